What follows belongs to an exercise in optimizing a design on an open flow for small area and a short achievable clock period; a production flow would make more cautious choices.
Where RTL was checked, it was by simulation tests only, not by an equivalence proof against the original.
Order is by start time. A run may have started before the one above it ended, and the first run may already hold edits.
The series may have gaps, and a smaller design here may also do less where the tests do not look.
The RTL of runs 2 and 3 was laid out without a check of its function.
Power figures rest on the tool's default switching activity, not on a simulated workload.

**design.v**
```verilog
module ALU(
	   input      [31:0]	 a, b,
	   input      [2:0]	 alucont,
	   output reg [31:0]     result
);
	wire [31:0] b2, sum, slt;
	assign b2 = alucont[2] ? ~b : b;
	assign sum = a + b2 + alucont[2];
	assign slt = sum[31];
	always @(*)
		case(alucont[1:0])
		  2'b00: result = a & b;
		  2'b01: result = a | b;
		  2'b10: result = sum;
		  2'b11: result = slt;
		endcase
endmodule
module adder(input  [31:0] a, b,
	     output reg [31:0] sum);
	     always @(*) 
                   sum = a + b;
endmodule
module shift_left_2(input  [31:0] a,
		    output reg [31:0] b);
	always @(*)
              b = {a[29:0], 2'b00};
endmodule
module sign_ext(input  [15:0] a,
		output reg [31:0] b);
	always @(*)
              b = {{16{a[15]}}, a};
endmodule
module mux2_32
	(input  [31 : 0] d0, d1,
	 input              s,
	 output reg [31 : 0] y);
	always @(*)
              if (s == 1) y = d1;
              else y = d0;
endmodule
module mux2_5
	(input  [4 : 0] d0, d1,
	 input              s,
	 output reg [4 : 0] y);
	always @(*)
              if (s == 1) y = d1;
              else y = d0;
endmodule
module mux3_32
	(input [31 : 0] d0, d1, d2,
	 input [1:0] s,
	 output reg [31 : 0] y);
	always @(*)
              if (s[1] == 1) y = d2;
              else if (s[0] == 1) y = d1;
              else y = d0;
endmodule
module mux4_32
	(input [31 : 0] d0, d1, d2, d3,
	 input [1:0] s,
	 input stall,
	 output reg [31 : 0] y);
	always @(*)
              if (stall == 1) y = d3;
              else if (s[1] == 1) y = d2;
              else if (s[0] == 1) y = d1;
              else y = d0;
endmodule
module reg_file(input        clk,
		input [4:0]  addr1, addr2,
		output reg [31:0] rd_data1, rd_data2,
		input        write_en,
		input [4:0]  addr3,
		input [31:0] write_data);
	reg [31:0] regfile[31:0];
	always @(*)
              begin
                if (addr1 != 0) rd_data1 = regfile[addr1];
                else rd_data1 = 0;
                if (addr2 != 0) rd_data2 = regfile[addr2];
                else rd_data2 = 0;
              end
	always @(negedge clk)   
		if (write_en) regfile[addr3] <= write_data;
endmodule
module flopr_32
(
	input			clk, reset,
	input	    [31 : 0]	d,
	output  reg [31 : 0]	q);
	always @(posedge clk, posedge reset)
		if(reset) q <= 0;
		else q <= d;
endmodule
module flopr_5
(
	input			clk, reset,
	input	    [4 : 0]	d,
	output  reg [4 : 0]	q);
	always @(posedge clk, posedge reset)
		if(reset) q <= 0;
		else q <= d;
endmodule
module flopr_4
(
	input			clk, reset,
	input	    [3 : 0]	d,
	output  reg [3 : 0]	q);
	always @(posedge clk, posedge reset)
		if(reset) q <= 0;
		else q <= d;
endmodule
module flopr_2
(
	input			clk, reset,
	input	    [1 : 0]	d,
	output  reg [1 : 0]	q);
	always @(posedge clk, posedge reset)
		if(reset) q <= 0;
		else q <= d;
endmodule
module floprc_32
	(input clk, reset, clear,
	 input [31 : 0] d,
	 output reg [31 : 0] q);
	 always @(posedge clk, posedge reset)
	     begin
	         if(reset) q <= 0;
		 else if(clear) q <= 0;
		 else q <= d;
	     end
endmodule
module floprc_10
	(input clk, reset, clear,
	 input [9 : 0] d,
	 output reg [9 : 0] q);
	 always @(posedge clk, posedge reset)
	     begin
	         if(reset) q <= 0;
		 else if(clear) q <= 0;
		 else q <= d;
	     end
endmodule
module floprc_5
	(input clk, reset, clear,
	 input [4 : 0] d,
	 output reg [4 : 0] q);
	 always @(posedge clk, posedge reset)
	     begin
	         if(reset) q <= 0;
		 else if(clear) q <= 0;
		 else q <= d;
	     end
endmodule
module flopenr_32
	(input clk, reset, en,
	 input [31 : 0] d,
	 output reg [31 : 0] q);
	 always @(posedge clk, posedge reset)
	     begin
	         if(reset) q <= 0;
		 else if(en) q <= d;
	     end
endmodule
module flopenrc_32
	(input clk, reset, en, clear,
	 input [31 : 0] d,
	 output reg [31 : 0] q);
	always @(posedge clk, posedge reset)
	    begin
	        if(reset) q <= 0;
		else if(clear) q <= 0;
		else if(en) q <= d;
	    end
endmodule
module eqcmp
(
     input [31 : 0] a, b,
     output reg y
);
     always @(*)
           if (a == b) y = 1;
           else y = 0;
endmodule
module hazard
(
	input [4:0] rsD, rtD, rsE, rtE,
	input memtoregE, memtoregM,
	input regwriteE, regwriteM, regwriteW,
	input [4:0] writeregE, writeregM, writeregW,
	input branchD,
	output stallF, stallD, 
	output reg forwardAD, forwardBD,
	output reg [1:0] forwardAE, forwardBE,
	output flushE
);
	wire lwstallD, branchstallD;
	always @(*)
		begin						
			if ((rsE != 0) & (rsE == writeregM) & regwriteM) forwardAE = 2'b10;
			else if ((rsE != 0) & (rsE == writeregW) & regwriteW) forwardAE = 2'b01;
			else forwardAE = 2'b00;
			if ((rtE != 0) & (rtE == writeregM) & regwriteM) forwardBE = 2'b10;
			else if ((rtE != 0) & (rtE == writeregW) & regwriteW) forwardBE = 2'b01;
			else forwardBE = 2'b00;
                        if (rsD != 0 & rsD == writeregM & regwriteM) forwardAD = 1;
                        else forwardAD = 0;
                        if (rtD != 0 & rtD == writeregM & regwriteM) forwardBD = 1;
                        else forwardBD = 0;
		end
	assign lwstallD = (rsD == rtE | rtD == rtE) & memtoregE;
	assign branchstallD = branchD & (((rsD == writeregE | rtD == writeregE) & regwriteE) | ((rsD == writeregM | rtD == writeregM) & memtoregM)); 
	assign flushE = lwstallD | branchstallD;   
	assign stallD = flushE;  
	assign stallF = flushE;  
endmodule
module datapath
(	input clk, reset, accbypass, loadstartaddrW, loaddatasizeW,
	input [31:0] instrF,
	input [31:0] readdataM,
	input jumpD,
	input memtoregE, memtoregM, memtoregW,
	input pcsrcD,
	input branchD,
	input [2:0] alucontrolE,
	input alusrcE,
	input regdstE,
	input regwriteE, regwriteM, regwriteW,
	output equalD,
	output [31:0] pcF,
	output [31:0] aluoutM,
	output [31:0] writedataM,
	output [5:0] opD,
	output [5:0] functD,
	output flushE,
        output [31:0] fullinstruction,
        output reg [31:0] startaddr,
        output reg [31:0] datasize
);
	wire [31:0] pcplus4F, pcplus4D, pcbranchD, pcshD, pcnext;
	wire [31:0] instrD;
	wire [31:0] readdata1, readdata2;
	wire [31:0] resultW;
	wire [31:0] signimmD, signimmshD, signimmE;
	wire [31:0] aluoutE, aluoutW, srcaD, srcbD;
	wire [4:0] writeregE, writeregM, writeregW;
	wire [31:0] writedataE;
	wire [31:0] readdataW;
	wire [4:0] rsD, rtD, rdD, rsE, rtE, rdE;
	wire [31:0]srcaE, srcbE, srca2E, srcb2E, srcb3E;
	wire stallF, stallD;
	wire forwardAD, forwardBD;
	wire [1:0] forwardAE, forwardBE;
	wire flushD;
	assign rsD = instrD[25:21];
	assign rtD = instrD[20:16];
	assign rdD = instrD[15:11];
	assign opD = instrD[31:26];
	assign functD = instrD[5:0];
        assign fullinstruction = instrD[31:0];
	hazard h(rsD, rtD, rsE, rtE, memtoregE, memtoregM, regwriteE, regwriteM, regwriteW, 
	         writeregE, writeregM, writeregW, branchD, stallF, stallD, forwardAD, forwardBD,
		 forwardAE, forwardBE, flushE);
	reg_file rg(clk, rsD, rtD, readdata1, readdata2, regwriteW, writeregW, resultW);
	flopenr_32 pcreg(clk, reset, ~stallF, pcnext, pcF);
	assign flushD = jumpD | pcsrcD | accbypass;
	flopenrc_32 r1D(clk, reset, ~stallD, flushD, pcplus4F, pcplus4D);
	flopenrc_32 r2D(clk, reset, ~stallD, flushD, instrF, instrD);
	sign_ext se(instrD[15:0], signimmD);
	shift_left_2 sl1(signimmD, signimmshD);
	mux2_32 equalforwarda(readdata1, aluoutM, forwardAD, srcaD);
	mux2_32 equalforwardb(readdata2, aluoutM, forwardBD, srcbD);
	eqcmp eq(srcaD, srcbD, equalD);
	shift_left_2 sl2({6'b000000, instrD[25:0]}, pcshD);
	adder pcadder1(signimmshD, pcplus4D, pcbranchD);
	adder pcadder2(pcF, 32'b100, pcplus4F);
	mux4_32 pcmux(pcplus4F, pcbranchD, {pcplus4D[31:28], pcshD[27:0]}, pcF, {jumpD, pcsrcD}, accbypass, pcnext);
	floprc_32 r1E(clk, reset, flushE, readdata1, srcaE);
	floprc_32 r2E(clk, reset, flushE, readdata2, srcbE);
	floprc_5 r3E(clk, reset, flushE, rsD, rsE);
	floprc_5 r4E(clk, reset, flushE, rtD, rtE);
	floprc_5 r5E(clk, reset, flushE, rdD, rdE);
	floprc_32 r6E(clk, reset, flushE, signimmD, signimmE);
	mux2_5 writedst(rtE, rdE, regdstE, writeregE);
	mux3_32 srcamux(srcaE, resultW, aluoutM, forwardAE, srca2E);
	mux3_32 srcbmux1(srcbE, resultW, aluoutM, forwardBE, srcb2E);
	mux2_32 srcbmux2(srcb2E, signimmE, alusrcE, srcb3E);
	ALU alu(srca2E, srcb3E, alucontrolE, aluoutE);
	flopr_32 r1M(clk, reset, aluoutE, aluoutM);
	flopr_32 r2M(clk, reset, srcb2E, writedataM);
	flopr_5 r3M(clk, reset, writeregE, writeregM);
	flopr_32 r1W(clk, reset, readdataM, readdataW);
	flopr_32 r2W(clk, reset, aluoutM, aluoutW);
	flopr_5 r3W(clk, reset, writeregM, writeregW);
	mux2_32 relsultmux(aluoutW, readdataW, memtoregW, resultW);
        always @(posedge clk, posedge reset)
              if (reset)
              begin 
                startaddr <= 0;
                datasize <= 0;
              end
              else if (loadstartaddrW) startaddr <= readdataW;
              else if (loaddatasizeW) datasize <= readdataW;
endmodule
module controller
(
	input clk, reset, accdone,
	input [5:0] functD, opD,
	input flushE,
	input equalD,
        input [31:0] fullinstruction,
	output jumpD,
	output memtoregE, memtoregM, memtoregW,
	output memwriteM,
	output pcsrcD,
	output branchD,
	output [2:0] alucontrolE,
	output alusrcE,
	output regdstE,
	output regwriteE, regwriteM, regwriteW, accbypass,
        output [31:0] accfullinstruction,
        output loadstartaddrW,
        output loaddatasizeW
);
	wire [1:0] aluopD;
	wire regwriteD, memtoregD, memwriteD, alusrcD, regdstD;
	wire [2:0] alucontrolD;
	wire memwriteE;
        wire loadstartaddrD, loadstartaddrE, loadstartaddrM;
        wire loaddatasizeD, loaddatasizeE, loaddatasizeM;
	main_decode md(clk, reset, opD, accdone, fullinstruction, jumpD, memtoregD, memwriteD, branchD, aluopD, alusrcD, regdstD, regwriteD, accbypass, accfullinstruction, loadstartaddrD, loaddatasizeD);
	alu_decode  ad(functD, aluopD, alucontrolD);
	assign pcsrcD = branchD & equalD;
	floprc_10 regE(clk, reset, flushE, 
			{regwriteD, memtoregD, memwriteD, alucontrolD, alusrcD, regdstD, loadstartaddrD, loaddatasizeD}, 
			{regwriteE, memtoregE, memwriteE, alucontrolE, alusrcE, regdstE, loadstartaddrE, loaddatasizeE});
	flopr_5 regM(clk, reset, {regwriteE, memtoregE, memwriteE, loadstartaddrE, loaddatasizeE}, {regwriteM, memtoregM, memwriteM, loadstartaddrM, loaddatasizeM});
	flopr_4 regW(clk, reset, {regwriteM, memtoregM, loadstartaddrM, loaddatasizeM}, {regwriteW, memtoregW, loadstartaddrW, loaddatasizeW});
endmodule
module main_decode(input clk, reset,
                   input [5:0] op,
                   input accdone,
                   input [31:0] fullinstruction,
		   output jump,
		   output memtoreg,
		   output memwrite,
		   output branch,
		   output [1:0] aluop,
		   output alusrc,
		   output regdst,
		   output regwrite,
                   output reg accbypass,
                   output reg [31:0] accfullinstruction,
                   output reg loadstartaddr,
                   output reg loaddatasize);
	reg [8:0] controls;
	assign {regwrite, regdst, alusrc, branch, 
		memwrite,memtoreg, jump, aluop} = controls;
	always @(*)
              begin
		if (op == 6'b000000) 
                begin
                  controls = 9'b110000010;   
                  loadstartaddr = 0;
                  loaddatasize = 0;
                end
		else if (op == 6'b001000) 
                begin
                  controls = 9'b101000000;   
                  loadstartaddr = 0;
                  loaddatasize = 0;
                end
                else if (op == 6'b100011)
                begin
                  controls = 9'b101001000;   
                  loadstartaddr = 0;
                  loaddatasize = 0;
                end
                else if (op == 6'b101011)
                begin
                  controls = 9'b001010000;   
                  loadstartaddr = 0;
                  loaddatasize = 0;
                end
                else if (op == 6'b000100)
                begin
                  controls = 9'b000100001;   
                  loadstartaddr = 0;
                  loaddatasize = 0;
                end
                else if (op == 6'b000010)
                begin
                  controls = 9'b000000111;   
                  loadstartaddr = 0;
                  loaddatasize = 0;
                end
                else if (op == 6'b111110) 
                begin
                  controls = 9'b001001000;   
                  loadstartaddr = 1;
                  loaddatasize = 0;
                end
                else if (op == 6'b111101) 
                begin 
                  controls = 9'b001001000;   
                  loadstartaddr = 0;
                  loaddatasize = 1;
                end
                else if (op == 6'b111111)
                begin
                  controls = 9'b000000000;   
                  loadstartaddr = 0;
                  loaddatasize = 0;
                end
                else
                begin
                  controls = 9'b000000000;   
                  loadstartaddr = 0;
                  loaddatasize = 0;
                end
               end
         always @(negedge clk)
               begin
                 if (reset | accdone == 1)
                 begin
                   accbypass <= 0;
                   accfullinstruction <= 0;
                 end
                 else if (op == 6'b111111)
                 begin
                   accbypass <= 1;
                   accfullinstruction <= fullinstruction;
                 end
               end
endmodule
module alu_decode
(
	input  [5:0] funct,
	input  [1:0] aluop,
	output reg [2:0] alucontrol);
	always @(*)
		case(aluop)
		          2'b00 : alucontrol <= 3'b010;   
			  2'b01 : alucontrol <= 3'b110;   
			  default: 
			      case(funct)		  
			          6'b100000 : alucontrol <= 3'b010;   
			          6'b100010 : alucontrol <= 3'b110;   
			          6'b100100 : alucontrol <= 3'b000;   
			          6'b100101 : alucontrol <= 3'b001;   
			          6'b101010 : alucontrol <= 3'b111;   
			          default :   alucontrol <= 3'b010;   
			      endcase
		  endcase
endmodule
module acc
(
	input clk, reset,
        input accbypass,
        input [31:0] fullinstruction,
        output reg accbypassA,
        output reg [31:0] fullinstructionA
);
	reg countflag;
 	reg [1:0] count;
	always @(posedge clk)
	begin
	  if (reset | ~accbypass) 
          begin
            count <= 0;
	  end
	  else
          begin
            if (countflag) count <= count + 1;
            else count <= count;
          end
	end
        always @(posedge clk)
        if (reset | ~accbypass)
        begin
          fullinstructionA <= 0;
          accbypassA <= 0;
        end
        else if (countflag == 0)
        begin
          fullinstructionA <= fullinstruction;
          accbypassA <= accbypass;
        end
        else
        begin
          fullinstructionA <= 0;
          accbypassA <= 0;
        end
        always @(*)
        begin
          if (reset | ~accbypass) countflag = 1;
          else if (count == 2'b11) countflag = 0;
          else countflag = 1;
        end
endmodule
module mipspipelined
(
	input clk, reset, accdone,
	input [31:0] instrF,
	input [31:0] readdataM,
	output memwriteM,
	output [31:0] pcF,
	output [31:0] aluoutM,
	output [31:0] writedataM,
        output accbypassA,
        output [31:0] fullinstructionA,
        output [31:0] startaddrA,
        output [31:0] datasizeA
);	
	wire [5:0] opD, functD;
	wire flushE, equalD;
	wire memtoregE, memtoregM, memtoregW;
	wire pcsrcD, branchD;
	wire [2:0] alucontrolE;
	wire jumpD;
	wire alusrcE, regdstE, regwriteE, regwriteM, regwriteW;
        wire accbypass;
        wire [31:0] accfullinstruction;
        wire [31:0] fullinstruction;
        wire loadstartaddrW;
        wire loaddatasizeW;
	controller c(clk, reset, accdone, functD, opD, flushE, equalD, fullinstruction,
		     jumpD, memtoregE, memtoregM, memtoregW, memwriteM, 
                     pcsrcD, branchD, alucontrolE, alusrcE, 
                     regdstE, regwriteE, regwriteM, regwriteW, accbypass, accfullinstruction, loadstartaddrW, loaddatasizeW);
	datapath dp(clk, reset, accbypass, loadstartaddrW, loaddatasizeW, instrF, readdataM, jumpD, memtoregE, memtoregM, memtoregW,
		    pcsrcD, branchD, alucontrolE, alusrcE, regdstE, regwriteE, regwriteM, regwriteW,
		    equalD, pcF, aluoutM, writedataM, opD, functD, flushE, fullinstruction, startaddrA, datasizeA);
        acc a(clk, reset, accbypass, accfullinstruction, accbypassA, fullinstructionA);
endmodule
```
**run.sh**
```bash
#!/bin/bash
# synth_recipe.tcl (not shown) runs the flow's synth.tcl, then flattens the netlist and writes it again
# the make line also repeats each setting of config.mk as NAME=value (left out here)
make -C /OpenROAD-flow-scripts/flow DESIGN_CONFIG=/design/flow/config.mk WORK_HOME=/design/flow/orfs CLKGATE_MAP_FILE= SYNTH_SCRIPT=/design/flow/synth_recipe.tcl finish
```
**constraint.sdc**
```tcl
create_clock -name core_clock -period 10.0 [get_ports {clk}]
set_input_delay 2.0000 -clock core_clock [delete_from_list [all_inputs] [get_ports {clk}]]
set_output_delay 2.0000 -clock core_clock [all_outputs]
set_load 0.01 [all_outputs]
```
**config.mk**
```make
export PLATFORM = sky130hd
export DESIGN_NAME = mipspipelined
export DESIGN_NICKNAME = mipspipelined
export VERILOG_FILES = /design/flow/design.v
export SDC_FILE = /design/flow/constraint.sdc
export NUM_CORES = 4
export LEC_CHECK = 0
export CAP_MARGIN = 20
export CORE_MARGIN = 2
export CORE_UTILIZATION = 40
export SLEW_MARGIN = 20
```
==> metrics.log, run 1 <==
[metrics] remaining number of nets flagged by the antenna check after routing: 0
[metrics] Die Width: 428 um
[metrics] biggest cell delay along the critical path: 0.74 ns
[metrics] cell count after placement: 7473
[metrics] simple-gate area share of the yosys netlist: 0.0722
[metrics] final instance count without filler cells: 8840
[metrics] wire length reported by the detailed router: roughly 260000 um
[metrics] ranking of synthesized cells by area: edfxtp_1 43%, dfrtp_1 14%, mux4_2 12%
[metrics] gate count of the mapped netlist: 5045
[metrics] category of the most critical setup path: reg -> reg
[metrics] slowest stage cell on the critical path: nor3_4
[metrics] Clock Latency Late Sink: about 0.86 ns
[metrics] Tightest Hold Check Type: reg -> reg
[metrics] count of synthesis-stage warnings from yosys: 23
[metrics] area taken by multi-input logic gates: ~0.028 sq mm
[metrics] Post-Synth Adder-Cell Area: 0.0154
[metrics] data arrival time of the worst path: ~10 ns
[metrics] instance count along the most critical hold path: 0
[metrics] DRC violation count after routing: 0
[metrics] Die Y-Extent: roughly 430 um
[metrics] number of max-capacitance violations reported: 0
[metrics] remaining global-route overflow: 0
[metrics] met3 track demand over resource: 0.0820
[metrics] setup repair after global routing missed its margin: false
[metrics] maximum fanout along the worst path: 24
[metrics] final weighted congestion in routability-driven placement: 0.973
[metrics] number of global-route vias before repair: ~54000
[metrics] H-tree levels: 4
[metrics] global route hottest layer: met2
[metrics] Post-Syn Area: just over 0.07 sq mm
[metrics] Yosys reg bits: 1499
[metrics] ratio of total power to cell area: between 200 and 250 mW/mm^2
[metrics] worst reg2reg path depth: 12
[metrics] Layout area overhead: 21.2%
[metrics] area of all sequential standard cells: 0.0423 sq mm
[metrics] worst-case clock buffer depth: 3
[metrics] HP Start: c.regE.q[0]
[metrics] root buffer cell: clkbuf_16
[metrics] initial standard-cell utilization of the core: 0.403
[metrics] post-synthesis area per instance: 14.3 sq um
[metrics] number of distinct standard cells referenced by the synthesized netlist: 102
[metrics] per-cell routed wire length: slightly below 30 um
[metrics] clock sink count: 1499
[metrics] CTS tree: built
[metrics] GR Util All Layers: 0.278
[metrics] worst slew margin relative to its limit: 0.171
[metrics] final setup vio count: 0
[metrics] result of the run: timing/DRC/antenna clean
[metrics] Sum Neg Setup Slack: 0 ns
[metrics] post-synthesis mux area share: 0.182
[metrics] violation count after the first detailed-route iteration: 6327
[metrics] maximum number of pins on one net before global-route repair: approximately 160
[metrics] clk_skew: 0.0867 ns
[metrics] ys async rst share: 0.272
[metrics] area fraction of the dominant cell type after synthesis: 0.427
[metrics] count of final max-slew check failures: 0
[metrics] fraction of the mapped netlist area in compound gates: 0.0923
[metrics] clock-pin slew of the registers on the worst-case setup and hold paths: 0.06 ns
[metrics] initial antenna violation count: 7
[metrics] Core Region: 0.179 sq mm
[metrics] number of synthesized flops with an enable pin: 1024
[metrics] kind of launch point of the worst setup path: flip-flop
[metrics] capture point of the worst reg-to-reg path: dp.r1D.q[5]
[metrics] fraction of synthesized cell area in xor and xnor cells: 0.0204
[metrics] measured slew at the worst slew-check pin: approximately 1.2 ns
[metrics] global-route wire length before repair: 371000 um
[metrics] # fillers: between 15000 and 20000
[metrics] portion of the post-synthesis area used by sequential elements: 0.587
[metrics] setup bufs post-CTS: 0
[metrics] hold bufs inserted after CTS: 0
[metrics] count of cells resized by post-cts repair: 0
[metrics] routed via count: 53445
[metrics] leakage power of the design: 35.0 nW
[metrics] IO Pins: 261
[metrics] share of layout cells above drive strength 1: 0.159
[metrics] endpoint with the worst hold slack: c.regM.q[0]
[metrics] GR met2 Demand/Resource: 0.425
[metrics] top cell type by total area after synthesis: edfxtp_1
[metrics] row cnt: 155
[metrics] die area: approximately 0.18 sq mm
[metrics] I/O Buffers: 260
[metrics] worst path cell trace: mux4_2 > a22oi_1 > nand4_1 > o22ai_1 > a222oi_1 > o2111a_1 > nand4_1 > or4_4 > o21ai_2 > nor3_4 > buf_4 > o2bb2ai_1
[metrics] number of hold violations in the final report: 0
[metrics] Required @ worst endpoint: 10.75 ns
[metrics] Post-layout nets: approximately 6500
[metrics] reg-to-reg slack, setup: approximately 0.31 ns
[metrics] TritonCTS Buffers: around 170
[metrics] VDD IR max: between 150 and 200 uV
[metrics] met1 usage: 0.354
[metrics] most used cell, CP: nand4_1
[metrics] startpoint of the worst register-to-register path: dp.rg.regfile[28][17]
[metrics] DR pass1 iterations: 6
[metrics] HPWL after detailed placement: 164000 um
[metrics] via density per instance: 6.05
[metrics] main combinational cell family by area after synthesis: multiplexers
[metrics] type of element capturing the critical path: flip-flop
[metrics] leading register cell type out of synthesis: edfxtp_1
==> flip-flops by register name, summed over array words and instances (netlist names), 10 cells and up <==
signal / flops
a.fullinstructionA: 32
c.md.accfullinstruction: 32
c.regE.q: 10
dp.datasize: 32
dp.pcreg.q: 32
dp.r1D.q: 32
dp.r1E.q: 32
dp.r1M.q: 32
dp.r1W.q: 32
dp.r2D.q: 32
dp.r2E.q: 32
dp.r2M.q: 32
dp.r2W.q: 32
dp.r6E.q: 12
dp.rg.regfile: 1024
dp.startaddr: 32
==> layout make-up <==
cell class,count,share of cell area
Sequential cell,1499,0.485
Multi-Input combinational cell,3106,0.320
Clock inverter,1171,0.0598
Clock buffer,186,0.0507
Timing Repair Buffer,430,0.0471
Tap cell,2355,0.0337
Inverter,84,0.00365
Antenna cell,9,0.000258
==> cell usage in the layout (no fill, tap or decap), types with 38 or more instances in the layout <==
cell	n
a22oi_1	140
a21oi_1	170
o21a_1	38
clkbuf_16	174
a22o_1	82
o21ai_0	169
and2_1	71
ha_1	61
inv_1	1167
nand2_1	353
dfrtp_1	397
buf_4	153
nor2_1	175
dfxtp_1	68
mux4_2	378
xor2_1	66
xnor2_1	102
clkdlybuf4s50_1	260
and3_1	52
nand4_1	53
mux2_2	99
edfxtp_1	1024
nand3_1	100
o22ai_1	60
mux2i_1	350
==> per-stage QoR <==
step	utilization	setup slack, ns	cell area [sq um]	hold WS, ns	power (W)
finish	0.488	0.313	87300	0.347	0.0200
global route	0.488	0.116	87300	0.363	0.0210
CTS	0.488	0.498	87300	0.351	0.0201
detailed placement	0.434	0.495	77600	0.335	0.0126
global placement	0.434	0.467	77500	0.333	0.0125
floorplan	-	0.368	72100	0.331	0.0108
==> routing by layer <==
layer	vias up	part of all wire
li1	22372	-
met1	27208	0.38
met2	3234	0.46
met3	625	0.11
met4	6	0.051
met5	-	0.00025
==> critical path: cells and delay by family (launching register included) <==
kind | cells | cell delay [ns]
flops | 1 | 0.40
compound gates | 6 | 1.64
buf+inv | 1 | 0.38
mux | 1 | 0.48
simple gates | 4 | 1.72
==> how the worst max path moves through the flow <==
stage / startpoint / end / slack (ns) / depth (start not counted)
2_1_floorplan: reset / a.fullinstructionA[22] / 0.37 / 4
3_3_place_gp: dp.rg.regfile[9][22] / dp.pcreg.q[13] / 0.47 / 13
3_5_place_dp: dp.rg.regfile[27][20] / dp.r1D.q[28] / 0.50 / 13
4_1_cts: dp.rg.regfile[25][20] / dp.r1D.q[5] / 0.50 / 13
5_1_grt: dp.rg.regfile[24][0] / dp.r1D.q[5] / 0.12 / 13
6_report: dp.rg.regfile[28][17] / dp.r1D.q[5] / 0.31 / 12
==> where the power goes <==
part	switching, W	internal [W]	total, W	leakage (nW)
Sequential	0.000493	0.00769	0.00819	14.7
Clock	0.00382	0.00425	0.00807	8.45
Combinational	0.00240	0.00135	0.00375	11.8
==> synthesized netlist by cell type (all sizes together) (20+ instances only) <==
master,number
o21ai,183
nor3,41
a21oi,170
a22oi,142
edfxtp,1024
o31ai,21
and2,76
clkbuf,173
maj3,31
o22ai,60
a31oi,29
mux4,378
nand3,100
nand4,53
dfxtp,68
and3,52
mux2i,351
ha,61
nor2,215
inv,83
a22o,82
dfrtp,407
a21o,27
a221oi,20
xor2,66
buf,182
xnor2,102
o221ai,22
nand2,353
o21a,38
nor2b,28
mux2,99
==> cells by family after synthesis <==
group | count (synthesis)
flops | 1499
mux | 828
buf+inv | 440
simple gates | 1051
compound gates | 965
xor+xnor | 168
fa+ha+maj | 94
==> run 2, diff against run 1 <==
==> design.v (replaced) <==
module mipspipelined
(
	input clk, reset, accdone,
	input [31:0] instrF,
	input [31:0] readdataM,
	output memwriteM,
	output [31:0] pcF,
	output [31:0] aluoutM,
	output [31:0] writedataM,
	output accbypassA,
	output [31:0] fullinstructionA,
	output [31:0] startaddrA,
	output [31:0] datasizeA
);
	reg [31:2] pc;
	reg [31:11] instrDh;
	reg [10:0]  instrDl;
	wire [31:0] instrD = {instrDh, instrDl};
	reg        accq;             
	reg [25:0] acccmd;           
	reg [1:0]  acccount;
	reg        accbypassA_r;
	reg [31:0] srcaE, srcbE;
	reg [15:0] immE;
	reg [4:0]  writeregE;
	reg        regwriteE, memtoregE, memwriteE, alusrcE, lsaE, ldsE;
	reg [2:0]  alucE;
	reg        fwdAE, fwdBE;     
	reg [31:0] aluoutM_r, writedataM_r;
	reg [4:0]  writeregM;
	reg        regwriteM, memtoregM, memwriteM_r, lsaM, ldsM;
	reg [31:0] ldW;
	reg        lsaW, ldsW;
	reg [31:0] startaddr, datasize;
	reg [31:0] rf [1:31];
	assign pcF = {pc, 2'b00};
	assign aluoutM = aluoutM_r;
	assign writedataM = writedataM_r;
	assign memwriteM = memwriteM_r;
	assign startaddrA = startaddr;
	assign datasizeA = datasize;
	assign accbypassA = accbypassA_r;
	assign fullinstructionA = {32{accbypassA_r}} & {6'b111111, acccmd};
	wire [5:0] opD = instrD[31:26];
	wire [4:0] rsD = instrD[25:21];
	wire [4:0] rtD = instrD[20:16];
	wire [4:0] rdD = instrD[15:11];
	wire [5:0] functD = instrD[5:0];
	wire isR   = opD == 6'b000000;
	wire isADDI= opD == 6'b001000;
	wire isLW  = opD == 6'b100011;
	wire isSW  = opD == 6'b101011;
	wire isBEQ = opD == 6'b000100;
	wire isJ   = opD == 6'b000010;
	wire isLSA = opD == 6'b111110;
	wire isLDS = opD == 6'b111101;
	wire isACC = opD == 6'b111111;
	wire regwriteD = isR | isADDI | isLW;
	wire memtoregD = isLW | isLSA | isLDS;
	wire alusrcD   = isADDI | isLW | isSW | isLSA | isLDS;
	wire [4:0] writeregD = isR ? rdD : rtD;
	reg  [2:0] alucD;
	always @(*)
		if (!isR) alucD = 3'b010;
		else case (functD)
			6'b100010: alucD = 3'b110;
			6'b100100: alucD = 3'b000;
			6'b100101: alucD = 3'b001;
			6'b101010: alucD = 3'b111;
			default:   alucD = 3'b010;
		endcase
	wire [31:0] rd1 = (rsD == 5'd0) ? 32'd0 : rf[rsD];
	wire [31:0] rd2 = (rtD == 5'd0) ? 32'd0 : rf[rtD];
	wire fwdAD = (rsD != 5'd0) & (rsD == writeregM) & regwriteM;
	wire fwdBD = (rtD != 5'd0) & (rtD == writeregM) & regwriteM;
	wire [31:0] srcaD = fwdAD ? aluoutM_r : rd1;
	wire [31:0] srcbD = fwdBD ? aluoutM_r : rd2;
	wire equalD = srcaD == srcbD;
	wire pcsrcD = isBEQ & equalD;
	wire lwstall = ((rsD == writeregE) | (rtD == writeregE)) & memtoregE;
	wire branchstall = isBEQ & ((((rsD == writeregE) | (rtD == writeregE)) & regwriteE) |
	                            (((rsD == writeregM) | (rtD == writeregM)) & memtoregM));
	wire stall = lwstall | branchstall;
	wire accb = ~reset & ~accdone & (isACC | accq);
	wire flushD = isJ | pcsrcD | accb;
	wire [31:2] pcplus1 = pc + 30'd1;
	wire [31:2] pcbranch = pc + {{14{instrD[15]}}, instrD[15:0]};
	wire [31:2] pcjump = {pc[31:28], instrD[25:0]};
	always @(posedge clk, posedge reset)
		if (reset) pc <= 0;
		else if (!(stall | accb))
			pc <= isJ ? pcjump : pcsrcD ? pcbranch : pcplus1;
	always @(posedge clk, posedge reset)
		if (reset) instrDh <= 0;
		else if (flushD) instrDh <= 0;
		else if (!stall) instrDh <= instrF[31:11];
	always @(posedge clk)
		if (!stall) instrDl <= instrF[10:0];
	always @(posedge clk) begin
		accq <= accb;
		if (!accq) acccmd <= instrD[25:0];
		if (!accb) begin
			acccount <= 0;
			accbypassA_r <= 0;
		end else begin
			if (acccount != 2'b11) acccount <= acccount + 2'd1;
			accbypassA_r <= acccount == 2'b11;
		end
	end
	wire [31:0] resultM = memtoregM ? readdataM : aluoutM_r;
	wire fwdWa = (rsD != 5'd0) & (rsD == writeregM) & regwriteM;
	wire fwdWb = (rtD != 5'd0) & (rtD == writeregM) & regwriteM;
	always @(posedge clk) begin
		srcaE <= fwdWa ? resultM : rd1;
		srcbE <= fwdWb ? resultM : rd2;
		immE <= instrD[15:0];
		writeregE <= writeregD;
		alusrcE <= alusrcD;
		alucE <= alucD;
		fwdAE <= (rsD != 5'd0) & (rsD == writeregE) & regwriteE;
		fwdBE <= (rtD != 5'd0) & (rtD == writeregE) & regwriteE;
	end
	always @(posedge clk, posedge reset)
		if (reset) begin
			regwriteE <= 0; memtoregE <= 0; memwriteE <= 0; lsaE <= 0; ldsE <= 0;
		end else if (stall) begin
			regwriteE <= 0; memtoregE <= 0; memwriteE <= 0; lsaE <= 0; ldsE <= 0;
		end else begin
			regwriteE <= regwriteD;
			memtoregE <= memtoregD;
			memwriteE <= isSW;
			lsaE <= isLSA;
			ldsE <= isLDS;
		end
	wire [31:0] srca2E = fwdAE ? aluoutM_r : srcaE;
	wire [31:0] srcb2E = fwdBE ? aluoutM_r : srcbE;
	wire [31:0] srcb3E = alusrcE ? {{16{immE[15]}}, immE} : srcb2E;
	wire [31:0] bb = alucE[2] ? ~srcb3E : srcb3E;
	wire [31:0] sum = srca2E + bb + {31'd0, alucE[2]};
	reg  [31:0] aluoutE;
	always @(*)
		case (alucE[1:0])
			2'b00: aluoutE = srca2E & srcb3E;
			2'b01: aluoutE = srca2E | srcb3E;
			2'b10: aluoutE = sum;
			2'b11: aluoutE = {31'd0, sum[31]};
		endcase
	always @(posedge clk) begin
		aluoutM_r <= aluoutE;
		writedataM_r <= srcb2E;
		writeregM <= writeregE;
	end
	always @(posedge clk, posedge reset)
		if (reset) begin
			regwriteM <= 0; memtoregM <= 0; memwriteM_r <= 0; lsaM <= 0; ldsM <= 0;
		end else begin
			regwriteM <= regwriteE;
			memtoregM <= memtoregE;
			memwriteM_r <= memwriteE;
			lsaM <= lsaE;
			ldsM <= ldsE;
		end
	integer i;
	always @(posedge clk)
		if (regwriteM)
			for (i = 1; i < 32; i = i + 1)
				if (writeregM == i) rf[i] <= resultM;
	always @(posedge clk) ldW <= readdataM;
	always @(posedge clk, posedge reset)
		if (reset) begin
			lsaW <= 0; ldsW <= 0;
		end else begin
			lsaW <= lsaM; ldsW <= ldsM;
		end
	always @(posedge clk, posedge reset)
		if (reset) begin
			startaddr <= 0;
			datasize <= 0;
		end else if (lsaW) startaddr <= ldW;
		else if (ldsW) datasize <= ldW;
endmodule
==> run 2 against run 1 <==
Net effect:
- register-to-register slack better by 0.43 ns
- via count up 7.5%
- highest routed layer unchanged
- die area down 11%
- critical path depth up 14
- utilization down 1.5 points
==> metrics.log, run 2 <==
[metrics] result of the run: timing/DRC/antenna clean
[metrics] measured slew at the worst slew-check pin: 1.30 ns (+0.0914 ns)
[metrics] remaining number of nets flagged by the antenna check after routing: 0 (unchanged)
[metrics] number of hold violations in the final report: 0 (unchanged)
[metrics] VDD IR max: 196 uV (+2.6%)
[metrics] slowest stage cell on the critical path: nor2_2
[metrics] Required @ worst endpoint: 10.75 ns (about the same)
[metrics] routed via count: 57465 (+7.5%)
[metrics] count of final max-slew check failures: 0 (unchanged)
[metrics] clk_skew: 0.0357 ns (-0.0510 ns)
[metrics] highest-count cells in the layout ignoring fill and taps: 1029 x edfxtp_1, 920 x and3_1, 271 x a2111oi_0
[metrics] Post-layout nets: 5740 (-11%)
[metrics] count leader, synth: edfxtp_1
[metrics] final critical path time including I/O delays and setup: 9.25 ns
[metrics] Die Y-Extent: 404 um (-5.7%)
[metrics] gate count of the mapped netlist: 5367 (+6.4%)
[metrics] post-synthesis area per instance: 11.9 sq um (-17%)
[metrics] die area: 0.163 sq mm (-11%)
[metrics] global-route wire length before repair: 449000 um (+21%)
[metrics] max reg flops: 992 (-3.1%)
[metrics] area of placed instances: 0.0700 sq mm (-9.8%)
[metrics] H-tree levels: 4 (unchanged)
[metrics] hold bufs inserted after CTS: 0 (unchanged)
[metrics] per-cell routed wire length: 42.8 um (+46%)
[metrics] biggest cell delay along the critical path: 0.91 ns (+0.17 ns)
[metrics] Yosys reg bits: 1352 (-9.8%)
[metrics] row cnt: 146 (-5.8%)
[metrics] Worst path top cell family by delay: simple AND/OR/NAND/NOR gates
[metrics] cell count after placement: 7527 (+0.72%)
[metrics] leading cell types by count after synthesis: 1029 x edfxtp_1, 923 x and3_1, 324 x clkbuf_1
[metrics] Max Freq: roughly 110 MHz
[metrics] final instance area: 0.0751 sq mm (-14%)
[metrics] final instance count without filler cells: 7845 (-11%)
[metrics] category of the most critical setup path: reg -> reg
[metrics] count of cells resized by post-cts repair: 0 (unchanged)
[metrics] count of synthesis-stage warnings from yosys: 34 (+48%)
[metrics] worst slew margin relative to its limit: 0.108 (-0.0627)
[metrics] most frequent standard cell in the layout excluding fill and tap cells: edfxtp_1
[metrics] ranking of synthesized cells by area: edfxtp_1 48%, and3_1 9.0%, dfxtp_1 6.1%
[metrics] violation count after the first detailed-route iteration: 11965 (+89%)
[metrics] Tightest Hold Check Type: reg -> reg
[metrics] most flop-heavy register: rf
[metrics] setup repair after global routing missed its margin: false
[metrics] number of synthesized flops with an enable pin: 1029 (+0.49%)
[metrics] type of element capturing the critical path: flip-flop
[metrics] IO Pins: 261 (unchanged)
[metrics] leakage power of the design: 29.7 nW (-15%)
[metrics] remaining global-route overflow: 0 (unchanged)
[metrics] ratio of total power to cell area: 216 mW/mm^2 (-5.9%)
[metrics] initial standard-cell utilization of the core: 0.404 (+0.000490)
[metrics] top cell type by total area after synthesis: edfxtp_1
[metrics] worst slack at placement: 1.08 ns (+0.581 ns)
[metrics] Layout area overhead: 17.3%
[metrics] area fraction of the dominant cell type after synthesis: 0.483 (+0.0562)
[metrics] final weighted congestion in routability-driven placement: 1.09 (+12%)
[metrics] buffering stage count on the worst path with inverters included: 3 (+2)
[metrics] CTS tree: built
[metrics] maximum fanout along the worst path: 22 (-8.3%)
[metrics] HPWL after detailed placement: 217000 um (+32%)
[metrics] Sum Neg Setup Slack: 0 ns (unchanged)
[metrics] Core Region: 0.159 sq mm (-11%)
[metrics] root buffer cell: clkbuf_16
[metrics] final setup vio count: 0 (unchanged)
[metrics] wire length reported by the detailed router: 335000 um (+29%)
[metrics] share of layout cells above drive strength 1: 0.133 (-0.0257)
[metrics] maximum number of pins on one net before global-route repair: 94 (-39%)
[metrics] # fillers: 14179 (-10%)
[metrics] worst-case clock buffer depth: 3 (unchanged)
[metrics] clock-pin slew of the registers on the worst-case setup and hold paths: 0.07 ns (about the same)
[metrics] leading register cell type out of synthesis: edfxtp_1
[metrics] number of max-capacitance violations reported: 0 (unchanged)
[metrics] data arrival time of the worst path: 10.00 ns (-0.44 ns)
[metrics] I/O Buffers: 258 (-0.77%)
[metrics] number of global-route vias before repair: 52749 (-2.8%)
[metrics] portion of the post-synthesis area used by sequential elements: 0.594 (+0.00702)
[metrics] Clock Latency Late Sink: 0.85 ns (about the same)
[metrics] DR pass1 iterations: 10 (+4)
[metrics] post-layout util: 0.474 (-0.0149)
[metrics] ys async rst share: 0.0939 (-0.178)
[metrics] initial antenna violation count: 37 (+30)
[metrics] kind of launch point of the worst setup path: flip-flop
[metrics] setup bufs post-CTS: 0 (unchanged)
[metrics] clock sink count: 1352 (-9.8%)
[metrics] post-route worst setup slack: 0.746 ns (+0.433 ns)
[metrics] TritonCTS Buffers: 148 (-10%)
[metrics] ratio of final minimum period to clock period: 0.925
[metrics] DRC violation count after routing: 0 (unchanged)
[metrics] GR Util All Layers: 0.399 (+0.121)
[metrics] Die Width: 404 um (-5.7%)
[metrics] via density per instance: 7.33 (+21%)
[metrics] Post-Syn Area: 0.0640 sq mm (-11%)
[metrics] number of distinct standard cells referenced by the synthesized netlist: 91 (-11%)
## run 2: kinds of logic after synthesis
family,synth area share
buffers and inverters,0.0353
XOR/XNOR,0.0140
flip-flops,0.594
adder cells (fa/ha/maj),0.0174
multiplexers,0.0341
AND/OR/NAND/NOR,0.168
other,0.0000586
AO/OA/AOI/OAI,0.137
## run 2: final timing paths
path,start,end,slack (ns),cells after the start
worst min register to register,ldsE,ldsM,0.35,0
worst max register to register,instrDh[20],pc[31],0.75,26
worst max-delay path,instrDh[20],pc[31],0.75,26
worst min-delay path,ldsE,ldsM,0.35,0
max in group asynchronous,reset,startaddr[4],6.96,3
min in group asynchronous,reset,instrDh[27],1.72,2
## run 2: layout make-up
class	count	area, sq um	share of cell area
well taps	2072	2590	0.0345
multi-input cells	3467	24200	0.323
repair buffers	534	4840	0.0645
clock inverters	78	861	0.0115
flip-flops and latches	1352	38000	0.506
inverters	108	410	0.00547
clock buffers	196	4040	0.0538
diodes	38	95.1	0.00127
## run 2: power breakdown
| part | internal (W) | total, W | switching (W) | leakage, nW |
|---|---|---|---|---|
| Clock | 0.00316 | 0.00561 | 0.00244 | 2.37 |
| Combinational | 0.00103 | 0.00326 | 0.00224 | 14.7 |
| Sequential | 0.00696 | 0.00732 | 0.000358 | 12.6 |
## run 2: through the flow
| step | hold slack (ns) | total power, W |
|---|---|---|
| finish | 0.350 | 0.0162 |
| global route | 0.353 | 0.0165 |
| CTS | 0.350 | 0.0160 |
| detailed placement | 0.335 | 0.0105 |
| global placement | 0.334 | 0.0105 |
| floorplan | 0.331 | 0.00882 |
## run 2: metal layers
| metal | vias up | share of wire | global-route usage |
|---|---|---|---|
| li1 | 21678 | - | - |
| met1 | 27982 | 0.35 | 0.487 |
| met2 | 6055 | 0.40 | 0.557 |
| met3 | 1728 | 0.16 | 0.178 |
| met4 | 22 | 0.089 | 0.283 |
| met5 | - | 0.0012 | 0.00892 |
==> run 3, diff against run 2 <==
--- a/design.v
+++ b/design.v
@@ -13,11 +13,10 @@
 	output [31:0] datasizeA
 );
 	reg [31:2] pc;
-	reg [31:11] instrDh;
-	reg [10:0]  instrDl;
-	wire [31:0] instrD = {instrDh, instrDl};
+	reg [31:0] instrD;           
+	reg        validD;           
+	reg [31:0] selA, selB;       
 	reg        accq;             
-	reg [25:0] acccmd;           
 	reg [1:0]  acccount;
 	reg        accbypassA_r;
 	reg [31:0] srcaE, srcbE;
@@ -40,11 +39,11 @@
 	assign startaddrA = startaddr;
 	assign datasizeA = datasize;
 	assign accbypassA = accbypassA_r;
-	assign fullinstructionA = {32{accbypassA_r}} & {6'b111111, acccmd};
-	wire [5:0] opD = instrD[31:26];
-	wire [4:0] rsD = instrD[25:21];
-	wire [4:0] rtD = instrD[20:16];
-	wire [4:0] rdD = instrD[15:11];
+	assign fullinstructionA = {32{accbypassA_r}} & {6'b111111, instrD[25:0]};
+	wire [5:0] opD = instrD[31:26] & {6{validD}};
+	wire [4:0] rsD = instrD[25:21] & {5{validD}};
+	wire [4:0] rtD = instrD[20:16] & {5{validD}};
+	wire [4:0] rdD = instrD[15:11] & {5{validD}};
 	wire [5:0] functD = instrD[5:0];
 	wire isR   = opD == 6'b000000;
 	wire isADDI= opD == 6'b001000;
@@ -69,12 +68,18 @@
 			6'b101010: alucD = 3'b111;
 			default:   alucD = 3'b010;
 		endcase
-	wire [31:0] rd1 = (rsD == 5'd0) ? 32'd0 : rf[rsD];
-	wire [31:0] rd2 = (rtD == 5'd0) ? 32'd0 : rf[rtD];
-	wire fwdAD = (rsD != 5'd0) & (rsD == writeregM) & regwriteM;
-	wire fwdBD = (rtD != 5'd0) & (rtD == writeregM) & regwriteM;
-	wire [31:0] srcaD = fwdAD ? aluoutM_r : rd1;
-	wire [31:0] srcbD = fwdBD ? aluoutM_r : rd2;
+	reg [31:0] rd1, rd2, srcaD, srcbD;
+	integer k;
+	always @(*) begin
+		rd1 = 0;
+		rd2 = 0;
+		for (k = 1; k < 32; k = k + 1) begin
+			rd1 = rd1 | ({32{selA[k]}} & rf[k]);
+			rd2 = rd2 | ({32{selB[k]}} & rf[k]);
+		end
+		srcaD = rd1 | ({32{selA[0]}} & aluoutM_r);
+		srcbD = rd2 | ({32{selB[0]}} & aluoutM_r);
+	end
 	wire equalD = srcaD == srcbD;
 	wire pcsrcD = isBEQ & equalD;
 	wire lwstall = ((rsD == writeregE) | (rtD == writeregE)) & memtoregE;
@@ -86,19 +91,28 @@
 	wire [31:2] pcplus1 = pc + 30'd1;
 	wire [31:2] pcbranch = pc + {{14{instrD[15]}}, instrD[15:0]};
 	wire [31:2] pcjump = {pc[31:28], instrD[25:0]};
+	wire        hold = stall | accb;
+	wire [31:2] pcseq = hold ? pc : isJ ? pcjump : pcplus1;
+	wire        takebranch = pcsrcD & ~hold;
 	always @(posedge clk, posedge reset)
 		if (reset) pc <= 0;
-		else if (!(stall | accb))
-			pc <= isJ ? pcjump : pcsrcD ? pcbranch : pcplus1;
+		else pc <= takebranch ? pcbranch : pcseq;
 	always @(posedge clk, posedge reset)
-		if (reset) instrDh <= 0;
-		else if (flushD) instrDh <= 0;
-		else if (!stall) instrDh <= instrF[31:11];
+		if (reset) validD <= 0;
+		else validD <= ~flushD & (validD | ~stall);
 	always @(posedge clk)
-		if (!stall) instrDl <= instrF[10:0];
+		if (!(stall | accb)) instrD <= instrF;
+	wire [4:0] rsN = stall ? rsD : instrF[25:21];
+	wire [4:0] rtN = stall ? rtD : instrF[20:16];
+	wire fwdAN = (rsN != 5'd0) & (rsN == writeregE) & regwriteE;
+	wire fwdBN = (rtN != 5'd0) & (rtN == writeregE) & regwriteE;
+	always @(posedge clk)
+		for (k = 0; k < 32; k = k + 1) begin
+			selA[k] <= (k == 0) ? fwdAN : ~fwdAN & (rsN == k);
+			selB[k] <= (k == 0) ? fwdBN : ~fwdBN & (rtN == k);
+		end
 	always @(posedge clk) begin
 		accq <= accb;
-		if (!accq) acccmd <= instrD[25:0];
 		if (!accb) begin
 			acccount <= 0;
 			accbypassA_r <= 0;
@@ -108,11 +122,9 @@
 		end
 	end
 	wire [31:0] resultM = memtoregM ? readdataM : aluoutM_r;
-	wire fwdWa = (rsD != 5'd0) & (rsD == writeregM) & regwriteM;
-	wire fwdWb = (rtD != 5'd0) & (rtD == writeregM) & regwriteM;
 	always @(posedge clk) begin
-		srcaE <= fwdWa ? resultM : rd1;
-		srcbE <= fwdWb ? resultM : rd2;
+		srcaE <= selA[0] ? resultM : rd1;
+		srcbE <= selB[0] ? resultM : rd2;
 		immE <= instrD[15:0];
 		writeregE <= writeregD;
 		alusrcE <= alusrcD;
==> flow/run.sh (new file) <==
#!/bin/bash
# The standard ORFS layout (standard.sh) with these changes:
#  - ports are buffered with buf_2 instead of the default delay buffer
#  - CTS does not insert dummy loads
set -euo pipefail
bash standard.sh \
  SETUP_SLACK_MARGIN=7 \
  "BUFFER_PORTS_ARGS=-buffer_cell sky130_fd_sc_hd__buf_2" \
  "CTS_ARGS=-sink_clustering_enable -repair_clock_nets -dont_use_dummy_load" \
  finish > standard_make.log 2>&1
==> standard.sh (new file) <==
#!/bin/bash
# synth_recipe.tcl (not shown) runs the flow's synth.tcl, then flattens the netlist and writes it again
# the make line also repeats each setting of config.mk as NAME=value (left out here)
make -C /OpenROAD-flow-scripts/flow DESIGN_CONFIG=/design/flow/config.mk WORK_HOME=/design/flow/orfs CLKGATE_MAP_FILE= SYNTH_SCRIPT=/design/flow/synth_recipe.tcl "${@:-finish}"
removed: run.sh
==> run 3 against run 2 <==
Net effect:
- still clean on timing, DRC and antenna
- final area shrank 0.17%
- register-to-register slack gained 5.1 ns
- first-iteration DRC count shrank 3.6%
- utilization grew 2.8 points
- largest power group unchanged
==> metrics.log, run 3 <==
[metrics] fraction of the mapped netlist area in compound gates: 0.177 (+0.0404)
[metrics] GR Util All Layers: 0.361 (-0.0374)
[metrics] routed via count: 51765 (-9.9%)
[metrics] most frequent standard cell in the layout excluding fill and tap cells: edfxtp_1
[metrics] Max Freq: 242 MHz (+120%)
[metrics] highest-count cells in the layout ignoring fill and taps: 1024 x edfxtp_1, 626 x a22oi_1, 299 x buf_4
[metrics] maximum fanout along the worst path: 24 (+9.1%)
[metrics] root buffer cell: clkbuf_16
[metrics] result of the run: timing/DRC/antenna clean
[metrics] Required @ worst endpoint: 10.63 ns (-0.12 ns)
[metrics] IO Pins: 261 (unchanged)
[metrics] post-synthesis area per instance: 13.1 sq um (+9.6%)
[metrics] ranking of synthesized cells by area: edfxtp_1 51%, dfxtp_1 8.6%, a22oi_1 7.8%
[metrics] Sum Neg Setup Slack: 0 ns (unchanged)
[metrics] final instance count without filler cells: 7190 (-8.3%)
[metrics] Die Y-Extent: 392 um (-3.0%)
[metrics] gate count of the mapped netlist: 4606 (-14%)
[metrics] Core Region: 0.150 sq mm (-5.7%)
[metrics] count leader, synth: edfxtp_1
[metrics] hold bufs inserted after CTS: 0 (unchanged)
[metrics] kind of launch point of the worst setup path: flip-flop
[metrics] # fillers: 12673 (-11%)
[metrics] cell count after placement: 6690 (-11%)
[metrics] ys async rst share: 0.0769 (-0.0170)
[metrics] number of hold violations in the final report: 0 (unchanged)
[metrics] number of global-route vias before repair: 48327 (-8.4%)
[metrics] CP Launch Point: selB[6]
[metrics] remaining global-route overflow: 0 (unchanged)
[metrics] fraction of synthesized cell area in xor and xnor cells: 0.0198 (+0.00583)
[metrics] final weighted congestion in routability-driven placement: 0.933 (-15%)
[metrics] startpoint of the worst register-to-register path: selB[6]
[metrics] setup repair after global routing missed its margin: true
[metrics] portion of the post-synthesis area used by sequential elements: 0.642 (+0.0479)
[metrics] CTS tree: built
[metrics] area taken by multi-input logic gates: 0.0223 sq mm (-8.1%)
[metrics] max reg flops: 992 (unchanged)
[metrics] worst-case clock buffer depth: 3 (unchanged)
[metrics] maximum number of pins on one net before global-route repair: 84 (-11%)
[metrics] leakage power of the design: 26.4 nW (-11%)
[metrics] clock sink count: 1391 (+2.9%)
[metrics] clock-pin slew of the registers on the worst-case setup and hold paths: 0.06 ns (about the same)
[metrics] measured slew at the worst slew-check pin: 1.17 ns (-0.131 ns)
[metrics] ratio of total power to cell area: 214 mW/mm^2 (-0.58%)
[metrics] number of max-capacitance violations reported: 0 (unchanged)
[metrics] Die Width: 392 um (-3.0%)
[metrics] wire length reported by the detailed router: 291000 um (-13%)
[metrics] violation count after the first detailed-route iteration: 11536 (-3.6%)
[metrics] final critical path time including I/O delays and setup: 4.13 ns (-5.13 ns)
[metrics] type of element capturing the critical path: flip-flop
[metrics] number of distinct standard cells referenced by the synthesized netlist: 87 (-4.4%)
[metrics] TritonCTS Buffers: 144 (-2.7%)
[metrics] simple-gate area share of the yosys netlist: 0.0782 (-0.0902)
[metrics] Clock Latency Late Sink: 0.81 ns (-0.04 ns)
[metrics] Yosys reg bits: 1391 (+2.9%)
[metrics] H-tree levels: 4 (unchanged)
[metrics] DR pass1 iterations: 22 (+12)
[metrics] per-cell routed wire length: 40.4 um (-5.5%)
[metrics] DRC violation count after routing: 0 (unchanged)
[metrics] Post-Syn Area: 0.0602 sq mm (-5.9%)
[metrics] ratio of final minimum period to clock period: 0.413 (-0.513)
[metrics] worst slew margin relative to its limit: 0.220 (+0.112)
[metrics] area of all sequential standard cells: 0.0390 sq mm (+2.6%)
[metrics] remaining number of nets flagged by the antenna check after routing: 0 (unchanged)
[metrics] leading cell types by count after synthesis: 1024 x edfxtp_1, 629 x a22oi_1, 269 x nor2_1
[metrics] clk_skew: 0.0886 ns (+0.0529 ns)
[metrics] area fraction of the dominant cell type after synthesis: 0.511 (+0.0280)
[metrics] die area: 0.154 sq mm (-5.9%)
[metrics] post-synthesis mux area share: 0.0377 (+0.00365)
[metrics] Layout area overhead: 24.5%
[metrics] via density per instance: 7.20 (-1.7%)
[metrics] data arrival time of the worst path: 4.75 ns (-5.25 ns)
[metrics] count of final max-slew check failures: 0 (unchanged)
[metrics] Tightest Hold Check Type: reg -> reg
[metrics] Final Total Pwr: 0.0161 W (-0.75%)
[metrics] category of the most critical setup path: reg -> reg
[metrics] count of synthesis-stage warnings from yosys: 2 (-94%)
[metrics] HP Start: lsaE
[metrics] most flop-heavy register: rf
[metrics] VDD IR max: 189 uV (-3.7%)
[metrics] number of synthesized flops with an enable pin: 1024 (-0.49%)
[metrics] top cell type by total area after synthesis: edfxtp_1
[metrics] global-route wire length before repair: 384000 um (-14%)
[metrics] Post-layout nets: 5297 (-7.7%)
[metrics] initial standard-cell utilization of the core: 0.402 (-0.00121)
[metrics] row cnt: 142 (-2.7%)
[metrics] share of layout cells above drive strength 1: 0.296 (+0.163)
[metrics] HPWL after detailed placement: 143000 um (-34%)
[metrics] final setup vio count: 0 (unchanged)
[metrics] I/O Buffers: 258 (unchanged)
[metrics] leading register cell type out of synthesis: edfxtp_1
[metrics] Post-Synth Adder-Cell Area: 0.0185 (+0.00114)
[metrics] main combinational cell family by area after synthesis: compound AO/OA/AOI/OAI gates
[metrics] initial antenna violation count: 12 (-68%)
run 3: changes by cell type after synthesis, sizes merged, moves of 59 or more:
cell	previous run	this run
nand2	245	172
a2111oi	279	6
a222oi	5	64
and3	923	20
a22oi	129	629
clkbuf	324	204
o21ai	150	72
a22o	25	148
dfxtp	196	260
nor2	185	269
run 3: cell families (layout without fill, tap and decap cells):
family                     Yosys count  after routing
AOI/OAI and AO/OA                 1426           1426
xor gates and xnor gates           136            136
adders and majority gates           94             94
buffers and inverters              394            952
DFF                               1391           1391
muxes                              214            214
other                                1             11
and+or+nand+nor                    950            950
run 3: metal layers:
metal  track usage  vias to the layer above  routed length, um
li1              -                    19477                  -
met1         0.446                    25097              97900
met2         0.494                     5577             114000
met3         0.167                     1587              50000
met4         0.258                       27              27600
met5        0.0131                        -                558
run 3: path summary, 6_finish.rpt:
kind	end	slack, ns	depth (start not counted)
hold / removal	lsaM	0.34	0
hold reg to reg	lsaM	0.34	0
setup / recovery	pc[31]	5.87	14
max in group asynchronous	startaddr[17]	7.48	4
min in group asynchronous	memwriteE	1.44	3
setup reg to reg	pc[31]	5.87	14
run 3: power by group:
part	internal, W	switching, W
logic	0.00150	0.00245
clock network	0.00252	0.00210
registers	0.00716	0.000338
total	0.0112	0.00489
run 3: per-stage QoR:
| step | hold slack [ns] | utilization | cell area [sq um] | setup WS (ns) |
|---|---|---|---|---|
| final | 0.342 | 0.501 | 75000 | 5.87 |
| after global routing | 0.339 | 0.501 | 74900 | 5.82 |
| after CTS | 0.338 | 0.488 | 72900 | 6.10 |
| after detailed placement | 0.336 | 0.430 | 64300 | 4.70 |
| after global placement | 0.333 | 0.430 | 64300 | 4.73 |
| after floorplan | 0.326 | - | 60700 | 6.15 |
run 3: worst max-delay path, cell delays in order, from the launching register on:
cell,delay (ns)
dfxtp_2,0.71
buf_8,0.41
a22oi_1,0.12
nand3_1,0.12
or4_4,0.26
buf_4,0.21
nand2_1,0.07
a21bo_2,0.27
a2111oi_4,0.48
o2111a_1,0.31
nand4_4,0.19
buf_12,0.22
or2_4,0.28
mux2i_1,0.14
xor2_1,0.16
run 3: area by class of cell:
class / count / area share
Antenna cell: 9 / 0.000300
Inverter: 97 / 0.00577
Sequential cell: 1391 / 0.520
Multi-Input combinational cell: 2822 / 0.297
Clock buffer: 144 / 0.0481
Tap cell: 2016 / 0.0336
Timing Repair inverter: 7 / 0.000668
Timing Repair Buffer: 704 / 0.0942
run 3: what timing repair did:
| action | CTS | global route |
|---|---|---|
| endpoints found under the setup margin | 688 | 488 |
| pin swaps | 114 | 104 |
| buffers inserted | 239 | 78 |
| resized for setup | 669 | 244 |
| cloned | 18 | 12 |
==> run 4, diff against run 3 <==
--- a/design.v
+++ b/design.v
@@ -19,6 +19,7 @@
 	reg        accq;             
 	reg [1:0]  acccount;
 	reg        accbypassA_r;
+	reg [25:0] fiA;              
 	reg [31:0] srcaE, srcbE;
 	reg [15:0] immE;
 	reg [4:0]  writeregE;
@@ -39,7 +40,7 @@
 	assign startaddrA = startaddr;
 	assign datasizeA = datasize;
 	assign accbypassA = accbypassA_r;
-	assign fullinstructionA = {32{accbypassA_r}} & {6'b111111, instrD[25:0]};
+	assign fullinstructionA = {{6{accbypassA_r}}, fiA};
 	wire [5:0] opD = instrD[31:26] & {6{validD}};
 	wire [4:0] rsD = instrD[25:21] & {5{validD}};
 	wire [4:0] rtD = instrD[20:16] & {5{validD}};
@@ -116,15 +117,17 @@
 		if (!accb) begin
 			acccount <= 0;
 			accbypassA_r <= 0;
+			fiA <= 0;
 		end else begin
 			if (acccount != 2'b11) acccount <= acccount + 2'd1;
 			accbypassA_r <= acccount == 2'b11;
+			fiA <= (acccount == 2'b11) ? instrD[25:0] : 26'd0;
 		end
 	end
 	wire [31:0] resultM = memtoregM ? readdataM : aluoutM_r;
 	always @(posedge clk) begin
-		srcaE <= selA[0] ? resultM : rd1;
-		srcbE <= selB[0] ? resultM : rd2;
+		srcaE <= rd1 | ({32{selA[0]}} & resultM);
+		srcbE <= rd2 | ({32{selB[0]}} & resultM);
 		immE <= instrD[15:0];
 		writeregE <= writeregD;
 		alusrcE <= alusrcD;
@@ -148,7 +151,18 @@
 	wire [31:0] srcb2E = fwdBE ? aluoutM_r : srcbE;
 	wire [31:0] srcb3E = alusrcE ? {{16{immE[15]}}, immE} : srcb2E;
 	wire [31:0] bb = alucE[2] ? ~srcb3E : srcb3E;
-	wire [31:0] sum = srca2E + bb + {31'd0, alucE[2]};
+	wire [31:0] pg0 = srca2E ^ bb;
+	wire [31:0] gg0 = (srca2E & bb) | {31'd0, pg0[0] & alucE[2]};
+	wire [31:0] g1 = gg0 | (pg0 & (gg0 << 1));
+	wire [31:0] p1 = pg0 & ((pg0 << 1) | 32'h1);
+	wire [31:0] g2 = g1 | (p1 & (g1 << 2));
+	wire [31:0] p2 = p1 & ((p1 << 2) | 32'h3);
+	wire [31:0] g3 = g2 | (p2 & (g2 << 4));
+	wire [31:0] p3 = p2 & ((p2 << 4) | 32'hf);
+	wire [31:0] g4 = g3 | (p3 & (g3 << 8));
+	wire [31:0] p4 = p3 & ((p3 << 8) | 32'hff);
+	wire [31:0] g5 = g4 | (p4 & (g4 << 16));
+	wire [31:0] sum = pg0 ^ {g5[30:0], alucE[2]};
 	reg  [31:0] aluoutE;
 	always @(*)
 		case (alucE[1:0])
==> run 4 against run 3 <==
Net effect:
- synthesized cell count increased by 1.7%
- total power increased by 0.15%
- largest cell class unchanged
- global-route usage increased by 1.3 points
- via count increased by 4.3%
- sequential power increased by 0.5%
- critical path type unchanged
- non-clock buffer count increased by 107
- sequential cell count increased by 26
- first-iteration DRC count increased by 9.8%
- utilization increased by 1.2 points
- final area increased by 3.6%
- die area increased by 1.2%
==> metrics.log, run 4 <==
[metrics] clk_skew: 0.0723 ns (-0.0163 ns)
[metrics] maximum number of pins on one net before global-route repair: 75 (-11%)
[metrics] final weighted congestion in routability-driven placement: 1.03 (+10%)
[metrics] IO Pins: 261 (unchanged)
[metrics] leakage power of the design: 27.7 nW (+4.7%)
[metrics] GR Util All Layers: 0.375 (+0.0134)
[metrics] remaining number of nets flagged by the antenna check after routing: 0 (unchanged)
[metrics] worst slew margin relative to its limit: 0.215 (-0.00493)
[metrics] area of placed instances: 0.0653 sq mm (+1.5%)
[metrics] via density per instance: 7.31 (+1.6%)
[metrics] # fillers: 12571 (-0.80%)
[metrics] ys async rst share: 0.0755 (-0.00141)
[metrics] leading cell types by count after synthesis: 1024 x edfxtp_1, 739 x a22oi_1, 303 x nand2_1
[metrics] die area: 0.155 sq mm (+1.2%)
[metrics] number of synthesized flops with an enable pin: 1024 (unchanged)
[metrics] ranking of synthesized cells by area: edfxtp_1 50%, dfxtp_1 9.4%, a22oi_1 9.1%
[metrics] Die Width: 394 um (+0.60%)
[metrics] top cell type by total area after synthesis: edfxtp_1
[metrics] leading register cell type out of synthesis: edfxtp_1
[metrics] Post-layout nets: 5468 (+3.2%)
[metrics] Sum Neg Setup Slack: 0 ns (unchanged)
[metrics] DRC violation count after routing: 0 (unchanged)
[metrics] initial standard-cell utilization of the core: 0.402 (about the same)
[metrics] count of final max-slew check failures: 0 (unchanged)
[metrics] clock-pin slew of the registers on the worst-case setup and hold paths: 0.06 ns (about the same)
[metrics] per-cell routed wire length: 41.3 um (+2.3%)
[metrics] startpoint of the worst register-to-register path: fwdBE
[metrics] area fraction of the dominant cell type after synthesis: 0.505 (-0.00616)
[metrics] VDD IR max: 204 uV (+8.3%)
[metrics] HPWL after detailed placement: 165000 um (+16%)
[metrics] kind of launch point of the worst setup path: flip-flop
[metrics] CTS tree: built
[metrics] Core Region: 0.152 sq mm (+1.3%)
[metrics] slowest stage cell on the critical path: dfxtp_4
[metrics] number of hold violations in the final report: 0 (unchanged)
[metrics] reg-to-reg slack, setup: 5.92 ns (+0.04 ns)
[metrics] setup repair after global routing missed its margin: true
[metrics] Post-Syn Area: 0.0609 sq mm (+1.2%)
[metrics] number of global-route vias before repair: 50594 (+4.7%)
[metrics] worst reg2reg path depth: 18 (+4)
[metrics] biggest cell delay along the critical path: 0.42 ns (-0.29 ns)
[metrics] clock sink count: 1417 (+1.9%)
[metrics] I/O Buffers: 258 (unchanged)
[metrics] final instance area: 0.0777 sq mm (+3.6%)
[metrics] data arrival time of the worst path: 4.74 ns (about the same)
[metrics] share of layout cells above drive strength 1: 0.319 (+0.0233)
[metrics] Die Y-Extent: 394 um (+0.60%)
[metrics] Tightest Hold Check Type: reg -> reg
[metrics] ratio of total power to cell area: 207 mW/mm^2 (-3.4%)
[metrics] max reg flops: 992 (unchanged)
[metrics] wire length reported by the detailed router: 305000 um (+5.0%)
[metrics] Required @ worst endpoint: 10.66 ns (+0.03 ns)
[metrics] row cnt: 143 (+0.70%)
[metrics] number of max-capacitance violations reported: 0 (unchanged)
[metrics] post-layout util: 0.513 (+0.0115)
[metrics] remaining global-route overflow: 0 (unchanged)
[metrics] category of the most critical setup path: reg -> reg
[metrics] root buffer cell: clkbuf_16
[metrics] initial antenna violation count: 17 (+5)
[metrics] Yosys reg bits: 1417 (+1.9%)
[metrics] post-synthesis area per instance: 13.0 sq um (-0.42%)
[metrics] measured slew at the worst slew-check pin: 1.18 ns (+0.00740 ns)
[metrics] Worst path top cell family by delay: compound AO/OA/AOI/OAI gates
[metrics] endpoint with the worst hold slack: lsaM
[metrics] worst-case clock buffer depth: 3 (unchanged)
[metrics] capture point of the worst reg-to-reg path: aluoutM_r[0]
[metrics] final setup vio count: 0 (unchanged)
[metrics] TritonCTS Buffers: 147 (+2.1%)
[metrics] H-tree levels: 4 (unchanged)
[metrics] ratio of final minimum period to clock period: 0.408 (-0.00427)
[metrics] portion of the post-synthesis area used by sequential elements: 0.643 (+0.000807)
[metrics] gate count of the mapped netlist: 4682 (+1.7%)
[metrics] count leader, synth: edfxtp_1
[metrics] highest-count cells in the layout ignoring fill and taps: 1024 x edfxtp_1, 713 x a22oi_1, 356 x buf_4
[metrics] final critical path time including I/O delays and setup: 4.08 ns (-0.0427 ns)
[metrics] most flop-heavy register: rf
[metrics] DR pass1 iterations: 15 (-32%)
[metrics] type of element capturing the critical path: flip-flop
[metrics] Max Freq: 245 MHz (+1.0%)
[metrics] Clock Latency Late Sink: 0.81 ns (about the same)
[metrics] buffering stage count on the worst path with inverters included: 4 (+1)
[metrics] global-route wire length before repair: 406000 um (+5.7%)
[metrics] instance count along the most critical hold path: 0 (unchanged)
[metrics] violation count after the first detailed-route iteration: 12663 (+9.8%)
[metrics] most frequent standard cell in the layout excluding fill and tap cells: edfxtp_1
[metrics] count of synthesis-stage warnings from yosys: 2 (unchanged)
[metrics] worst path cell trace: buf_12 > buf_16 > buf_12 > mux2_4 > mux2i_4 > xnor2_2 > ha_1 > a21o_1 > a21oi_2 > o21ai_2 > a31oi_2 > a21oi_4 > a2111oi_4 > buf_4 > o31ai_4 > a21oi_4 > xnor2_2 > a311oi_2
[metrics] maximum fanout along the worst path: 6 (-75%)
[metrics] routed via count: 53981 (+4.3%)
[metrics] number of distinct standard cells referenced by the synthesized netlist: 81 (-6.9%)
[metrics] HP Start: lsaE
[metrics] result of the run: timing/DRC/antenna clean
[metrics] Layout area overhead: 27.5%
[metrics] hold bufs inserted after CTS: 0 (unchanged)
run 4: cell type report:
type                       count  area (sq um)  area share
sequential                  1417         39500       0.509
timing repair inverter         1          5.00   0.0000644
inverter                      72           320     0.00412
clock buffer                 147          3680      0.0474
tap                         2030          2540      0.0327
multi-input combinational   2888         23200       0.299
timing repair buffer         811          8350       0.107
antenna                       15          37.5    0.000483
run 4: how the worst max path moves through the flow:
| stage | startpoint | slack (ns) | cells after the start | endpoint |
|---|---|---|---|---|
| finish | fwdBE | 5.92 | 18 | aluoutM_r[0] |
| global route | fwdBE | 5.85 | 18 | aluoutM_r[0] |
| CTS | fwdBE | 6.07 | 17 | aluoutM_r[28] |
| detailed placement | selB[18] | 4.30 | 13 | pc[18] |
| global placement | selB[0] | 4.18 | 12 | pc[10] |
| floorplan | instrF[18] | 6.53 | 9 | selB[30] |
run 4: power by group:
part / switching (W) / leakage, nW / internal, W
sequential: 0.000296 / 13.0 / 0.00724
combinational: 0.00238 / 12.8 / 0.00145
clock: 0.00216 / 1.81 / 0.00257
total: 0.00483 / 27.7 / 0.0113
run 4: worst register-to-register path, cell delays in order, from the launching register on:
cell       delay, ns
dfxtp_4         0.42
buf_12          0.13
buf_16          0.13
buf_12          0.13
mux2_4          0.33
mux2i_4         0.21
xnor2_2         0.09
ha_1            0.36
a21o_1          0.23
a21oi_2         0.22
o21ai_2         0.12
a31oi_2         0.21
a21oi_4         0.08
a2111oi_4       0.29
buf_4           0.20
o31ai_4         0.09
a21oi_4         0.35
xnor2_2         0.14
a311oi_2        0.26
run 4: repair_timing:
item,4_1_cts,5_1_grt
cloned,28,5
setup endpoints to repair,413,344
resized for setup,956,219
setup buffers,283,89
pin swaps,177,131
run 4: cells by family after synthesis:
kind of cell / Yosys count / synth area share
compound gates: 1423 / 0.175
flops: 1417 / 0.643
simple gates: 1043 / 0.0851
buf+inv: 383 / 0.0255
mux: 208 / 0.0369
xor+xnor: 113 / 0.0162
fa+ha+maj: 94 / 0.0183
other cells: 1 / 0.0000615
run 4: metal layers:
layer	share of wire	global-route usage	wire length, um
met1	0.33	0.462	102000
met2	0.40	0.514	121000
met3	0.18	0.182	54500
met4	0.092	0.251	28000
met5	0.0013	0.00985	400
run 4: through the flow:
| stage | total power [W] | hold slack (ns) | worst slack [ns] | instances |
|---|---|---|---|---|
| floorplan | 0.00916 | 0.326 | 6.53 | 4683 |
| detailed placement | 0.0104 | 0.335 | 4.30 | 6812 |
| finish | 0.0161 | 0.347 | 5.92 | 7381 |
| global route | 0.0164 | 0.360 | 5.85 | 7370 |
| global placement | 0.0104 | 0.336 | 4.18 | 6812 |
| CTS | 0.0157 | 0.347 | 6.07 | 7270 |
==> run 5, diff against run 4 <==
==> flow/run.sh (replaced) <==
#!/bin/bash
# The standard ORFS layout (standard.sh) with these changes:
#  - ports are buffered with buf_2 instead of the default delay buffer
#  - CTS uses sink clusters of up to 16 and no dummy loads
set -euo pipefail
bash standard.sh \
  SETUP_SLACK_MARGIN=7 \
  TNS_END_PERCENT=5 \
  "BUFFER_PORTS_ARGS=-buffer_cell sky130_fd_sc_hd__buf_2" \
  "CTS_ARGS=-sink_clustering_enable -repair_clock_nets -dont_use_dummy_load -buf_list sky130_fd_sc_hd__clkbuf_16 -sink_clustering_size 16 -sink_clustering_max_diameter 60" \
  finish > standard_make.log 2>&1
==> run 5 against run 4 <==
Net effect:
- final cell count down 4.1%
- critical path type unchanged
- sequential power up 0.5%
- die area unchanged
- largest power group unchanged
- worst hold slack worse by 0.016 ns
- register-to-register slack worse by 0.28 ns
- first-iteration DRC count down 7.1%
- non-clock buffer count down 259
- critical endpoint is now pc[16]
==> metrics.log, run 5 <==
[metrics] result of the run: timing/DRC/antenna clean
[metrics] Die Y-Extent: 394 um (unchanged)
[metrics] ys async rst share: 0.0755 (unchanged)
[metrics] detailed-routing wirelength on met1: 99700 um (-1.9%)
[metrics] Switch Pwr: 0.00449 W (-7.1%)
[metrics] combinational share of power: 0.209 (-0.029)
[metrics] via density per instance: 7.26 (-0.75%)
[metrics] IO Pins: 261 (unchanged)
[metrics] most flop-heavy register: rf
[metrics] clock sink count: 1417 (unchanged)
[metrics] row cnt: 143 (unchanged)
[metrics] kind of launch point of the worst setup path: flip-flop
[metrics] number of max-capacitance violations reported: 0 (unchanged)
[metrics] routed via count: 51391 (-4.8%)
[metrics] ratio of final minimum period to clock period: 0.437 (+0.0285)
[metrics] wire length reported by the detailed router: 293000 um (-3.9%)
[metrics] leading register cell type out of synthesis: edfxtp_1
[metrics] portion of the post-synthesis area used by sequential elements: 0.643 (unchanged)
[metrics] proportion of power drawn by the clock network: 0.275 (-0.019)
[metrics] Post-Syn Area: 0.0609 sq mm (unchanged)
[metrics] Core Region: 0.152 sq mm (unchanged)
[metrics] initial standard-cell utilization of the core: 0.402 (unchanged)
[metrics] routed length on met3: 48100 um (-12%)
[metrics] H-tree levels: 3 (-1)
[metrics] startpoint of the worst register-to-register path: selB[23]
[metrics] final setup vio count: 0 (unchanged)
[metrics] gate count of the mapped netlist: 4682 (unchanged)
[metrics] worst slew margin relative to its limit: 0.243 (+0.0279)
[metrics] number of global-route vias before repair: 47581 (-6.0%)
[metrics] worst setup path end: pc[16]
[metrics] ranking of synthesized cells by area: edfxtp_1 50%, dfxtp_1 9.4%, a22oi_1 9.1%
[metrics] share of layout cells above drive strength 1: 0.221 (-0.0983)
[metrics] maximum number of pins on one net before global-route repair: 69 (-8.0%)
[metrics] Die Width: 394 um (unchanged)
[metrics] Sum Neg Setup Slack: 0 ns (unchanged)
[metrics] maximum fanout along the worst path: 23 (+17)
[metrics] worst hold slack across all endpoints: 0.332 ns (-0.0158 ns)
[metrics] GR Util All Layers: 0.363 (-0.0121)
[metrics] Layout area overhead: 16.8%
[metrics] I/O Buffers: 258 (unchanged)
[metrics] number of distinct standard cells referenced by the synthesized netlist: 81 (unchanged)
[metrics] most frequent standard cell in the layout excluding fill and tap cells: edfxtp_1
[metrics] top cell type by total area after synthesis: edfxtp_1
[metrics] DRC violation count after routing: 0 (unchanged)
[metrics] ratio of total power to cell area: 206 mW/mm^2 (-0.43%)
[metrics] global-route wire length before repair: 393000 um (-3.3%)
[metrics] die area: 0.155 sq mm (unchanged)
[metrics] count of synthesis-stage warnings from yosys: 2 (unchanged)
[metrics] data arrival time of the worst path: 5.01 ns (+0.27 ns)
[metrics] VDD IR max: 142 uV (-30%)
[metrics] met2 wire len: 117000 um (-2.9%)
[metrics] initial antenna violation count: 9 (-8)
[metrics] reg-to-reg slack, setup: 5.63 ns (-0.28 ns)
[metrics] instance count along the most critical hold path: 0 (unchanged)
[metrics] Tightest Hold Check Type: reg -> reg
[metrics] violation count after the first detailed-route iteration: 11764 (-7.1%)
[metrics] Final Total Pwr: 0.0147 W (-8.8%)
[metrics] HPWL after detailed placement: 169000 um (+2.4%)
[metrics] # fillers: 13325 (+6.0%)
[metrics] category of the most critical setup path: reg -> reg
[metrics] top routing layer in use: met5
[metrics] root buffer cell: clkbuf_16
[metrics] capture point of the worst reg-to-reg path: pc[16]
[metrics] max reg flops: 992 (unchanged)
[metrics] measured slew at the worst slew-check pin: 1.14 ns (-0.0419 ns)
[metrics] number of synthesized flops with an enable pin: 1024 (unchanged)
[metrics] Required @ worst endpoint: 10.64 ns (-0.02 ns)
[metrics] area fraction of the dominant cell type after synthesis: 0.505 (unchanged)
[metrics] internal power summed over all cells: 0.0102 W (-9.5%)
[metrics] worst reg2reg path depth: 14 (-4)
[metrics] final weighted congestion in routability-driven placement: 1.04 (+1.6%)
[metrics] DR pass1 iterations: 15 (unchanged)
[metrics] Max Freq: 229 MHz (-6.5%)
[metrics] sequential group share of total power: 0.516 (+0.047)
[metrics] TritonCTS Buffers: 116 (-21%)
[metrics] leading cell types by count after synthesis: 1024 x edfxtp_1, 739 x a22oi_1, 303 x nand2_1
[metrics] type of element capturing the critical path: flip-flop
[metrics] clk_skew: 0.0573 ns (-0.0151 ns)
[metrics] count of final max-slew check failures: 0 (unchanged)
[metrics] remaining number of nets flagged by the antenna check after routing: 0 (unchanged)
[metrics] Clock Latency Late Sink: 0.77 ns (-0.04 ns)
[metrics] Post-layout nets: 5177 (-5.3%)
[metrics] post-synthesis area per instance: 13.0 sq um (unchanged)
[metrics] CP Launch Point: selB[23]
[metrics] setup repair after global routing missed its margin: true
[metrics] final critical path time including I/O delays and setup: 4.37 ns (+0.285 ns)
[metrics] remaining global-route overflow: 0 (unchanged)
[metrics] clock-pin slew of the registers on the worst-case setup and hold paths: 0.07 ns (about the same)
[metrics] worst-case clock buffer depth: 3 (unchanged)
[metrics] CTS tree: built
[metrics] per-cell routed wire length: 41.4 um (+0.19%)
[metrics] leakage power of the design: 25.0 nW (-9.6%)
[metrics] post-layout util: 0.470 (-0.0429)
[metrics] Yosys reg bits: 1417 (unchanged)
[metrics] highest-count cells in the layout ignoring fill and taps: 1024 x edfxtp_1, 733 x a22oi_1, 300 x nand2_1
[metrics] hold bufs inserted after CTS: 0 (unchanged)
[metrics] number of hold violations in the final report: 0 (unchanged)
[metrics] count leader, synth: edfxtp_1
[metrics] switching part of the total: 0.306 (+0.00546)
run 5: cell counts after synthesis:
Identical to the previous run, type by type.
run 5: logic make-up (layout without fill, tap and decap cells):
| kind of cell | count (synthesis) | after routing | share of synthesized area |
|---|---|---|---|
| other cells | 1 | 7 | 0.0000615 |
| simple gates | 1043 | 1048 | 0.0851 |
| xor+xnor | 113 | 113 | 0.0162 |
| buf+inv | 383 | 740 | 0.0255 |
| flops | 1417 | 1417 | 0.643 |
| compound gates | 1423 | 1423 | 0.175 |
| mux | 208 | 208 | 0.0369 |
| fa+ha+maj | 94 | 94 | 0.0183 |
run 5: timing repair:
item | in CTS | in global routing
setup endpoints to repair | 373 | 346
pin swaps | 56 | 85
cloned | 8 | 7
setup buffers | 54 | 82
resized for setup | 259 | 177
run 5: how the worst min path moves through the flow:
stage	to	from
floorplan	writeregM[1]	writeregE[1]
global placement	ldsM	ldsE
detailed placement	memwriteM_r	memwriteE
CTS	memwriteM_r	memwriteE
global route	ldsM	ldsE
finish	memwriteM_r	memwriteE
run 5: layout make-up:
| cell class | instances | area, sq um | share of cell area |
|---|---|---|---|
| Clock buffer | 116 | 2900 | 0.0408 |
| Multi-Input combinational cell | 2888 | 21700 | 0.305 |
| Antenna cell | 5 | 12.5 | 0.000176 |
| Timing Repair Buffer | 552 | 4430 | 0.0623 |
| Tap cell | 2030 | 2540 | 0.0357 |
| Sequential cell | 1417 | 39300 | 0.552 |
| Inverter | 72 | 285 | 0.00401 |
run 5: power by group through the flow:
stage | clock network (W) | registers, W | logic (W)
after floorplan | 0 | 0.00758 | 0.00155
after global placement | 0 | 0.00769 | 0.00269
final | 0.00404 | 0.00758 | 0.00306
after detailed placement | 0 | 0.00770 | 0.00271
after CTS | 0.00404 | 0.00756 | 0.00282
after global routing | 0.00425 | 0.00760 | 0.00319
run 5: worst max-delay path, stage by stage (launching register included):
cell	delay (ns)
dfxtp_2	0.70
buf_4	0.71
a22oi_1	0.14
nand4_1	0.15
nor2_1	0.09
nand3_1	0.09
xor2_1	0.13
nor4_4	0.60
nand4_1	0.48
nor4_4	0.28
buf_6	0.17
buf_12	0.13
nand2b_4	0.20
a31oi_1	0.07
o32a_1	0.30
run 5: routing by layer:
layer	track usage	up-vias
met1	0.453	24890
met3	0.153	1632
met5	0.0129	-
li1	-	19427
met2	0.501	5428
met4	0.259	14
run 5: metrics by stage:
step                worst slack (ns)  cell area [sq um]  cells
floorplan                       6.53              61000   4683
global placement                3.49              65000   6806
detailed placement              3.91              65000   6806
CTS                             5.95              69500   6984
global route                    5.79              71200   7075
finish                          5.63              71200   7080
==> run 6, diff against run 5 <==
--- a/design.v
+++ b/design.v
@@ -21,10 +21,11 @@
 	reg        accbypassA_r;
 	reg [25:0] fiA;              
 	reg [31:0] srcaE, srcbE;
-	reg [15:0] immE;
+	reg [31:0] bE;               
 	reg [4:0]  writeregE;
-	reg        regwriteE, memtoregE, memwriteE, alusrcE, lsaE, ldsE;
-	reg [2:0]  alucE;
+	reg        regwriteE, memtoregE, memwriteE, lsaE, ldsE;
+	reg        subE, andE, orE, sumE, sltE;    
+	reg        fwdBaluE;         
 	reg        fwdAE, fwdBE;     
 	reg [31:0] aluoutM_r, writedataM_r;
 	reg [4:0]  writeregM;
@@ -89,7 +90,12 @@
 	wire stall = lwstall | branchstall;
 	wire accb = ~reset & ~accdone & (isACC | accq);
 	wire flushD = isJ | pcsrcD | accb;
-	wire [31:2] pcplus1 = pc + 30'd1;
+	wire [29:0] a1 = pc & ((pc << 1) | 30'h1);
+	wire [29:0] a2 = a1 & ((a1 << 2) | 30'h3);
+	wire [29:0] a3 = a2 & ((a2 << 4) | 30'hf);
+	wire [29:0] a4 = a3 & ((a3 << 8) | 30'hff);
+	wire [29:0] a5 = a4 & ((a4 << 16) | 30'hffff);
+	wire [31:2] pcplus1 = pc ^ {a5[28:0], 1'b1};
 	wire [31:2] pcbranch = pc + {{14{instrD[15]}}, instrD[15:0]};
 	wire [31:2] pcjump = {pc[31:28], instrD[25:0]};
 	wire        hold = stall | accb;
@@ -128,10 +134,15 @@
 	always @(posedge clk) begin
 		srcaE <= rd1 | ({32{selA[0]}} & resultM);
 		srcbE <= rd2 | ({32{selB[0]}} & resultM);
-		immE <= instrD[15:0];
+		bE <= alusrcD ? {{16{instrD[15]}}, instrD[15:0]} :
+		      (rd2 | ({32{selB[0]}} & resultM)) ^ {32{alucD[2]}};
+		fwdBaluE <= ~alusrcD & (rtD != 5'd0) & (rtD == writeregE) & regwriteE;
 		writeregE <= writeregD;
-		alusrcE <= alusrcD;
-		alucE <= alucD;
+		subE <= alucD[2];
+		andE <= alucD[1:0] == 2'b00;
+		orE  <= alucD[1:0] == 2'b01;
+		sumE <= alucD[1:0] == 2'b10;
+		sltE <= alucD[1:0] == 2'b11;
 		fwdAE <= (rsD != 5'd0) & (rsD == writeregE) & regwriteE;
 		fwdBE <= (rtD != 5'd0) & (rtD == writeregE) & regwriteE;
 	end
@@ -149,10 +160,9 @@
 		end
 	wire [31:0] srca2E = fwdAE ? aluoutM_r : srcaE;
 	wire [31:0] srcb2E = fwdBE ? aluoutM_r : srcbE;
-	wire [31:0] srcb3E = alusrcE ? {{16{immE[15]}}, immE} : srcb2E;
-	wire [31:0] bb = alucE[2] ? ~srcb3E : srcb3E;
+	wire [31:0] bb = fwdBaluE ? aluoutM_r ^ {32{subE}} : bE;
 	wire [31:0] pg0 = srca2E ^ bb;
-	wire [31:0] gg0 = (srca2E & bb) | {31'd0, pg0[0] & alucE[2]};
+	wire [31:0] gg0 = (srca2E & bb) | {31'd0, pg0[0] & subE};
 	wire [31:0] g1 = gg0 | (pg0 & (gg0 << 1));
 	wire [31:0] p1 = pg0 & ((pg0 << 1) | 32'h1);
 	wire [31:0] g2 = g1 | (p1 & (g1 << 2));
@@ -162,15 +172,9 @@
 	wire [31:0] g4 = g3 | (p3 & (g3 << 8));
 	wire [31:0] p4 = p3 & ((p3 << 8) | 32'hff);
 	wire [31:0] g5 = g4 | (p4 & (g4 << 16));
-	wire [31:0] sum = pg0 ^ {g5[30:0], alucE[2]};
-	reg  [31:0] aluoutE;
-	always @(*)
-		case (alucE[1:0])
-			2'b00: aluoutE = srca2E & srcb3E;
-			2'b01: aluoutE = srca2E | srcb3E;
-			2'b10: aluoutE = sum;
-			2'b11: aluoutE = {31'd0, sum[31]};
-		endcase
+	wire [31:0] sum = pg0 ^ {g5[30:0], subE};
+	wire [31:0] aluoutE = ({32{andE}} & (srca2E & bb)) | ({32{orE}} & (srca2E | bb)) |
+	                      ({32{sumE}} & sum) | {31'd0, sltE & sum[31]};
 	always @(posedge clk) begin
 		aluoutM_r <= aluoutE;
 		writedataM_r <= srcb2E;
==> flow/run.sh (replaced) <==
#!/bin/bash
# The standard ORFS layout (standard.sh) with these changes:
#  - ports are buffered with buf_2 instead of the default delay buffer
#  - CTS does not insert dummy loads
set -euo pipefail
bash standard.sh \
  SETUP_SLACK_MARGIN=7 \
  "BUFFER_PORTS_ARGS=-buffer_cell sky130_fd_sc_hd__buf_2" \
  "CTS_ARGS=-sink_clustering_enable -repair_clock_nets -dont_use_dummy_load" \
  finish > standard_make.log 2>&1
==> run 6 against run 5 <==
Net effect:
- still clean on timing, DRC and antenna
- sequential cell count increased by 18
- register-to-register slack improved by 0.17 ns
- critical path depth down 2
- synthesized cell count increased by 2.0%
- worst setup slack improved by 0.17 ns
- non-clock buffer count increased by 150
- die area rose by 1.8%
- sequential power is 0.8% higher
- via count up 3.8%
- clock skew fell by 0.0054 ns
- highest routed layer unchanged
==> metrics.log, run 6 <==
[metrics] DRC violation count after routing: 0 (unchanged)
[metrics] final critical path time including I/O delays and setup: 4.20 ns (-0.171 ns)
[metrics] Final Total Pwr: 0.0165 W (+13%)
[metrics] post-route worst setup slack: 5.80 ns (+0.171 ns)
[metrics] top cell type by total area after synthesis: edfxtp_1
[metrics] gate count of the mapped netlist: 4777 (+2.0%)
[metrics] via density per instance: 7.24 (-0.31%)
[metrics] final instance count without filler cells: 7369 (+4.1%)
[metrics] result of the run: timing/DRC/antenna clean
[metrics] clk_skew: 0.0519 ns (-0.00540 ns)
[metrics] Post-layout nets: 5479 (+5.8%)
[metrics] number of distinct standard cells referenced by the synthesized netlist: 76 (-6.2%)
[metrics] ratio of final minimum period to clock period: 0.420 (-0.0171)
[metrics] Die Width: 398 um (+0.89%)
[metrics] Max Freq: 238 MHz (+4.1%)
[metrics] area taken by multi-input logic gates: 0.0231 sq mm (+6.5%)
[metrics] HP Start: lsaM
[metrics] cell count after placement: 6890 (+1.2%)
[metrics] measured slew at the worst slew-check pin: 1.26 ns (+0.128 ns)
[metrics] TritonCTS Buffers: 149 (+28%)
[metrics] worst reg2reg path depth: 12 (-2)
[metrics] maximum number of pins on one net before global-route repair: 57 (-17%)
[metrics] number of synthesized flops with an enable pin: 1024 (unchanged)
[metrics] remaining number of nets flagged by the antenna check after routing: 0 (unchanged)
[metrics] wire length reported by the detailed router: 304000 um (+3.7%)
[metrics] die area: 0.158 sq mm (+1.8%)
[metrics] CTS tree: built
[metrics] count of synthesis-stage warnings from yosys: 2 (unchanged)
[metrics] DR pass1 iterations: 14 (-1)
[metrics] data arrival time of the worst path: 4.84 ns (-0.17 ns)
[metrics] final weighted congestion in routability-driven placement: 0.963 (-7.6%)
[metrics] Core Region: 0.154 sq mm (+1.7%)
[metrics] Post-Syn Area: 0.0620 sq mm (+1.8%)
[metrics] Sum Neg Setup Slack: 0 ns (unchanged)
[metrics] remaining global-route overflow: 0 (unchanged)
[metrics] leakage power of the design: 27.3 nW (+9.2%)
[metrics] # fillers: 12954 (-2.8%)
[metrics] most frequent standard cell in the layout excluding fill and tap cells: edfxtp_1
[metrics] final setup vio count: 0 (unchanged)
[metrics] per-cell routed wire length: 41.3 um (-0.36%)
[metrics] count leader, synth: edfxtp_1
[metrics] post-synthesis area per instance: 13.0 sq um (-0.22%)
[metrics] routed via count: 53323 (+3.8%)
[metrics] Die Y-Extent: 398 um (+0.89%)
[metrics] clock sink count: 1435 (+1.3%)
[metrics] ratio of total power to cell area: 215 mW/mm^2 (+4.3%)
[metrics] H-tree levels: 4 (+1)
[metrics] endpoint with the worst hold slack: lsaW
[metrics] GR Util All Layers: 0.364 (+0.00173)
[metrics] number of global-route vias before repair: 49033 (+3.1%)
[metrics] GR met2 Demand/Resource: 0.523 (+0.0224)
[metrics] area fraction of the dominant cell type after synthesis: 0.496 (-0.00894)
[metrics] number of hold violations in the final report: 0 (unchanged)
[metrics] global route hottest layer: met2
[metrics] met1 usage: 0.461 (+0.00751)
[metrics] worst slew margin relative to its limit: 0.152 (-0.0910)
[metrics] CP Launch Point: selB[4]
[metrics] category of the most critical setup path: reg -> reg
[metrics] Tightest Hold Check Type: reg -> reg
[metrics] capture point of the worst reg-to-reg path: pc[29]
[metrics] root buffer cell: clkbuf_16
[metrics] kind of launch point of the worst setup path: flip-flop
[metrics] instance count along the most critical hold path: 0 (unchanged)
[metrics] area of all sequential standard cells: 0.0399 sq mm (+1.4%)
[metrics] startpoint of the worst register-to-register path: selB[4]
[metrics] setup repair after global routing missed its margin: true
[metrics] portion of the post-synthesis area used by sequential elements: 0.637 (-0.00557)
[metrics] maximum fanout along the worst path: 32 (+39%)
[metrics] highest-count cells in the layout ignoring fill and taps: 1024 x edfxtp_1, 605 x a22oi_1, 283 x buf_4
[metrics] max reg flops: 992 (unchanged)
[metrics] HPWL after detailed placement: 160000 um (-5.0%)
[metrics] VDD IR max: 196 uV (+38%)
[metrics] met3 track demand over resource: 0.137 (-0.0162)
[metrics] type of element capturing the critical path: flip-flop
[metrics] worst slack at placement: 4.89 ns (+0.978 ns)
[metrics] row cnt: 144 (+0.70%)
[metrics] I/O Buffers: 258 (unchanged)
[metrics] share of layout cells above drive strength 1: 0.283 (+0.0623)
[metrics] Clock Latency Late Sink: 0.81 ns (+0.04 ns)
[metrics] number of max-capacitance violations reported: 0 (unchanged)
[metrics] leading cell types by count after synthesis: 1024 x edfxtp_1, 610 x a22oi_1, 304 x dfxtp_1
[metrics] most flop-heavy register: rf
[metrics] clock-pin slew of the registers on the worst-case setup and hold paths: 0.06 ns (about the same)
[metrics] worst-case clock buffer depth: 3 (unchanged)
[metrics] Layout area overhead: 23.8%
[metrics] IO Pins: 261 (unchanged)
[metrics] ys async rst share: 0.0746 (-0.000947)
[metrics] Required @ worst endpoint: 10.65 ns (about the same)
[metrics] count of final max-slew check failures: 0 (unchanged)
[metrics] violation count after the first detailed-route iteration: 12688 (+7.9%)
[metrics] initial standard-cell utilization of the core: 0.403 (+0.000603)
[metrics] hold bufs inserted after CTS: 0 (unchanged)
[metrics] Yosys reg bits: 1435 (+1.3%)
[metrics] ranking of synthesized cells by area: edfxtp_1 50%, dfxtp_1 9.8%, a22oi_1 7.4%
[metrics] initial antenna violation count: 17 (+8)
[metrics] global-route wire length before repair: 400000 um (+1.9%)
[metrics] leading register cell type out of synthesis: edfxtp_1
[metrics] reg-to-reg slack, setup: 5.80 ns (+0.17 ns)
## run 6: logic make-up (layout without fill, tap and decap cells)
family / count (synthesis) / after routing / synth area share
DFF: 1435 / 1435 / 0.637
other: 1 / 15 / 0.0000605
and+or+nand+nor: 1004 / 1005 / 0.0808
adders and majority gates: 98 / 98 / 0.0201
buffers and inverters: 419 / 952 / 0.0268
muxes: 200 / 200 / 0.0350
xor gates and xnor gates: 164 / 164 / 0.0232
AOI/OAI and AO/OA: 1456 / 1456 / 0.177
## run 6: metal layers
metal	up-vias	part of all wire
met2	5575	0.41
li1	20101	-
met3	1666	0.16
met5	-	0.00037
met1	25973	0.34
met4	8	0.088
## run 6: area by class of cell
class | count | share of cell area
Inverter | 100 | 0.00502
Sequential cell | 1435 | 0.519
Clock buffer | 149 | 0.0486
Antenna cell | 13 | 0.000424
Tap cell | 2044 | 0.0333
Timing Repair Buffer | 702 | 0.0922
Multi-Input combinational cell | 2925 | 0.301
Timing Repair inverter | 1 | 0.0000978
## run 6: stage by stage
step / instance area, sq um / hold WS, ns / utilization
after floorplan: 62500 / 0.326 / -
after CTS: 75100 / 0.346 / 0.488
after global routing: 76800 / 0.355 / 0.498
after global placement: 66200 / 0.331 / 0.430
final: 76800 / 0.346 / 0.498
after detailed placement: 66200 / 0.335 / 0.430
## run 6: how the worst max path moves through the flow
stage,end
4_1_cts,pc[29]
6_report,pc[29]
3_5_place_dp,pc[29]
3_3_place_gp,pc[29]
5_1_grt,pc[3]
2_1_floorplan,pc[27]
## run 6: critical path: stages, from the launching register on
cell,delay [ns]
dfxtp_2,0.34
buf_12,0.21
a22o_1,0.27
a221oi_1,0.27
nand3_1,0.13
or4_4,0.68
a211o_1,0.33
o311ai_2,0.15
nand4_1,0.24
or4_4,0.64
buf_16,0.20
and2_4,0.16
a221o_1,0.32
## run 6: repair_timing
item / CTS / global route
pin swaps: 85 / 71
hold endpoints to repair: 0 / 0
cloned: 19 / 7
resized for setup: 708 / 185
setup endpoints to repair: 375 / 363
setup buffers: 228 / 63
## run 6: power by group
part	leakage (nW)	total, W	internal [W]	switching (W)
Clock	1.84	0.00478	0.00260	0.00218
Combinational	12.3	0.00411	0.00152	0.00259
Sequential	13.2	0.00764	0.00734	0.000292
==> run 7, diff against run 6 <==
==> flow/run.sh (replaced) <==
#!/bin/bash
# The standard ORFS layout (standard.sh) with these changes:
#  - ports are buffered with buf_2 instead of the default delay buffer
#  - CTS uses sink clusters of up to 16 and no dummy loads
set -euo pipefail
bash standard.sh \
  SETUP_SLACK_MARGIN=7 \
  TNS_END_PERCENT=5 \
  "BUFFER_PORTS_ARGS=-buffer_cell sky130_fd_sc_hd__buf_2" \
  "CTS_ARGS=-sink_clustering_enable -repair_clock_nets -dont_use_dummy_load -buf_list sky130_fd_sc_hd__clkbuf_16 -sink_clustering_size 16 -sink_clustering_max_diameter 60" \
  finish > standard_make.log 2>&1
==> run 7 against run 6 <==
Net effect:
- largest cell class unchanged
- final area decreased by 5.6%
- sequential power is 2% higher
- die area unchanged
- sequential share of layout area rose by 2.8 points
- final cell count down 2.5%
- critical path type unchanged
- register-to-register slack worse by 0.06 ns
- highest routed layer unchanged
- global-route usage rose by 0.83 points
- utilization is 2.8 points lower
==> metrics.log, run 7 <==
[metrics] result of the run: timing/DRC/antenna clean
[metrics] clock-pin slew of the registers on the worst-case setup and hold paths: 0.07 ns (about the same)
[metrics] VDD IR max: 150 uV (-24%)
[metrics] HPWL after detailed placement: 163000 um (+1.7%)
[metrics] Sum Neg Setup Slack: 0 ns (unchanged)
[metrics] data arrival time of the worst path: 4.86 ns (+0.02 ns)
[metrics] DRC violation count after routing: 0 (unchanged)
[metrics] number of gates on the worst path with buffers counted: 14 (+2)
[metrics] CTS tree: built
[metrics] I/O Buffers: 258 (unchanged)
[metrics] die area: 0.158 sq mm (unchanged)
[metrics] slowest stage cell on the critical path: or4_4
[metrics] final critical path time including I/O delays and setup: 4.26 ns (+0.0642 ns)
[metrics] worst-case clock buffer depth: 3 (unchanged)
[metrics] most frequent standard cell in the layout excluding fill and tap cells: edfxtp_1
[metrics] DR pass1 iterations: 19 (+5)
[metrics] worst reg2reg path depth: 14 (+2)
[metrics] clock sink count: 1435 (unchanged)
[metrics] leading cell types by count after synthesis: 1024 x edfxtp_1, 610 x a22oi_1, 304 x dfxtp_1
[metrics] TritonCTS Buffers: 114 (-23%)
[metrics] row cnt: 144 (unchanged)
[metrics] Core Region: 0.154 sq mm (unchanged)
[metrics] max reg flops: 992 (unchanged)
[metrics] category of the most critical setup path: reg -> reg
[metrics] number of distinct standard cells referenced by the synthesized netlist: 76 (unchanged)
[metrics] # fillers: 13465 (+3.9%)
[metrics] clk_skew: 0.0951 ns (+0.0432 ns)
[metrics] measured slew at the worst slew-check pin: 1.22 ns (-0.0425 ns)
[metrics] reg-to-reg slack, setup: 5.74 ns (-0.06 ns)
[metrics] HP Start: lsaM
[metrics] wire length reported by the detailed router: 307000 um (+1.0%)
[metrics] maximum number of pins on one net before global-route repair: 57 (unchanged)
[metrics] top cell type by total area after synthesis: edfxtp_1
[metrics] type of element capturing the critical path: flip-flop
[metrics] Required @ worst endpoint: 10.60 ns (-0.05 ns)
[metrics] biggest cell delay along the critical path: 0.65 ns (-0.03 ns)
[metrics] ys async rst share: 0.0746 (unchanged)
[metrics] Worst path top cell family by delay: simple AND/OR/NAND/NOR gates
[metrics] portion of the post-synthesis area used by sequential elements: 0.637 (unchanged)
[metrics] final setup vio count: 0 (unchanged)
[metrics] count of final max-slew check failures: 0 (unchanged)
[metrics] Max Freq: 235 MHz (-1.5%)
[metrics] global-route wire length before repair: 406000 um (+1.3%)
[metrics] per-cell routed wire length: 42.8 um (+3.6%)
[metrics] startpoint of the worst register-to-register path: selB[20]
[metrics] Die Width: 398 um (unchanged)
[metrics] share of layout cells above drive strength 1: 0.206 (-0.0768)
[metrics] Clock Latency Late Sink: 0.80 ns (about the same)
[metrics] post-synthesis area per instance: 13.0 sq um (unchanged)
[metrics] remaining global-route overflow: 0 (unchanged)
[metrics] setup repair after global routing missed its margin: true
[metrics] Post-Syn Area: 0.0620 sq mm (unchanged)
[metrics] IO Pins: 261 (unchanged)
[metrics] H-tree levels: 3 (-1)
[metrics] ratio of final minimum period to clock period: 0.426 (+0.00642)
[metrics] area fraction of the dominant cell type after synthesis: 0.496 (unchanged)
[metrics] hold bufs inserted after CTS: 0 (unchanged)
[metrics] endpoint with the worst hold slack: lsaW
[metrics] leading register cell type out of synthesis: edfxtp_1
[metrics] instance count along the most critical hold path: 0 (unchanged)
[metrics] Layout area overhead: 16.9%
[metrics] number of synthesized flops with an enable pin: 1024 (unchanged)
[metrics] count of synthesis-stage warnings from yosys: 2 (unchanged)
[metrics] number of max-capacitance violations reported: 0 (unchanged)
[metrics] via density per instance: 7.43 (+2.6%)
[metrics] worst path cell trace: buf_16 > buf_6 > a22o_1 > a221oi_1 > nand3_1 > or4_4 > a211o_1 > nand4_1 > nand4_1 > or4_4 > buf_12 > buf_16 > a21boi_1 > a221o_1
[metrics] Final Total Pwr: 0.0151 W (-8.8%)
[metrics] initial antenna violation count: 22 (+5)
[metrics] Yosys reg bits: 1435 (unchanged)
[metrics] ranking of synthesized cells by area: edfxtp_1 50%, dfxtp_1 9.8%, a22oi_1 7.4%
[metrics] number of global-route vias before repair: 48805 (-0.46%)
[metrics] routed via count: 53367 (+0.083%)
[metrics] leakage power of the design: 25.7 nW (-5.8%)
[metrics] GR Util All Layers: 0.373 (+0.00832)
[metrics] highest-count cells in the layout ignoring fill and taps: 1024 x edfxtp_1, 607 x a22oi_1, 258 x buf_2
[metrics] kind of launch point of the worst setup path: flip-flop
[metrics] remaining number of nets flagged by the antenna check after routing: 0 (unchanged)
[metrics] root buffer cell: clkbuf_16
[metrics] most flop-heavy register: rf
[metrics] count leader, synth: edfxtp_1
[metrics] initial standard-cell utilization of the core: 0.403 (unchanged)
[metrics] buffering stage count on the worst path with inverters included: 4 (+2)
[metrics] maximum fanout along the worst path: 6 (-81%)
[metrics] ratio of total power to cell area: 208 mW/mm^2 (-3.4%)
[metrics] Die Y-Extent: 398 um (unchanged)
[metrics] gate count of the mapped netlist: 4777 (unchanged)
[metrics] Tightest Hold Check Type: reg -> reg
[metrics] number of hold violations in the final report: 0 (unchanged)
[metrics] violation count after the first detailed-route iteration: 13287 (+4.7%)
[metrics] post-layout util: 0.471 (-0.0278)
[metrics] final weighted congestion in routability-driven placement: 0.991 (+2.8%)
[metrics] Post-layout nets: 5291 (-3.4%)
[metrics] capture point of the worst reg-to-reg path: pc[27]
[metrics] worst slew margin relative to its limit: 0.186 (+0.0340)
run 7: cell counts after synthesis:
No cell type changed its count.
run 7: report_power, final:
part	switching (W)	internal [W]	leakage (nW)	total, W
Combinational	0.00217	0.00104	11.1	0.00322
Sequential	0.000531	0.00728	13.2	0.00781
Clock	0.00206	0.00199	1.40	0.00405
Total	0.00477	0.0103	25.7	0.0151
run 7: worst register-to-register path: cells and delay by family (launching register included):
kind / cells / cell delay [ns]
AOI/OAI and AO/OA: 5 / 1.09
buffers and inverters: 4 / 0.72
DFF: 1 / 0.42
and+or+nand+nor: 5 / 1.83
run 7: cell type report:
class / instances / area [sq um] / share of cell area
diodes: 18 / 45.0 / 0.000621
clock buffers: 114 / 2850 / 0.0393
inverters: 100 / 383 / 0.00528
multi-input cells: 2924 / 21900 / 0.302
flip-flops and latches: 1435 / 39700 / 0.548
well taps: 2044 / 2560 / 0.0353
repair buffers: 550 / 5040 / 0.0695
repair inverters: 1 / 7.51 / 0.000104
run 7: cells by family after synthesis:
family	Yosys count	share of synthesized area
AND/OR/NAND/NOR	1004	0.0808
adder cells (fa/ha/maj)	98	0.0201
multiplexers	200	0.0350
XOR/XNOR	164	0.0232
other	1	0.0000605
buffers and inverters	419	0.0268
flip-flops	1435	0.637
AO/OA/AOI/OAI	1456	0.177
run 7: metal layers:
layer	wire length, um	share of wire	global-route usage
met1	101000	0.33	0.442
met2	121000	0.39	0.514
met5	435	0.0014	0.0127
met4	30500	0.099	0.273
met3	54000	0.18	0.190
run 7: how the worst max path moves through the flow:
stage | startpoint | end | slack (ns)
2_1_floorplan | accdone | pc[27] | 6.40
3_3_place_gp | selA[16] | pc[29] | 4.90
3_5_place_dp | selA[16] | pc[29] | 4.97
4_1_cts | selA[8] | pc[27] | 6.03
5_1_grt | selB[20] | pc[9] | 5.74
6_report | selB[20] | pc[27] | 5.74
run 7: repair_timing:
item / in CTS / in global routing
setup endpoints to repair: 360 / 413
gates cloned: 20 / 1
endpoints found under the hold margin: 0 / 0
gates resized for setup: 337 / 69
pin swaps: 43 / 17
setup buffers: 129 / 20
run 7: stage by stage:
step | hold slack [ns] | cells | worst slack (ns) | instance area, sq um
3_3_place_gp | 0.333 | 6884 | 4.90 | 65900
5_1_grt | 0.359 | 7171 | 5.74 | 72500
3_5_place_dp | 0.335 | 6884 | 4.97 | 65900
6_report | 0.350 | 7186 | 5.74 | 72500
4_1_cts | 0.350 | 7147 | 6.03 | 72000
2_1_floorplan | 0.326 | 4778 | 6.40 | 62100

==> static timing again, ports no longer ideal <==
No port has a modelled driver above. Below, the same layouts with a new extraction and two added sets of constraints. Step 1 (the two cells are an assumption about what drives the block):
set clk [get_ports {clk}]
set_driving_cell -lib_cell sky130_fd_sc_hd__clkbuf_16 $clk
set_driving_cell -lib_cell sky130_fd_sc_hd__buf_2 [delete_from_list [all_inputs] $clk]
Step 2 times the ports against the registers' clock, not the clock port: input delays grow and output delays shrink by t, the midpoint of the rising clock arrivals with the driver on. Three values: no drivers, after step 1, after step 2; two values: the first two.
run | shift t [ns] | slack for setup (ns) | hold slack, ns | slew at the worst register clock pin (ns) | worst slew at a driven data input, ns
run 2 | 0.911 | 0.746 / 0.746 / 0.746 | 0.350 / 0.350 / 0.350 | 0.07 / 0.07 | 0.07
run 3 | 0.851 | 5.874 / 5.874 / 5.874 | 0.342 / 0.342 / 0.342 | 0.07 / 0.07 | 0.08
run 4 | 0.863 | 5.917 / 5.917 / 5.917 | 0.347 / 0.347 / 0.347 | 0.07 / 0.07 | 0.10
run 5 | 0.838 | 5.632 / 5.632 / 5.632 | 0.332 / 0.332 / 0.332 | 0.08 / 0.08 | 0.11
run 6 | 0.868 | 5.803 / 5.803 / 5.803 | 0.346 / 0.346 / 0.346 | 0.07 / 0.07 | 0.08
run 7 | 0.841 | 5.739 / 5.739 / 5.739 | 0.350 / 0.350 / 0.350 | 0.08 / 0.08 | 0.09
After both steps setup and hold are still met in every run listed.
